Source: an optimization exercise on an open RTL-to-GDS flow (aim: small area and a short achievable clock period). Production flows keep margins and buffers that such runs may drop. Only simulation tests tie the RTL to the original design; equivalence was not proved. The runs stand in the order in which they began. Some may have run side by side, so a run need not build on the results above it, and the first need not be the original design. The series may have gaps, and a smaller design here may also do less where the tests do not look. Power is estimated from default activity; no workload was simulated.

===== flow/config.mk =====
export PLATFORM = sky130hd
export DESIGN_NAME = singlecycle
export DESIGN_NICKNAME = singlecycle
export VERILOG_FILES = /design/flow/design.v
export SDC_FILE = /design/flow/constraint.sdc
export NUM_CORES = 4
export LEC_CHECK = 0
export CAP_MARGIN = 20
export CORE_MARGIN = 2
export CORE_UTILIZATION = 30
export PLACE_DENSITY = 0.5
export SETUP_SLACK_MARGIN = 1.0
export SLEW_MARGIN = 20

===== flow/run.sh =====
#!/bin/bash
# synth_recipe.tcl (not shown) runs the flow's synth.tcl, then flattens the netlist and writes it again
# the make line also repeats each setting of config.mk as NAME=value (left out here)
make -C /OpenROAD-flow-scripts/flow DESIGN_CONFIG=/design/flow/config.mk WORK_HOME=/design/flow/orfs CLKGATE_MAP_FILE= SYNTH_SCRIPT=/design/flow/synth_recipe.tcl finish

===== flow/design.v =====
module FF32(i_clk, i_rst, D, Q);
input i_clk, i_rst;
input logic [31:0] D;
output logic [31:0] Q;
always@(posedge i_clk) begin
	if (!i_rst)
		Q <= 32'b0;
	else 
		Q <= D;
end
endmodule
module FF1(i_clk, i_rst, D, Q);
input logic i_clk, i_rst;
input logic D;
output logic Q;
always@(posedge i_clk) begin
	if (i_rst)
		Q <= 32'b0;
	else 
		Q <= D;
end
endmodule: FF1
module ImmGen(inst_in, sel, imm_out);
input [31:0] inst_in;
input [2:0] sel;
output reg [31:0] imm_out;
parameter I = 3'd1;
parameter S = 3'd2;
parameter B = 3'd3;
parameter Jal = 3'd4;
parameter Jalr = 3'd5;
parameter U = 3'd6;
always @(inst_in or sel) begin
	case(sel)
		I: imm_out = {{20{inst_in[31]}},inst_in[31:20]};
		S: imm_out = {{20{inst_in[31]}},inst_in[31:25],inst_in[11:7]};
		B: imm_out = {{20{inst_in[31]}},inst_in[7],inst_in[30:25],inst_in[11:8],1'b0};
		Jal: imm_out = {{12{inst_in[31]}}, inst_in[19:12], inst_in[20], inst_in[30:21],1'b0};
		Jalr: imm_out = {{20{inst_in[31]}},inst_in[31:20]};
		U: imm_out = {inst_in[31:12], 12'b0};
		default: imm_out = 32'd0;
	endcase
end
endmodule  
module PC(i_clk, i_rst, pc_next, pc);
input logic i_clk, i_rst;
input logic [31:0] pc_next;
output logic [31:0] pc;
always @(posedge i_clk) begin
	if (!i_rst)
		pc <= 32'b0;
	else
		pc <= pc_next;
end
endmodule
module alu(i_operand_a,  i_operand_b, i_alu_op, o_alu_data);
input logic  [31:0] i_operand_a,  i_operand_b;
input logic [3:0] i_alu_op;
output logic [31:0] o_alu_data;
wire [31:0] a0, b0, a1, b1, a2, b2, a3, b3, a4, b4, a5, b5, a6, b6, a7, b7, a8, b8, a9, b9;
wire [31:0] o0, o1, o2, o3, o4 ,o5 ,o6 ,o7 ,o8 ,o9;
assign a0 = i_operand_a;
assign b0 = i_operand_b;
assign a1 = i_operand_a;
assign b1 = i_operand_b;
assign a2 = i_operand_a;
assign b2 = i_operand_b;
assign a3 = i_operand_a;
assign b3 = i_operand_b;
assign a4 = i_operand_a;
assign b4 = i_operand_b;
assign a5 = i_operand_a;
assign b5 = i_operand_b;
assign a6 = i_operand_a;
assign b6 = i_operand_b;
assign a7 = i_operand_a;
assign b7 = i_operand_b;
assign a8 = i_operand_a;
assign b8 = i_operand_b;
assign a9 = i_operand_a;
assign b9 = i_operand_b;
FA_32 FA_32(.x(a0),
		.y(b0),
		.out(o0),
		.z(0),
		.c());
FS FS(.x(a1),
		.y(b1),
		.out(o1),
		.s());
SLT SLT(.x(a2),
		  .y(b2),
		  .out(o2));
SLTU SLTU(.x(a3),
			 .y(b3),
			 .out(o3));
EXOR EXOR(.x(a4),
			 .y(b4),
			 .out(o4));
ORR ORR(.x(a5),
		  .y(b5),
		  .out(o5));
ANDD ANDD(.x(a6),
			 .y(b6),
			 .out(o6));
SLL SLL(.x(a7),
		  .y(b7),
		  .out(o7));
SRL SRL(.x(a8),
		  .y(b8),
		  .out(o8));
SRA SRA(.x(a9),
		  .y(b9),
		  .out(o9));
Muxx Mux(.a0(o0),
		  .a1(o1),
		  .a2(o2),
		  .a3(o3),
		  .a4(o4),
		  .a5(o5),
		  .a6(o6),
		  .a7(o7),
		  .a8(o8),
		  .a9(o9),
		  .sel(i_alu_op),
		  .out(o_alu_data)
		);
endmodule
module FA(x, y, z, out, c);
input   x, y;
input  z;
output  out;
output  c;
assign out = x^y^z;
assign c = x&y|y&z|x&z;
endmodule: FA  
module FA_32(x, y, z, out, c);
input [31:0] x, y;
input  z;
output  [31:0] out;
output  c;
wire c0, c1, c2, c3, c4, c5, c6, c7, c8, c9, c10, c11, c12, c13, c14, c15, c16, c17, c18, c19, c20, c21, c22, c23, c24, c25, c26, c27, c28, c29, c30, c31;
assign c = c31;
FA FA0(.x(x[0]),
		 .y(y[0]),
		 .z(z),
		 .c(c0),
		 .out(out[0]));	 
FA FA1(.x(x[1]),
		 .y(y[1]),
		 .z(c0),
		 .c(c1),
		 .out(out[1]));
FA FA2(.x(x[2]),
		 .y(y[2]),
		 .z(c1),
		 .c(c2),
		 .out(out[2]));
FA FA3(.x(x[3]),
		 .y(y[3]),
		 .z(c2),
		 .c(c3),
		 .out(out[3]));
FA FA4(.x(x[4]),
		 .y(y[4]),
		 .z(c3),
		 .c(c4),
		 .out(out[4]));
FA FA5(.x(x[5]),
		 .y(y[5]),
		 .z(c4),
		 .c(c5),
		 .out(out[5]));
FA FA6(.x(x[6]),
		 .y(y[6]),
		 .z(c5),
		 .c(c6),
		 .out(out[6]));
FA FA7(.x(x[7]),
		 .y(y[7]),
		 .z(c6),
		 .c(c7),
		 .out(out[7]));
FA FA8(.x(x[8]),
		 .y(y[8]),
		 .z(c7),
		 .c(c8),
		 .out(out[8]));
FA FA9(.x(x[9]),
		 .y(y[9]),
		 .z(c8),
		 .c(c9),
		 .out(out[9]));
FA FA10(.x(x[10]),
		 .y(y[10]),
		 .z(c9),
		 .c(c10),
		 .out(out[10]));
FA FA11(.x(x[11]),
		 .y(y[11]),
		 .z(c10),
		 .c(c11),
		 .out(out[11]));
FA FA12(.x(x[12]),
		 .y(y[12]),
		 .z(c11),
		 .c(c12),
		 .out(out[12]));
FA FA13(.x(x[13]),
		 .y(y[13]),
		 .z(c12),
		 .c(c13),
		 .out(out[13]));
FA FA14(.x(x[14]),
		 .y(y[14]),
		 .z(c13),
		 .c(c14),
		 .out(out[14]));
FA FA15(.x(x[15]),
		 .y(y[15]),
		 .z(c14),
		 .c(c15),
		 .out(out[15]));
FA FA16(.x(x[16]),
		 .y(y[16]),
		 .z(c15),
		 .c(c16),
		 .out(out[16]));
FA FA17(.x(x[17]),
		 .y(y[17]),
		 .z(c16),
		 .c(c17),
		 .out(out[17]));
FA FA18(.x(x[18]),
		 .y(y[18]),
		 .z(c17),
		 .c(c18),
		 .out(out[18]));
FA FA19(.x(x[19]),
		 .y(y[19]),
		 .z(c18),
		 .c(c19),
		 .out(out[19]));
FA FA20(.x(x[20]),
		 .y(y[20]),
		 .z(c19),
		 .c(c20),
		 .out(out[20]));
FA FA21(.x(x[21]),
		 .y(y[21]),
		 .z(c20),
		 .c(c21),
		 .out(out[21]));
FA FA22(.x(x[22]),
		 .y(y[22]),
		 .z(c21),
		 .c(c22),
		 .out(out[22]));
FA FA23(.x(x[23]),
		 .y(y[23]),
		 .z(c22),
		 .c(c23),
		 .out(out[23]));
FA FA24(.x(x[24]),
		 .y(y[24]),
		 .z(c23),
		 .c(c24),
		 .out(out[24]));
FA FA25(.x(x[25]),
		 .y(y[25]),
		 .z(c24),
		 .c(c25),
		 .out(out[25]));
FA FA26(.x(x[26]),
		 .y(y[26]),
		 .z(c25),
		 .c(c26),
		 .out(out[26]));
FA FA27(.x(x[27]),
		 .y(y[27]),
		 .z(c26),
		 .c(c27),
		 .out(out[27]));
FA FA28(.x(x[28]),
		 .y(y[28]),
		 .z(c27),
		 .c(c28),
		 .out(out[28]));
FA FA29(.x(x[29]),
		 .y(y[29]),
		 .z(c28),
		 .c(c29),
		 .out(out[29]));
FA FA30(.x(x[30]),
		 .y(y[30]),
		 .z(c29),
		 .c(c30),
		 .out(out[30]));
FA FA31(.x(x[31]),
		 .y(y[31]),
		 .z(c30),
		 .c(c31),
		 .out(out[31]));	 
endmodule: FA_32
module FS(x, y,s, out);
input  [31:0] x, y;
output  [31:0] out;
output s;
wire [31:0] ycom;
wire c;
assign ycom = ~y;
assign c = 1;
FA_32 FA1(.x(x),
			.y(ycom),
			.z(c),
			.out(out),
			.c(s));
endmodule: FS
module SLTU(x, y, out);
input [31:0] x, y;
output [31:0] out;
wire outtemp;
FS FS(.x(x),
		.y(y),
		.s(outtemp),
		.out());
assign out = {31'b0,~outtemp};
endmodule: SLTU
module SLT (x, y, out);
input logic [31:0] x, y;
output logic  [31:0] out;
wire t;
wire a_s;
wire b_s;
assign a_s = x[31];
assign b_s = y[31];
FS FS(.x(x), 
		.y(y),
		.s(t),
		.out());
always @(*) begin
	if (a_s && !b_s)
		out = 32'b1;
	else if (!a_s && b_s)
		out = 32'b0;
	else 
		out = {31'b0,~t};
end
endmodule: SLT
module EXOR(x, y, out);
input [31:0] x, y;
output [31:0] out;
assign out = x^y;
endmodule: EXOR
module ANDD(x, y, out);
input [31:0] x, y;
output [31:0] out;
assign out = x&y;
endmodule: ANDD
module ORR(x, y, out);
input [31:0] x, y;
output [31:0] out;
assign out = x|y;
endmodule: ORR
module SLL (x, y, out);
input [31:0] x, y;
output logic [31:0] out;
always @(*) begin
	case(y[4:0])
		32'd1: out = {x[30:0], 1'b0};
		32'd2: out = {x[29:0], 2'b0};
		32'd3: out = {x[28:0], 3'b0};
		32'd4: out = {x[27:0], 4'b0};
		32'd5: out = {x[26:0], 5'b0};
		32'd6: out = {x[25:0], 6'b0};
		32'd7: out = {x[24:0], 7'b0};
		32'd8: out = {x[23:0], 8'b0};
		32'd9: out = {x[22:0], 9'b0};
		32'd10: out = {x[21:0], 10'b0};
		32'd11: out = {x[20:0], 11'b0};
		32'd12: out = {x[19:0], 12'b0};
		32'd13: out = {x[18:0], 13'b0};
		32'd14: out = {x[17:0], 14'b0};
		32'd15: out = {x[16:0], 15'b0};
		32'd16: out = {x[15:0], 16'b0};
		32'd17: out = {x[14:0], 17'b0};
		32'd18: out = {x[13:0], 18'b0};
		32'd19: out = {x[12:0], 19'b0};
		32'd20: out = {x[11:0], 20'b0}; 
		32'd21: out = {x[10:0], 21'b0};
		32'd22: out = {x[9:0], 22'b0};
		32'd23: out = {x[8:0], 23'b0};
		32'd24: out = {x[7:0], 24'b0};
		32'd25: out = {x[6:0], 25'b0};
		32'd26: out = {x[5:0], 26'b0};
		32'd27: out = {x[4:0], 27'b0};
		32'd28: out = {x[3:0], 28'b0};
		32'd29: out = {x[2:0], 29'b0};
		32'd30: out = {x[1:0], 30'b0};
		32'd31: out = {x[0], 31'b0};
		default:  out = x;
	endcase
end
endmodule: SLL
module SRL (x, y, out);
input [31:0] x, y;
output logic [31:0] out;
always @(*) begin
	case(y[4:0])
		32'd1: out = {1'b0 ,x[31:1]};
		32'd2:out = {2'b0 ,x[31:2]};
		32'd3: out = {3'b0 ,x[31:3]};
		32'd4: out = {4'b0 ,x[31:4]};
		32'd5: out = {5'b0 ,x[31:5]};
		32'd6: out = {6'b0 ,x[31:6]};
		32'd7: out = {7'b0 ,x[31:7]};
		32'd8: out = {8'b0 ,x[31:8]};
		32'd9: out = {9'b0 ,x[31:9]};
		32'd10: out = {10'b0 ,x[31:10]};
		32'd11: out = {11'b0 ,x[31:11]};
		32'd12: out = {12'b0 ,x[31:12]};
		32'd13: out = {13'b0 ,x[31:13]};
		32'd14: out = {14'b0 ,x[31:14]};
		32'd15: out = {15'b0 ,x[31:15]};
		32'd16: out = {16'b0 ,x[31:16]};
		32'd17: out = {17'b0 ,x[31:17]};
		32'd18: out = {18'b0 ,x[31:18]};
		32'd19: out = {19'b0 ,x[31:19]};
		32'd20: out = {20'b0 ,x[31:20]};
		32'd21: out = {21'b0 ,x[31:21]};
		32'd22: out = {22'b0 ,x[31:22]};
		32'd23: out = {23'b0 ,x[31:23]};
		32'd24: out = {24'b0 ,x[31:24]};
		32'd25: out = {25'b0 ,x[31:25]};
		32'd26: out = {26'b0 ,x[31:26]};
		32'd27: out = {27'b0 ,x[31:27]};
		32'd28: out = {28'b0 ,x[31:28]};
		32'd29: out = {29'b0 ,x[31:29]};
		32'd30: out = {30'b0 ,x[31:30]};
		32'd31: out = {31'b0 ,x[31:31]};
		default:  out = x;
	endcase
end
endmodule: SRL
module SRA (x, y, out);
input [31:0] x, y;
output logic [31:0] out;
wire x_s = x[31];
always@(*)
begin
	if (x_s)
		begin
				case(y[4:0])
					32'd1: out = {1'd1 ,x[31:1]};
					32'd2: out = {2'd3 ,x[31:2]};
					32'd3: out = {3'd7 ,x[31:3]};
					32'd4: out = {4'd15 ,x[31:4]};
					32'd5: out = {5'd31 ,x[31:5]};
					32'd6: out = {6'd63 ,x[31:6]};
					32'd7: out = {7'd127 ,x[31:7]};
					32'd8: out = {8'd255 ,x[31:8]};
					32'd9: out = {9'd511 ,x[31:9]};
					32'd10: out = {10'd1023 ,x[31:10]};
					32'd11: out = {11'd2047 ,x[31:11]};
					32'd12: out = {12'd4095 ,x[31:12]};
					32'd13: out = {13'd8191 ,x[31:13]};
					32'd14: out = {14'd16383 ,x[31:14]};
					32'd15: out = {15'd32767 ,x[31:15]};
					32'd16: out = {16'd65535 ,x[31:16]};
					32'd17: out = {17'd131071 ,x[31:17]};
					32'd18: out = {18'd262143 ,x[31:18]};
					32'd19: out = {19'd524287 ,x[31:19]};
					32'd20: out = {20'd1048575 ,x[31:20]};
					32'd21: out = {21'd2097151 ,x[31:21]};
					32'd22: out = {22'd4194303 ,x[31:22]};
					32'd23: out = {23'd8388607 ,x[31:23]};
					32'd24: out = {24'd16777215 ,x[31:24]};
					32'd25: out = {25'd33554431 ,x[31:25]};
					32'd26: out = {26'd67108863 ,x[31:26]};
					32'd27: out = {27'd134217727 ,x[31:27]};
					32'd28: out = {28'd268435455 ,x[31:28]};
					32'd29: out = {29'd536870911 ,x[31:29]};
					32'd30: out = {30'd1073741823 ,x[31:30]};
					32'd31: out = {31'd2147483647 ,x[31:31]};
					default:  out = x;
				 endcase
			end
	else begin
				case(y[4:0])
					32'd1: out = {1'b0 ,x[31:1]};
					32'd2:out = {2'b0 ,x[31:2]};
					32'd3: out = {3'b0 ,x[31:3]};
					32'd4: out = {4'b0 ,x[31:4]};
					32'd5: out = {5'b0 ,x[31:5]};
					32'd6: out = {6'b0 ,x[31:6]};
					32'd7: out = {7'b0 ,x[31:7]};
					32'd8: out = {8'b0 ,x[31:8]};
					32'd9: out = {9'b0 ,x[31:9]};
					32'd10: out = {10'b0 ,x[31:10]};
					32'd11: out = {11'b0 ,x[31:11]};
					32'd12: out = {12'b0 ,x[31:12]};
					32'd13: out = {13'b0 ,x[31:13]};
					32'd14: out = {14'b0 ,x[31:14]};
					32'd15: out = {15'b0 ,x[31:15]};
					32'd16: out = {16'b0 ,x[31:16]};
					32'd17: out = {17'b0 ,x[31:17]};
					32'd18: out = {18'b0 ,x[31:18]};
					32'd19: out = {19'b0 ,x[31:19]};
					32'd20: out = {20'b0 ,x[31:20]};
					32'd21: out = {21'b0 ,x[31:21]};
					32'd22: out = {22'b0 ,x[31:22]};
					32'd23: out = {23'b0 ,x[31:23]};
					32'd24: out = {24'b0 ,x[31:24]};
					32'd25: out = {25'b0 ,x[31:25]};
					32'd26: out = {26'b0 ,x[31:26]};
					32'd27: out = {27'b0 ,x[31:27]};
					32'd28: out = {28'b0 ,x[31:28]};
					32'd29: out = {29'b0 ,x[31:29]};
					32'd30: out = {30'b0 ,x[31:30]};
					32'd31: out = {31'b0 ,x[31:31]};
				 default:  out = x;
				 endcase
			end
end
endmodule: SRA
module Muxx(a0, a1, a2, a3, a4, a5, a6, a7, a8, a9, sel, out);
input logic [31:0] a0, a1, a2, a3, a4, a5, a6, a7, a8, a9;
input logic [3:0] sel;
output logic [32:0] out;
always@(*) begin
	case (sel)
		4'd0: out = a0;
		4'd1: out = a1;
		4'd2: out = a2;
		4'd3: out = a3;
		4'd4: out = a4;
		4'd5: out = a5;
		4'd6: out = a6;
		4'd7: out = a7;
		4'd8: out = a8;
		4'd9: out = a9;
		default: out = 32'b0;
	endcase
end
endmodule: Muxx
module brc(i_rs1_data, i_rs2_data, i_br_un, o_br_less, o_br_equal);
input [31:0] i_rs1_data, i_rs2_data;
input i_br_un;
output reg o_br_less, o_br_equal;
wire [31:0] a0, a1, a2, b0, b1, b2;
wire o0, o1, o2;
assign a0 = i_rs1_data;
assign b0 = i_rs2_data;
assign a1 = i_rs1_data;
assign b1 = i_rs2_data;
assign a2 = i_rs1_data;
assign b2 = i_rs2_data;
SLT SLT(.x(a1),
		  .y(b1),
		  .out(o1));
SLTU SLTU(.x(a0),
			 .y(b0),
			 .out(o0));
zero zero(.x(a2),
			 .y(b2),
			 .out(o2));
always@(*) begin
	if (i_br_un) begin
		if (!o2) begin
			o_br_less = o0;
			o_br_equal = 0; end
		else begin
			o_br_equal = 1;
			o_br_less = 0; end
	end
	else begin
		if (!o2) begin
			o_br_less = o1;
			o_br_equal = 0; end
		else begin
			o_br_equal = 1;
			o_br_less = 0; end
	end
end
endmodule
module zero(x, y, out);
input [31:0] x, y;
output reg out;
wire [31:0] temp;
assign temp = x^y;
always@(*) begin
	if(!temp)
	 out = 1;
	else 
	 out = 0;
end
endmodule: zero
module control_unit(imm_sel, inst_in, pc_sel, rd_wren, inst_vld, br_un, br_less, br_equal, opa_sel, opb_sel, alu_op, mem_wren, wb_sel);
input [31:0] inst_in;
input br_less, br_equal;
output logic [2:0] imm_sel;
output logic pc_sel, rd_wren, br_un, opa_sel, opb_sel, inst_vld;
output logic mem_wren;  
output logic [1:0]  wb_sel;
output logic [3:0] alu_op;
logic [4:0] opcode;
logic [2:0] funct3;
logic [6:0] funct7;
assign opcode = inst_in[6:2];
assign funct3 = inst_in[14:12];
assign funct7 = inst_in[31:25];
assign imm_sel = (opcode == 5'b01100) ? 3'b000 : 												 
					  ((opcode == 5'b00000) | (opcode == 5'b00100)) ? 3'b001 :				 
					  (opcode == 5'b01000) ? 3'b010 : 												 
					  (opcode == 5'b11000) ? 3'b011 :												 
					  (opcode == 5'b11011) ? 3'b100 :												 
					  (opcode == 5'b11001) ? 3'b101 :												 
					  ((opcode == 5'b01101) | (opcode == 5'b00101)) ? 3'b110 : 3'b000;	 
assign pc_sel = ((((opcode == 5'b11000)&&((funct3 == 3'b000)|(funct3 == 3'b101)|(funct3 == 3'b111)))&&br_equal)|(((opcode == 5'b11000)&&((funct3 == 3'b001)|(funct3 == 3'b100)|(funct3 == 3'b110)))&&br_less)|(((opcode == 5'b11000)&&((funct3 == 3'b001)|(funct3 == 3'b101)|(funct3 == 3'b111)))&&(~br_equal)&&(~br_less))|
	(((opcode == 5'b11011))|(opcode == 5'b11001)))?1'b1:1'b0;
assign rd_wren = ((opcode == 5'b01100) | (opcode == 5'b00100) | (opcode == 5'b11011) | (opcode == 5'b11001)|(opcode == 5'b00000)|(opcode == 5'b01101)|(opcode == 5'b00101)) ? 1'b1 : 1'b0;
assign inst_vld = ((opcode == 5'b01100) | (opcode == 5'b00100) | (opcode == 5'b00000) | (opcode == 5'b01000) | (opcode == 5'b11000) | (opcode == 5'b11011) | (opcode == 5'b11001) | (opcode == 5'b01101) | (opcode == 5'b00101)) ? 1'b1 : 1'b0;
assign opa_sel = ((opcode == 5'b01100) | (opcode == 5'b00000) | (opcode == 5'b00100) | (opcode == 5'b11001)|(opcode == 5'b01000)) ? 1'b0 : 1'b1;
assign opb_sel = (opcode == 5'b01100) ? 1'b1 : 1'b0;
assign alu_op =  ((opcode == 5'b00000)|(opcode==5'b01000)|(opcode==5'b11000)|(opcode==5'b11011)|(opcode==5'b11001)|(opcode==5'b01101)|((opcode==5'b00100)&&(funct3==3'b000))|((opcode==5'b01100)&&(funct3==3'b000)&&(funct7 == 7'b0000000)))?4'b0000:  
					  ((opcode == 5'b01100) && (funct3 == 3'b000) && (funct7 == 7'b0100000)) ? 4'b0001 : 																																								   
					  (((opcode == 5'b01100) && (funct3 == 3'b010) && (funct7 == 7'b0000000)) | ((opcode == 5'b00100) && (funct3 == 3'b010))) ? 4'b0010 :																								   
					  (((opcode == 5'b01100) && (funct3 == 3'b011) && (funct7 == 7'b0000000)) | ((opcode == 5'b00100) && (funct3 == 3'b011))) ? 4'b0011 : 																								   
					  (((opcode == 5'b01100) && (funct3 == 3'b100) && (funct7 == 7'b0000000)) | ((opcode == 5'b00100) && (funct3 == 3'b100))) ? 4'b0100 :																								   
					  (((opcode == 5'b01100) && (funct3 == 3'b110) && (funct7 == 7'b0000000)) | ((opcode == 5'b00100) && (funct3 == 3'b110))) ? 4'b0101 :                           
					  (((opcode == 5'b01100) && (funct3 == 3'b111) && (funct7 == 7'b0000000)) | ((opcode == 5'b00100) && (funct3 == 3'b111))) ? 4'b0110 :                           
					  (((opcode == 5'b01100) && (funct3 == 3'b001))|((opcode == 5'b00100) && (funct3 == 3'b001))) ? 4'b0111 :                                                                                                      
					  (((opcode == 5'b01100) && (funct3 == 3'b101) && (funct7 == 7'b0100000))|((opcode == 5'b00100) && (funct3 == 3'b101) && (funct7 == 7'b0100000))) ? 4'b1001 :                                              
					  (((opcode == 5'b01100) && (funct3 == 3'b101))|((opcode == 5'b00100) && (funct3 == 3'b101))) ? 4'b1000 :                                                                                                      
					  ((((opcode == 5'b01100) && (funct3 == 3'b101) && (funct7 == 7'b0000000)))|(((opcode == 5'b00100) && (funct3 == 3'b101) && (funct7 == 7'b0000000)))) ? 4'b0111 : 4'b0000;                                                                 
assign mem_wren = ((opcode == 5'b01000)) ? 1'b1 : 1'b0;
assign wb_sel = ((opcode == 5'b00100) | (opcode == 5'b01100) | (opcode == 5'b01101) | (opcode == 5'b00101)) ? 2'b01 : 
					 ((opcode == 5'b11011) | (opcode == 5'b11001)) ? 2'b10 : 2'b00;
assign br_un = (((opcode == 5'b11000)&&((funct3 == 3'b110)|(funct3 == 3'b111)))|((opcode == 5'b00000)&&((funct3 == 3'b100)|(funct3 == 3'b101)))|((opcode == 5'b00100)&&(funct3 == 3'b011))|((opcode == 5'b01100)&&(funct3 == 3'b011)))?1'b1:1'b0;
endmodule
module mux2(x, y, sel, out);
input logic [31:0] x, y;
input logic sel;
output logic [31:0] out;
assign out = (sel) ? y : x;
endmodule 
module mux4(a, b, c, d, sel, y);
input logic [31:0] a, b, c, d;
input [1:0] sel;
output logic [31:0] y;
logic sel0, sel1;
assign sel0 = sel[0];
assign sel1 = sel[1];
assign y = sel1 ? (sel0 ? d : c) : (sel0 ? b : a);
endmodule
module regfile(i_clk, i_rst, i_rs1_addr, i_rs2_addr, o_rs1_data, o_rs2_data, i_rd_addr, i_rd_data, i_rd_wren);
input i_clk, i_rst;
input i_rd_wren;
input logic [4:0] i_rs1_addr, i_rs2_addr, i_rd_addr;
input logic [31:0] i_rd_data;
output logic [31:0] o_rs1_data, o_rs2_data;
reg [31:0] registers[31:0];
always @(posedge i_clk) begin
	if (!i_rst) begin
		for(int i = 0; i < 32; i++) begin
			registers[i] <= 32'b0;
		end
	end
	else begin
		if (i_rd_wren) begin
			registers[i_rd_addr] <= i_rd_data;
			registers[0] <= 32'b0;
		end
		else 
			registers[i_rd_addr] <= registers[i_rd_addr];
			registers[0] <= 32'b0;
	end
end
assign o_rs1_data = registers[i_rs1_addr];
assign o_rs2_data = registers[i_rs2_addr];
endmodule 
module singlecycle(i_clk, i_rst_n, o_pc, i_instr, o_dmem_addr, o_dmem_wdata, o_dmem_we, i_ld_data, o_pc_debug, o_insn_vld);
input logic i_clk, i_rst_n;
output logic [31:0] o_pc;
input logic [31:0] i_instr;
output logic [31:0] o_dmem_addr;
output logic [31:0] o_dmem_wdata;
output logic o_dmem_we;
input logic [31:0] i_ld_data;
output logic o_insn_vld;
output logic [31:0] o_pc_debug;
logic [31:0] pc_next, pc, instr, operand_a, operand_b, alu_data, rs2_data, ld_data, wb_data;
logic pc_sel;
logic rd_wren;
logic br_un;
logic insn_vld;
logic br_less;
logic br_equal;
logic opa_sel;
logic opb_sel;
logic [3:0] alu_op;
logic mem_wren;
logic [1:0] wb_sel;
logic [31:0] rs1_data;
logic [31:0] immgen;
logic [2:0] four;
logic [31:0] rd_data;
logic [2:0] imm_sel;
logic lui_zero;
logic [31:0] pc_or_zero;
assign four = 3'd4;
wire [31:0] pc_temp;
wire [31:0] pc_next_temp;
wire [31:0] pc_four;
assign pc_temp = pc;
assign pc_next_temp = pc_next;
control_unit controlunit(.pc_sel(pc_sel),
								 .rd_wren(rd_wren),
								 .inst_vld(o_insn_vld),
								 .imm_sel(imm_sel),
								 .br_un(br_un),
								 .br_less(br_less),
								 .br_equal(br_equal),
								 .opa_sel(opa_sel),
								 .opb_sel(opb_sel),
								 .alu_op(alu_op),
								 .mem_wren(mem_wren),
								 .wb_sel(wb_sel),
								 .inst_in(instr));
mux2 pcmux(.x(pc_four),
			  .y(alu_data),
			  .sel(pc_sel),
			  .out(pc_next));
PC PC(.i_clk(i_clk),
		.i_rst(i_rst_n),
		.pc_next(pc_next),
		.pc(pc));
assign pc_four = pc_temp + 'd4;
assign o_pc = pc;
assign instr = i_instr;
regfile regfile(.i_clk(i_clk),
					 .i_rst(i_rst_n),
					 .i_rs1_addr(instr[19:15]),
					 .i_rs2_addr(instr[24:20]),
					 .o_rs1_data(rs1_data),
					 .o_rs2_data(rs2_data),
					 .i_rd_addr(instr[11:7]),
					 .i_rd_data(wb_data),
					 .i_rd_wren(rd_wren));
ImmGen ImmGen(.inst_in(instr),
				  .sel(imm_sel),
				  .imm_out(immgen));
brc brc(.i_rs1_data(rs1_data),
		  .i_rs2_data(rs2_data),
		  .i_br_un(br_un),
		  .o_br_less(br_less),
		  .o_br_equal(br_equal));
assign lui_zero = (instr[6:2] == 5'b01101);
assign pc_or_zero = lui_zero ? 32'd0 : pc;
mux2 muxa(.x(rs1_data),
			 .y(pc_or_zero),
			 .sel(opa_sel),
			 .out(operand_a));
mux2 muxb(.x(immgen),
			 .y(rs2_data),
			 .sel(opb_sel),
			 .out(operand_b));
alu alu(.i_operand_a(operand_a),
		  .i_operand_b(operand_b),
		  .i_alu_op(alu_op),
		  .o_alu_data(alu_data));
assign o_dmem_addr = alu_data;
assign o_dmem_wdata = rs2_data;
assign o_dmem_we = mem_wren;
assign ld_data = i_ld_data;
mux4 muxwb(.a(ld_data),
			  .b(alu_data),
			  .c(pc_four),
			  .d(),
			  .sel(wb_sel),
			  .y(wb_data));
FF32 FFPC(.i_clk(i_clk),
			 .i_rst(i_rst_n),
			 .D(pc),
			 .Q(o_pc_debug));
endmodule

===== flow/constraint.sdc =====
create_clock -name core_clock -period 28.0 [get_ports {i_clk}]
set_input_delay 5.6000 -clock core_clock [delete_from_list [all_inputs] [get_ports {i_clk}]]
set_output_delay 5.6000 -clock core_clock [all_outputs]
set_load 0.01 [all_outputs]

==> impl_metrics.ini, run 1 <==
[worst_setup_path]
cp-startpoint = i_instr[15]
rrSetupSlack_ns = 11.66
cp-end-kind = primary output
slowest_delay_ns = 0.58
r2r_start = regfile.registers[17][0]$_SDFFCE_PN0P_
cp_max_fo = 7
critPathLaunchType = input port
cpMaxStageDelayCell = clkdlybuf4s50_1
critPathKind = in -> out
cpMostUsedCell = fa_2
arrival_ns = 21.22
required_ns = 22.40

[clock_tree]
clockBufferDepth = 3
hold_buffers = 0
cts_sinks = 1088
htree_levels = 4
clk_latency_ns = 0.86
cts-root-buf = clkbuf_16
cts_tree = done
cts_made_buffers = 134
cts.clk_slew.worst_paths_ns = 0.05

[yosys]
yosysWarnings = 47
avgSynthCellArea_um2 = 11.34
synth-seq-area-share_pct = 46.18
synth_cell_type_count = 115
synth_top_area_share_pct = 44.33
yosys-top-cells-area = edfxtp_1 (44%), mux4_2 (12%), mux2i_1 (6.0%)
synth.most_common_cell = nor2_1
syn_inst = 6119
synth_common_cells = nor2_1 (1,047), edfxtp_1 (1,024), mux2i_1 (418), mux4_2 (364), nand2_1 (306)
ys.flop_type = edfxtp_1
synth_seq_cells = 1088
syn-cell-area_mm2 = 0.06936
ys_async_sr_fraction_pct = 0
synth-edff-count = 1024
synth_largest_area_cell = edfxtp_1

[timing]
setup_ws_ns = 1.180
worst_slew_pin_slew_ns = 1.255
fin_skew_ns = 0.1045
fin_crit_ns = 26.82
post-route-period-util_pct = 95.78
hold_viol = 0
timing.fmax_mhz = 37.29
timing.hold.ws_ns = 0.6189
rsz0062_at_grt = true
slew_headroom_pct = 16.36
slew_violations = 0
setup_viol = 0

[power]
powerDensity_mw_per_mm2 = 56.83
clockPowerShare_pct = 37.6
leakage_nw = 28.96
power.total_mw = 4.582
switching_share_pct = 32.06
comb_power_share_pct = 21.7
p_int_mw = 3.113
power_switching_mw = 1.469
power_frac_seq_pct = 40.7
vdd_drop_max_mv = 0.05128

[routing]
dr.pass1.iters = 8
drtAntennaViolNets = 0
wl_met2_mm = 175.5
wire_per_inst_um = 41.47
wirelength_met1_mm = 140.2
highest_layer = met5
routed_wl_mm = 394.7
drcViolationCount = 0
routed_via_density = 6.433
num_vias = 61230
wl_met3_mm = 42.33
drt_iter0_drc = 8845

[placed_design]
place.gp.congestion = 1.044
port_buffers = 193
hpwlAfterDp_mm = 265.8
place_ws_ns = -0.6138

[die]
die_x_um = 484.8
start_util_pct = 30.17
ios = 196
die_h_um = 484.8
rows = 176
coreArea_mm2 = 0.2299
die_area_mm2 = 0.2351

[grt]
antenna_found_initial = 29
gr-total-overflow = 0
grt_pass1_wl_mm = 525.2
grt_pass1_vias = 59920
grt_max_degree = 68
track_usage_pct = 32.64

[flow_run]
maxCapViolations = 0

[min_path]
min_path_type = reg -> reg
worstHoldStart = PC.pc[10]$_SDFF_PN0_

[cells_and_area]
syn2layout_area_growth_pct = 16.23
finalNetCount = 6636
fillers = 22860
ff_latch_area_mm2 = 0.03203
layout-drive-gt1-share_pct = 20.69
multi_input_area_mm2 = 0.03426

[status]
status = no timing/DRC/antenna violations
==> path summary, 6_finish.rpt <==
kind	end	depth (start not counted)
worst max register to register	regfile.registers[20][0]$_SDFFCE_PN0P_	51
worst min register to register	FFPC.Q[10]$_SDFF_PN0_	1
worst min-delay path	FFPC.Q[10]$_SDFF_PN0_	1
worst max-delay path	o_dmem_addr[28]	42
==> metal layers <==
layer  vias up  global-route usage, %
li1      23940                      -
met1     31280                  38.36
met2      4612                  50.72
met3      1384                  8.895
met4        16                  25.08
met5         -                      0
==> kinds of logic after synthesis <==
family | share of synthesized area [%]
and+or+nand+nor | 13.59
other | 0.01083
muxes | 18.28
adders and majority gates | 4.080
xor gates and xnor gates | 0.3536
buffers and inverters | 5.718
DFF | 46.18
AOI/OAI and AO/OA | 11.79
==> placed cells by master (no fill, tap or decap), drive strengths merged, types with 86 or more instances in the layout <==
cell type	synthesis	final
nor2	1049	1049
edfxtp	1024	1024
buf	385	501
mux2i	422	422
mux4	364	364
nand2	307	307
nor3	289	289
o22ai	259	259
a22oi	230	230
clkdlybuf4s50	0	179
a21oi	178	178
clkbuf	236	177
nand3	138	138
ha	127	127
inv	119	125
o21ai	121	121
nand4	86	86
==> stage by stage <==
stage,utilization (%),std cells,setup TNS [ns],area (um2)
6_report,35.07,9518,0,80620
5_1_grt,35.05,9506,0,80590
4_1_cts,35.02,9501,0,80510
3_5_place_dp,33.15,9268,-2.417,76210
3_3_place_gp,33.14,9267,-2.515,76190
2_1_floorplan,-,6181,0,69660
==> cell type report <==
cell class,count,area share [%]
tap,3026,4.696
sequential,1088,39.73
inverter,128,0.5991
multi-input combinational,4344,42.50
clock inverter,57,0.7511
antenna,14,0.04345
clock buffer,176,4.459
timing repair buffer,685,7.224
==> worst max-delay path: cells and delay by family <==
kind | cells | cell delay, ns
AO/OA/AOI/OAI | 5 | 1.26
adder cells (fa/ha/maj) | 29 | 12.01
buffers and inverters | 5 | 1.14
multiplexers | 1 | 0.57
AND/OR/NAND/NOR | 2 | 0.59
==> registers in the layout, summed over array words and instances, names as in the netlist <==
signal and cells:
regfile.registers 1024, FFPC.Q 32, PC.pc 32
==> power by group through the flow <==
stage	clock network, mW	logic (mW)	registers (mW)
2_1_floorplan	0	0.489	1.89
3_3_place_gp	0	0.948	1.89
3_5_place_dp	0	0.949	1.90
4_1_cts	1.74	0.955	1.86
5_1_grt	1.80	1.01	1.87
6_report	1.72	0.993	1.86
==> timing repair <==
action,in CTS,in global routing
buffers inserted,0,1
pin swaps,8,5
resized for setup,39,14
setup endpoints to repair,8,4
==> run 2, diff against run 1 <==
==> flow/design.v (replaced) <==
module singlecycle(i_clk, i_rst_n, o_pc, i_instr, o_dmem_addr, o_dmem_wdata, o_dmem_we, i_ld_data, o_pc_debug, o_insn_vld);
input  logic        i_clk, i_rst_n;
output logic [31:0] o_pc;
input  logic [31:0] i_instr;
output logic [31:0] o_dmem_addr;
output logic [31:0] o_dmem_wdata;
output logic        o_dmem_we;
input  logic [31:0] i_ld_data;
output logic        o_insn_vld;
output logic [31:0] o_pc_debug;
wire [4:0] opc = i_instr[6:2];
wire [2:0] f3  = i_instr[14:12];
wire [4:0] rd_a  = i_instr[11:7];
wire [4:0] rs1_a = i_instr[19:15];
wire [4:0] rs2_a = i_instr[24:20];
wire is_op     = (opc == 5'b01100);
wire is_opimm  = (opc == 5'b00100);
wire is_load   = (opc == 5'b00000);
wire is_store  = (opc == 5'b01000);
wire is_branch = (opc == 5'b11000);
wire is_jal    = (opc == 5'b11011);
wire is_jalr   = (opc == 5'b11001);
wire is_lui    = (opc == 5'b01101);
wire is_auipc  = (opc == 5'b00101);
assign o_insn_vld = is_op | is_opimm | is_load | is_store | is_branch |
                    is_jal | is_jalr | is_lui | is_auipc;
assign o_dmem_we  = is_store;
wire rd_wren = is_op | is_opimm | is_load | is_jal | is_jalr | is_lui | is_auipc;
wire [31:0] imm_i = {{20{i_instr[31]}}, i_instr[31:20]};
wire [31:0] imm_s = {{20{i_instr[31]}}, i_instr[31:25], i_instr[11:7]};
wire [31:0] imm_b = {{20{i_instr[31]}}, i_instr[7], i_instr[30:25], i_instr[11:8], 1'b0};
wire [31:0] imm_j = {{12{i_instr[31]}}, i_instr[19:12], i_instr[20], i_instr[30:21], 1'b0};
wire [31:0] imm_u = {i_instr[31:12], 12'b0};
logic [31:0] pc, pc_dbg;
logic [31:0] rf [1:31];
logic [31:0] rs1, rs2;
always_comb begin
	rs1 = 32'b0;
	rs2 = 32'b0;
	for (int k = 1; k < 32; k++) begin
		rs1 = rs1 | (rf[k] & {32{rs1_a == k[4:0]}});
		rs2 = rs2 | (rf[k] & {32{rs2_a == k[4:0]}});
	end
end
wire [31:0] imm_ls  = (i_instr[5] & ~i_instr[6]) ? imm_s : imm_i;
wire [31:0] addr    = rs1 + imm_ls;
assign o_dmem_addr  = addr;
assign o_dmem_wdata = rs2;
wire        use_imm = ~i_instr[5];             
wire [31:0] opb     = use_imm ? imm_i : rs2;
wire        sub     = is_branch | (f3[2:1] == 2'b01) | (is_op & (f3 == 3'b000) & i_instr[30]);
wire [31:0] opbx    = opb ^ {32{sub}};
wire [32:0] sum     = {1'b0, rs1} + {1'b0, opbx} + {32'b0, sub};
wire        ltu     = ~sum[32];
wire        lt      = (rs1[31] ^ opb[31]) ? rs1[31] : sum[31];
wire [31:0] x_xor   = rs1 ^ opb;
wire        eq      = (x_xor == 32'b0);
wire [4:0]  shamt   = opb[4:0];
wire        left    = ~f3[2];
wire        fill    = f3[2] & i_instr[30] & rs1[31];
logic [31:0] sh_in, sh1, sh2, sh4, sh8, sh16, sh_out;
always_comb begin
	for (int k = 0; k < 32; k++) sh_in[k] = left ? rs1[31-k] : rs1[k];
	sh1  = shamt[0] ? {fill, sh_in[31:1]}       : sh_in;
	sh2  = shamt[1] ? {{2{fill}}, sh1[31:2]}    : sh1;
	sh4  = shamt[2] ? {{4{fill}}, sh2[31:4]}    : sh2;
	sh8  = shamt[3] ? {{8{fill}}, sh4[31:8]}    : sh4;
	sh16 = shamt[4] ? {{16{fill}}, sh8[31:16]}  : sh8;
	for (int k = 0; k < 32; k++) sh_out[k] = left ? sh16[31-k] : sh16[k];
end
logic [31:0] alu;
always_comb begin
	case (f3)
		3'b000: alu = sum[31:0];
		3'b001: alu = sh_out;
		3'b010: alu = {31'b0, lt};
		3'b011: alu = {31'b0, ltu};
		3'b100: alu = x_xor;
		3'b101: alu = sh_out;
		3'b110: alu = rs1 | opb;
		default: alu = rs1 & opb;
	endcase
end
wire [31:0] pc4    = pc + 32'd4;
wire [31:0] imm_t  = is_branch ? imm_b : is_jal ? imm_j : imm_u;
wire [31:0] pc_tgt = pc + imm_t;
wire        taken  = (f3[2] ? (f3[1] ? ltu : lt) : eq) ^ f3[0];
wire        jump   = is_jal | (is_branch & taken);
wire [31:0] pc_nxt = is_jalr ? addr : jump ? pc_tgt : pc4;
wire [31:0] wb = is_load  ? i_ld_data :
                 is_lui   ? imm_u :
                 is_auipc ? pc_tgt :
                 (is_jal | is_jalr) ? pc4 : alu;
wire [31:0] wd = wb & {32{i_rst_n}};
wire        we = rd_wren | ~i_rst_n;
always_ff @(posedge i_clk) begin
	for (int k = 1; k < 32; k++)
		if (we & (~i_rst_n | (rd_a == k[4:0])))
			rf[k] <= wd;
end
always_ff @(posedge i_clk) begin
	if (!i_rst_n) begin
		pc     <= 32'b0;
		pc_dbg <= 32'b0;
	end else begin
		pc     <= pc_nxt;
		pc_dbg <= pc;
	end
end
assign o_pc       = pc;
assign o_pc_debug = pc_dbg;
endmodule
==> impl_metrics.ini, run 2 <==
[yosys]
yosys-top-cells-area = edfxtp_1 (51%), a22oi_1 (7.4%), and3_1 (3.8%)
synth-seq-area-share_pct = 53.44
ys_async_sr_fraction_pct = 0
synth-simple-area-share_pct = 15.40
synth-adder-area-share_pct = 3.482
synth.most_common_cell = edfxtp_1
syn_inst = 5199
yosysWarnings = 2
synth_xor_area_share_pct = 2.019
synth_compound_area_share_pct = 19.54
ys.flop_type = edfxtp_1
avgSynthCellArea_um2 = 11.18
synth_cell_type_count = 101
syn-cell-area_mm2 = 0.05814
synth_largest_area_cell = edfxtp_1
synth_top_area_share_pct = 51.23
synth-edff-count = 992
synth_top_family_by_area = compound AO/OA/AOI/OAI gates
synth_seq_cells = 1056
synth_common_cells = edfxtp_1 (992), a22oi_1 (571), and3_1 (357), nand2_1 (354), nor2_1 (321)
synth_mux_area_share_pct = 2.501

[cells_and_area]
fillers = 18980
fin_cells = 8004
regMostFlops = rf
fin_util_pct = 35.40
most-common-layout-cells = edfxtp_1 (992), a22oi_1 (570), and3_1 (355), nand2_1 (353), nor2_1 (250)
final_common_cell = edfxtp_1
finalNetCount = 5576
largestRegisters = rf: 992 flops, pc: 32 flops, pc_dbg: 32 flops
syn2layout_area_growth_pct = 17.26
layout-drive-gt1-share_pct = 11.86
largest_reg_flops = 992

[worst_setup_path]
r2r_start = rf[31][0]$_DFFE_PP_
cp_max_fo = 30
required_ns = 22.40
reg2reg_to = pc[17]$_SDFF_PN0_
cpMostUsedCell = buf_4
path_cells = buf_2 > buf_4 > buf_4 > nand2b_1 > nor2_4 > buf_4 > a2111oi_0 > nand4_1 > or4_1 > ha_1 > a21boi_0 > o221ai_1 > a211o_1 > a31oi_1 > a41oi_1 > nand3_1 > o211ai_1 > o21ai_0 > o21a_1 > nor2_1 > xnor2_1 > clkdlybuf4s50_1
cpMaxStageDelayCell = or4_1
critPathKind = in -> out
critPathLaunchType = input port
rrSetupSlack_ns = 19.91
cp-end-kind = primary output
reg2reg_depth = 24
slowest_delay_ns = 0.90
arrival_ns = 13.86

[placed_design]
port_buffers = 193
dp.cells = 7759
hpwlAfterDp_mm = 205.5
place.gp.congestion = 0.9737

[timing]
hold_viol = 0
post-route-period-util_pct = 69.49
worst_slew_pin_slew_ns = 1.256
slew_violations = 0
rsz0062_at_grt = false
slew_headroom_pct = 15.61
timing.fmax_mhz = 51.40
setup_tns_ns = 0
fin_skew_ns = 0.06964
fin_crit_ns = 19.46
setup_viol = 0

[flow_run]
maxCapViolations = 0

[clock_tree]
cts.clk_slew.worst_paths_ns = 0.06
htree_levels = 3
postCtsSetupRepairBufs = 0
post_cts_resized = 0
hold_buffers = 0
cts_made_buffers = 115
clk_latency_ns = 0.80
cts-root-buf = clkbuf_16
cts_sinks = 1056
cts_tree = done
clockBufferDepth = 3

[grt]
busiest_layer = met2
grtUsageMet3_pct = 10.85
met1_usage_pct = 42.30
gr-total-overflow = 0
antenna_found_initial = 38
grt_use_met2_pct = 48.36
grt_pass1_vias = 51180
track_usage_pct = 33.35
grt_max_degree = 57
grt_pass1_wl_mm = 451.8

[routing]
drcViolationCount = 0
routed_wl_mm = 342.6
num_vias = 55340
drt_iter0_drc = 12190
drtAntennaViolNets = 0
routed_via_density = 6.914
wire_per_inst_um = 42.81
dr.pass1.iters = 9

[die]
start_util_pct = 30.19
rows = 161
die_area_mm2 = 0.1973
die_h_um = 444.2
die_x_um = 444.2
ios = 196
coreArea_mm2 = 0.1926

[min_path]
min_path_type = reg -> reg
holdPathEnd = pc_dbg[30]$_SDFF_PN0_
worstHoldStart = pc[30]$_SDFF_PN0_
min_path_cells = 1

[power]
leakage_nw = 25.32
vdd_drop_max_mv = 0.06467
powerDensity_mw_per_mm2 = 71.13

[status]
status = no timing/DRC/antenna violations
-- run 2: changes by cell type after synthesis, moves of 56 or more --
| cell | change |
|---|---|
| nor2_1 | -726 |
| mux2i_1 | -356 |
| a22oi_1 | +348 |
| mux4_2 | -338 |
| and3_1 | +336 |
| o22ai_1 | -240 |
| nor3_1 | -232 |
| buf_2 | -165 |
| a2111oi_0 | +81 |
| buf_4 | -80 |
| clkbuf_1 | +65 |
| a21o_1 | +64 |
| fa_1 | -59 |
| xor2_1 | +56 |
-- run 2: final cells by class --
cell class | instances | area, um2 | area share (%)
Timing Repair Buffer | 428 | 3641 | 5.340
Multi-Input combinational cell | 3644 | 25940 | 38.04
Clock buffer | 137 | 3034 | 4.450
Tap cell | 2526 | 3161 | 4.636
Clock inverter | 77 | 865.8 | 1.270
Inverter | 105 | 394.1 | 0.5781
Antenna cell | 31 | 77.57 | 0.1138
Sequential cell | 1056 | 31070 | 45.57
-- run 2: how the worst max path moves through the flow --
stage | slack [ns] | from | to | depth (start not counted)
finish | 8.54 | i_instr[15] | o_dmem_addr[30] | 22
global route | 8.46 | i_instr[15] | o_dmem_addr[30] | 22
CTS | 8.89 | i_instr[15] | o_dmem_addr[30] | 22
detailed placement | 8.91 | i_instr[15] | o_dmem_addr[30] | 22
global placement | 8.95 | i_instr[15] | o_dmem_addr[30] | 23
floorplan | 12.22 | i_instr[17] | o_dmem_addr[30] | 24
-- run 2: stage by stage --
step / area (um2) / setup slack, ns / total power, mW / hold slack, ns
global placement: 64180 / 8.947 / 3.211 / 0.5568
global route: 68150 / 8.458 / 4.942 / 0.5811
finish: 68180 / 8.544 / 4.850 / 0.5677
detailed placement: 64200 / 8.914 / 3.211 / 0.5567
CTS: 68100 / 8.891 / 4.789 / 0.5687
floorplan: 58140 / 12.22 / 2.603 / 0.4970
-- run 2: cell families after synthesis --
kind of cell    Yosys count
compound gates         1543
mux                     110
xor+xnor                134
fa+ha+maj               160
buf+inv                 499
flops                  1056
simple gates           1697
-- run 2: worst max-delay path, delay by kind of cell --
kind,cells,cell delay [ns]
buf+inv,5,2.20
simple gates,6,2.16
xor+xnor,1,0.40
fa+ha+maj,1,0.50
compound gates,9,2.92
-- run 2: report_power, final --
part | switching, mW | leakage, nW | internal, mW
Clock | 0.694 | 1.89 | 0.913
Sequential | 0.0871 | 10.2 | 1.93
Combinational | 0.867 | 13.2 | 0.361
-- run 2: per-layer routing --
| metal | wire length [um] | up-vias |
|---|---|---|
| li1 | - | 21080 |
| met1 | 122700 | 27240 |
| met2 | 141700 | 5583 |
| met3 | 50450 | 1426 |
| met4 | 27720 | 18 |
| met5 | 122 | - |
==> run 3, diff against run 2 <==
--- a/flow/design.v
+++ b/flow/design.v
@@ -1,3 +1,17 @@
+module aoi222(input logic a1, input logic a2, input logic b1, input logic b2,
+              input logic c1, input logic c2, output logic y);
+assign y = ~((a1 & a2) | (b1 & b2) | (c1 & c2));
+endmodule
+module rd_bit(input logic [31:1] d, input logic [31:1] s, output logic y);
+logic [10:0] n;
+genvar g;
+generate for (g = 0; g < 10; g++) begin : g_t
+	aoi222 u (.a1(d[3*g+1]), .a2(s[3*g+1]), .b1(d[3*g+2]), .b2(s[3*g+2]),
+	          .c1(d[3*g+3]), .c2(s[3*g+3]), .y(n[g]));
+end endgenerate
+assign n[10] = ~(d[31] & s[31]);
+assign y = ~&n;
+endmodule
 module singlecycle(i_clk, i_rst_n, o_pc, i_instr, o_dmem_addr, o_dmem_wdata, o_dmem_we, i_ld_data, o_pc_debug, o_insn_vld);
 input  logic        i_clk, i_rst_n;
 output logic [31:0] o_pc;
@@ -33,18 +47,31 @@
 wire [31:0] imm_u = {i_instr[31:12], 12'b0};
 logic [31:0] pc, pc_dbg;
 logic [31:0] rf [1:31];
+logic [31:1] s1, s2;
+always_comb
+	for (int k = 1; k < 32; k++) begin
+		s1[k] = (rs1_a == k[4:0]);
+		s2[k] = (rs2_a == k[4:0]);
+	end
 logic [31:0] rs1, rs2;
-always_comb begin
-	rs1 = 32'b0;
-	rs2 = 32'b0;
-	for (int k = 1; k < 32; k++) begin
-		rs1 = rs1 | (rf[k] & {32{rs1_a == k[4:0]}});
-		rs2 = rs2 | (rf[k] & {32{rs2_a == k[4:0]}});
+genvar b;
+generate for (b = 0; b < 32; b++) begin : g_rd
+	logic [31:1] col;
+	for (genvar k = 1; k < 32; k++) begin : g_col
+		assign col[k] = rf[k][b];
 	end
-end
-wire [31:0] imm_ls  = (i_instr[5] & ~i_instr[6]) ? imm_s : imm_i;
-wire [31:0] addr    = rs1 + imm_ls;
-assign o_dmem_addr  = addr;
+	rd_bit u1 (.d(col), .s(s1), .y(rs1[b]));
+	rd_bit u2 (.d(col), .s(s2), .y(rs2[b]));
+end endgenerate
+wire        pcrel   = is_branch | is_jal | is_auipc;
+wire        use_rs1 = ~pcrel & ~is_lui;
+wire [31:0] base    = (pc & {32{pcrel}}) | (rs1 & {32{use_rs1}});
+wire [31:0] imm_x   = is_branch ? imm_b :
+                      is_jal    ? imm_j :
+                      (is_lui | is_auipc) ? imm_u :
+                      is_store  ? imm_s : imm_i;
+wire [31:0] tgt     = base + imm_x;
+assign o_dmem_addr  = tgt;
 assign o_dmem_wdata = rs2;
 wire        use_imm = ~i_instr[5];             
 wire [31:0] opb     = use_imm ? imm_i : rs2;
@@ -81,15 +108,12 @@
 		default: alu = rs1 & opb;
 	endcase
 end
-wire [31:0] pc4    = pc + 32'd4;
-wire [31:0] imm_t  = is_branch ? imm_b : is_jal ? imm_j : imm_u;
-wire [31:0] pc_tgt = pc + imm_t;
+wire [31:0] pc4    = {pc[31:2] + 30'd1, pc[1:0]};
 wire        taken  = (f3[2] ? (f3[1] ? ltu : lt) : eq) ^ f3[0];
-wire        jump   = is_jal | (is_branch & taken);
-wire [31:0] pc_nxt = is_jalr ? addr : jump ? pc_tgt : pc4;
-wire [31:0] wb = is_load  ? i_ld_data :
-                 is_lui   ? imm_u :
-                 is_auipc ? pc_tgt :
+wire        jump   = is_jal | is_jalr | (is_branch & taken);
+wire [31:0] pc_nxt = jump ? tgt : pc4;
+wire [31:0] wb = is_load ? i_ld_data :
+                 (is_lui | is_auipc) ? tgt :
                  (is_jal | is_jalr) ? pc4 : alu;
 wire [31:0] wd = wb & {32{i_rst_n}};
 wire        we = rd_wren | ~i_rst_n;
--- a/flow/config.mk
+++ b/flow/config.mk
@@ -11,3 +11,5 @@
 export PLACE_DENSITY = 0.5
 export SETUP_SLACK_MARGIN = 1.0
 export SLEW_MARGIN = 20
+export SYNTH_HIERARCHICAL = 1
+export SYNTH_MINIMUM_KEEP_SIZE = 0
==> impl_metrics.ini, run 3 <==
[die]
start_util_pct = 30.10
die_x_um = 418.2
rows = 152
die_area_mm2 = 0.1749
coreArea_mm2 = 0.1710
ios = 196
die_h_um = 418.2

[yosys]
synth.most_common_cell = edfxtp_1
syn_inst = 3839
synth-edff-count = 992
syn-cell-area_mm2 = 0.05146
synth_common_cells = edfxtp_1 (992), a222oi_1 (642), nand2_1 (246), nor2_1 (205), a21oi_1 (203)
synth-seq-area-share_pct = 60.38
ys_async_sr_fraction_pct = 0
synth_cell_type_count = 85
ys.flop_type = edfxtp_1
synth_largest_area_cell = edfxtp_1
yosys-top-cells-area = edfxtp_1 (58%), a222oi_1 (12%), ha_1 (3.1%)
synth_top_area_share_pct = 57.89
avgSynthCellArea_um2 = 13.40
synth_seq_cells = 1056
yosysWarnings = 8

[routing]
routed_wl_mm = 243.3
wire_per_inst_um = 37.34
dr.pass1.iters = 15
drt_iter0_drc = 8370
routed_via_density = 6.651
drtAntennaViolNets = 0
drcViolationCount = 0
num_vias = 43340

[worst_setup_path]
critPathLaunchType = input port
arrival_ns = 13.39
required_ns = 22.40
cp-end-kind = primary output
critPathKind = in -> out
cp_max_fo = 32

[cells_and_area]
syn2layout_area_growth_pct = 19.43
largest_reg_flops = 992
layout-drive-gt1-share_pct = 12.68
fin_cells = 6517
final_common_cell = edfxtp_1
most-common-layout-cells = edfxtp_1 (992), a222oi_1 (642), nand2_1 (246), clkdlybuf4s50_1 (188), buf_4 (180)
regMostFlops = rf
largestRegisters = rf: 992 flops, pc: 32 flops, pc_dbg: 32 flops
fillers = 16510
finalNetCount = 4380

[grt]
grt_pass1_vias = 41250
track_usage_pct = 26.78
busiest_layer = met2
grt_pass1_wl_mm = 331.0
gr-total-overflow = 0
grt_use_met2_pct = 40.98
met1_usage_pct = 34.80
grt_max_degree = 65
grtUsageMet3_pct = 7.157
antenna_found_initial = 13

[min_path]
min_path_type = reg -> reg

[timing]
fin_crit_ns = 18.99
setup_viol = 0
setup_tns_ns = 0
rsz0062_at_grt = false
slew_headroom_pct = 14.12
slew_violations = 0
post-route-period-util_pct = 67.81
timing.fmax_mhz = 52.67
fin_skew_ns = 0.09302
worst_slew_pin_slew_ns = 1.276
hold_viol = 0

[clock_tree]
hold_buffers = 0
post_cts_resized = 0
clockBufferDepth = 3
cts_sinks = 1056
htree_levels = 3
cts-root-buf = clkbuf_16
clk_latency_ns = 0.76
postCtsSetupRepairBufs = 0
cts_tree = done
cts.clk_slew.worst_paths_ns = 0.06
cts_made_buffers = 107

[placed_design]
hpwlAfterDp_mm = 153.6
dp.cells = 6308
port_buffers = 193
place.gp.congestion = 0.9932

[power]
p_int_mw = 3.201
clockPowerShare_pct = 30.0
powerDensity_mw_per_mm2 = 78.88
leakage_nw = 21.15
power_frac_seq_pct = 42.8
vdd_drop_max_mv = 0.05403
power_switching_mw = 1.647
comb_power_share_pct = 27.2
switching_share_pct = 33.97

[status]
status = no timing/DRC/antenna violations

[flow_run]
maxCapViolations = 0
run 3: cells by family after synthesis:
kind of cell	share of synthesized area, %
flops	60.38
compound gates	21.69
buf+inv	1.717
xor+xnor	2.008
fa+ha+maj	3.190
mux	2.650
simple gates	8.362
run 3: final timing paths:
| path | end | from | depth (start not counted) | slack (ns) |
|---|---|---|---|---|
| max reg2reg | pc[10]$_SDFF_PN0_ | rf[1][0]$_DFFE_PP_ | 18 | 20.28 |
| min | pc_dbg[20]$_SDFF_PN0_ | pc[20]$_SDFF_PN0_ | 2 | 0.54 |
| min reg2reg | pc_dbg[20]$_SDFF_PN0_ | pc[20]$_SDFF_PN0_ | 2 | 0.54 |
| max | o_dmem_addr[29] | i_instr[17] | 18 | 9.01 |
run 3: routing by layer:
metal,part of all wire [%],up-vias,wire length (um)
met5,0.023,-,56
met4,5.9,6,14360
met3,12,608,29910
met1,38,21970,92320
li1,-,17670,-
met2,44,3092,106700
run 3: cell type report:
class | instances | area, um2 | share of cell area (%)
Clock inverter | 69 | 706.9 | 1.150
Timing Repair Buffer | 372 | 3253 | 5.293
Tap cell | 2233 | 2794 | 4.546
Clock buffer | 130 | 2785 | 4.532
Multi-Input combinational cell | 2560 | 20490 | 33.35
Antenna cell | 10 | 25.02 | 0.04072
Sequential cell | 1056 | 31070 | 50.56
Inverter | 87 | 326.6 | 0.5314
run 3: critical path, stage by stage:
cell             delay (ns)
clkdlybuf4s50_1        0.63
inv_1                  0.26
nand2_1                0.54
nor2_4                 0.07
buf_4                  0.31
a222oi_1               0.55
nand4_1                0.54
a2111o_1               0.80
a22o_1                 0.33
ha_1                   0.34
o21ai_0                0.25
nor4_1                 0.10
a211oi_1               0.51
o21ai_0                0.45
o221ai_1               0.53
a31oi_1                0.25
xor2_1                 0.60
clkdlybuf4s50_1        0.70
run 3: through the flow:
step | hold slack (ns) | util (%) | cell area (um2) | worst slack (ns) | total power [mW]
after floorplan | 0.5227 | - | 51460 | 11.66 | 2.745
after global placement | 0.5316 | 33.88 | 57930 | 9.246 | 3.375
after detailed placement | 0.5252 | 33.89 | 57940 | 9.284 | 3.386
after CTS | 0.5399 | 35.93 | 61430 | 9.278 | 4.823
after global routing | 0.5618 | 35.93 | 61430 | 8.859 | 4.995
final | 0.5386 | 35.94 | 61460 | 9.014 | 4.847
run 3: per-module statistics from Yosys, one instance, submodules excluded:
module / cells / times used
rd_bit: 4 / 64
singlecycle: 2943 / 1
aoi222: 1 / 640
run 3: power by group through the flow:
stage	sequential, mW	combinational (mW)	clock, mW
5_1_grt	2.10	1.37	1.53
3_3_place_gp	2.10	1.28	0
4_1_cts	2.07	1.29	1.47
6_report	2.08	1.32	1.45
2_1_floorplan	2.09	0.657	0
3_5_place_dp	2.10	1.28	0
==> run 4, diff against run 3 <==
==> flow/flow/run.sh (new file) <==
#!/bin/bash
set -euo pipefail
MARGIN=$(cat flow/margin.txt)
bash standard.sh SETUP_SLACK_MARGIN=$MARGIN finish > flow_make.log 2>&1
==> flow/flow/margin.txt (new file) <==
13
==> flow/standard.sh (new file) <==
#!/bin/bash
# synth_recipe.tcl (not shown) runs the flow's synth.tcl, then flattens the netlist and writes it again
# the make line also repeats each setting of config.mk as NAME=value (left out here)
make -C /OpenROAD-flow-scripts/flow DESIGN_CONFIG=/design/flow/config.mk WORK_HOME=/design/flow/orfs CLKGATE_MAP_FILE= SYNTH_SCRIPT=/design/flow/synth_recipe.tcl "${@:-finish}"
--- a/flow/config.mk
+++ b/flow/config.mk
@@ -9,7 +9,6 @@
 export CORE_MARGIN = 2
 export CORE_UTILIZATION = 30
 export PLACE_DENSITY = 0.5
-export SETUP_SLACK_MARGIN = 1.0
 export SLEW_MARGIN = 20
 export SYNTH_HIERARCHICAL = 1
 export SYNTH_MINIMUM_KEEP_SIZE = 0
removed: flow/run.sh
==> impl_metrics.ini, run 4 <==
[placed_design]
place.gp.congestion = 0.9609
dp.cells = 6311
hpwlAfterDp_mm = 154.7
place_ws_ns = 9.315
port_buffers = 193

[routing]
drtAntennaViolNets = 0
routed_via_density = 6.648
dr.pass1.iters = 13
routed_wl_mm = 250.2
wire_per_inst_um = 37.48
drt_iter0_drc = 8975
num_vias = 44380
drcViolationCount = 0

[worst_setup_path]
required_ns = 22.40
cp_max_fo = 7
critPathKind = in -> out
reg2reg_depth = 17
cp-startpoint = i_instr[15]
r2r_start = rf[16][0]$_DFFE_PP_
arrival_ns = 10.63
critPathLaunchType = input port
rrSetupSlack_ns = 20.08
reg2reg_to = pc[8]$_SDFF_PN0_
cpMaxStageDelayCell = or4_1
cp-end-kind = primary output
crit_buf_inv = 10
cp_top_family = compound AO/OA/AOI/OAI gates
slowest_delay_ns = 0.51

[cells_and_area]
final_common_cell = edfxtp_1
finalNetCount = 4535
regMostFlops = rf
syn2layout_area_growth_pct = 24.81
largestRegisters = rf: 992 flops, pc: 32 flops, pc_dbg: 32 flops
most-common-layout-cells = edfxtp_1 (992), a222oi_1 (642), buf_4 (278), nand2_1 (238), a21oi_1 (159)
fin_cells = 6675
layout-drive-gt1-share_pct = 19.52
largest_reg_flops = 992

[clock_tree]
hold_buffers = 0
clockBufferDepth = 3
cts-root-buf = clkbuf_16
cts.clk_slew.worst_paths_ns = 0.08
cts_made_buffers = 108
clk_latency_ns = 0.78
htree_levels = 3
cts_tree = done
cts_sinks = 1056

[die]
ios = 196
die_x_um = 418.2
die_h_um = 418.2
rows = 152
start_util_pct = 30.10
die_area_mm2 = 0.1749
coreArea_mm2 = 0.1710

[yosys]
synth-edff-count = 992
synth_cell_type_count = 85
yosysWarnings = 8
synth_common_cells = edfxtp_1 (992), a222oi_1 (642), nand2_1 (246), nor2_1 (205), a21oi_1 (203)
syn_inst = 3839
synth-seq-area-share_pct = 60.38
ys_async_sr_fraction_pct = 0
yosys-top-cells-area = edfxtp_1 (58%), a222oi_1 (12%), ha_1 (3.1%)
syn-cell-area_mm2 = 0.05146
ys.flop_type = edfxtp_1
avgSynthCellArea_um2 = 13.40
synth_largest_area_cell = edfxtp_1
synth_top_area_share_pct = 57.89
synth_seq_cells = 1056
synth.most_common_cell = edfxtp_1

[power]
vdd_drop_max_mv = 0.05206
power.total_mw = 5.009
powerDensity_mw_per_mm2 = 78.00
leakage_nw = 22.45

[grt]
grt_pass1_wl_mm = 336.2
grt_max_degree = 53
track_usage_pct = 27.29
antenna_found_initial = 15
gr-total-overflow = 0
grt_pass1_vias = 41900

[min_path]
min_path_type = reg -> reg
worstHoldStart = pc[23]$_SDFF_PN0_
min_path_cells = 1
holdPathEnd = pc_dbg[23]$_SDFF_PN0_

[timing]
setup_tns_ns = 0
setup_viol = 0
fin_crit_ns = 16.23
timing.hold.ws_ns = 0.5356
setup_ws_ns = 11.77
timing.fmax_mhz = 61.61
hold_viol = 0
worst_slew_pin_slew_ns = 1.073
slew_headroom_pct = 28.19
rsz0062_at_grt = true
post-route-period-util_pct = 57.97
slew_violations = 0
fin_skew_ns = 0.08301

[flow_run]
maxCapViolations = 0

[status]
status = no timing/DRC/antenna violations
-- run 4: cell count changes in the layout (fill, tap and decap cells not counted), moves of 17 or more --
cell / before / now
buf_12: 0 / 23
buf_4: 180 / 278
buf_6: 0 / 36
clkdlybuf4s50_1: 188 / 147
xnor2_1: 87 / 64
xnor2_2: 0 / 17
-- run 4: per-layer routing --
layer / part of all wire [%] / global-route usage (%) / up-vias
met5: 0.020 / 0 / -
met4: 5.2 / 12.43 / 8
met3: 12 / 6.526 / 566
met2: 44 / 41.66 / 3219
met1: 39 / 36.61 / 22600
li1: - / - / 17990
-- run 4: cell type report --
class	count	area [um2]
well taps	2233	2794
repair buffers	526	4976
clock inverters	75	754.5
multi-input cells	2560	21480
fillers	16400	106800
diodes	11	27.53
clock buffers	127	2774
inverters	87	345.3
flip-flops and latches	1056	31070
-- run 4: worst max path at each step --
stage	end	slack, ns	depth (start not counted)
floorplan	o_dmem_addr[31]	13.00	18
global placement	o_dmem_addr[30]	9.28	21
detailed placement	o_dmem_addr[30]	9.32	21
CTS	o_dmem_addr[30]	11.81	21
global route	o_dmem_addr[30]	11.66	22
finish	o_dmem_addr[31]	11.77	25
-- run 4: repair_timing --
action	in CTS	in global routing
endpoints found under the setup margin	64	32
endpoints found under the hold margin	0	0
setup buffers	86	54
cloned	5	6
pin swaps	88	78
gates resized for setup	343	71
-- run 4: power by group --
part | leakage [nW] | switching, mW | internal [mW]
logic | 10.5 | 0.940 | 0.529
registers | 10.2 | 0.111 | 1.96
clock network | 1.71 | 0.659 | 0.806
total | 22.4 | 1.71 | 3.30
-- run 4: Yosys stat by module (local to each module, per instance) --
module / cell area (um2) / times used / flops+latches
singlecycle: 43290 / 1 / 1056
rd_bit: 27.53 / 64 / 0
aoi222: 10.01 / 640 / 0
-- run 4: through the flow --
stage               utilization, %  cell area [um2]
global route                 37.55            64200
detailed placement           33.97            58080
global placement             33.97            58080
CTS                          37.09            63410
finish                       37.56            64220
floorplan                        -            51760
-- run 4: kinds of logic after synthesis --
family	synth area share, %
xor gates and xnor gates	2.008
buffers and inverters	1.717
muxes	2.650
DFF	60.38
and+or+nand+nor	8.362
adders and majority gates	3.190
AOI/OAI and AO/OA	21.69
==> run 5, diff against run 4 <==
--- a/flow/design.v
+++ b/flow/design.v
@@ -1,16 +1,86 @@
-module aoi222(input logic a1, input logic a2, input logic b1, input logic b2,
-              input logic c1, input logic c2, output logic y);
+module add32_ks(input logic [31:0] a, input logic [31:0] b, output logic [31:0] s);
+logic [31:0] gg [0:5];
+logic [31:0] tt [0:5];
+logic [31:0] p;
+genvar l, i;
+generate
+	for (i = 0; i < 32; i++) begin : g_l0
+		g_nand2 u_g (.a(a[i]), .b(b[i]), .y(gg[0][i]));
+		g_nor2  u_t (.a(a[i]), .b(b[i]), .y(tt[0][i]));
+		g_xor2  u_p (.a(a[i]), .b(b[i]), .y(p[i]));
+	end
+	for (l = 1; l <= 5; l++) begin : g_lv
+		localparam int D = 1 << (l - 1);
+		for (i = 0; i < 32; i++) begin : g_b
+			if (i < D) begin : g_pass
+				g_inv u_g (.a(gg[l-1][i]), .y(gg[l][i]));
+				assign tt[l][i] = 1'b0;
+			end else if (l % 2 == 1) begin : g_odd
+				g_oai21 u_g (.a(gg[l-1][i]), .b(tt[l-1][i]), .c(gg[l-1][i-D]), .y(gg[l][i]));
+				if (i >= 2 * D) begin : g_t
+					g_nor2 u_t (.a(tt[l-1][i]), .b(tt[l-1][i-D]), .y(tt[l][i]));
+				end else begin : g_nt
+					assign tt[l][i] = 1'b0;
+				end
+			end else begin : g_even
+				g_aoi21 u_g (.a(gg[l-1][i]), .b(tt[l-1][i]), .c(gg[l-1][i-D]), .y(gg[l][i]));
+				if (i >= 2 * D) begin : g_t
+					g_nand2 u_t (.a(tt[l-1][i]), .b(tt[l-1][i-D]), .y(tt[l][i]));
+				end else begin : g_nt
+					assign tt[l][i] = 1'b0;
+				end
+			end
+		end
+	end
+	assign s[0] = p[0];
+	for (i = 1; i < 32; i++) begin : g_s
+		g_xor2 u_s (.a(p[i]), .b(gg[5][i-1]), .y(s[i]));
+	end
+endgenerate
+endmodule
+module g_inv  (input logic a, output logic y); assign y = ~a; endmodule
+module g_nand2(input logic a, input logic b, output logic y); assign y = ~(a & b); endmodule
+module g_nor2 (input logic a, input logic b, output logic y); assign y = ~(a | b); endmodule
+module g_xor2 (input logic a, input logic b, output logic y); assign y = a ^ b; endmodule
+module g_xnor2(input logic a, input logic b, output logic y); assign y = ~(a ^ b); endmodule
+module g_nand3(input logic a, input logic b, input logic c, output logic y); assign y = ~(a & b & c); endmodule
+module g_nand4(input logic a, input logic b, input logic c, input logic d, output logic y); assign y = ~(a & b & c & d); endmodule
+module g_nor3 (input logic a, input logic b, input logic c, output logic y); assign y = ~(a | b | c); endmodule
+module g_or3  (input logic a, input logic b, input logic c, output logic y); assign y = a | b | c; endmodule
+module g_aoi21(input logic a, input logic b, input logic c, output logic y); assign y = ~(a | (b & c)); endmodule
+module g_oai21(input logic a, input logic b, input logic c, output logic y); assign y = ~(a & (b | c)); endmodule
+module g_aoi222(input logic a1, input logic a2, input logic b1, input logic b2,
+                input logic c1, input logic c2, output logic y);
 assign y = ~((a1 & a2) | (b1 & b2) | (c1 & c2));
 endmodule
 module rd_bit(input logic [31:1] d, input logic [31:1] s, output logic y);
 logic [10:0] n;
+logic [2:0]  h;
 genvar g;
 generate for (g = 0; g < 10; g++) begin : g_t
-	aoi222 u (.a1(d[3*g+1]), .a2(s[3*g+1]), .b1(d[3*g+2]), .b2(s[3*g+2]),
-	          .c1(d[3*g+3]), .c2(s[3*g+3]), .y(n[g]));
+	g_aoi222 u (.a1(d[3*g+1]), .a2(s[3*g+1]), .b1(d[3*g+2]), .b2(s[3*g+2]),
+	            .c1(d[3*g+3]), .c2(s[3*g+3]), .y(n[g]));
 end endgenerate
-assign n[10] = ~(d[31] & s[31]);
-assign y = ~&n;
+g_nand2 u_n10 (.a(d[31]), .b(s[31]), .y(n[10]));
+g_nand4 u_h0 (.a(n[0]), .b(n[1]), .c(n[2]), .d(n[3]), .y(h[0]));
+g_nand4 u_h1 (.a(n[4]), .b(n[5]), .c(n[6]), .d(n[7]), .y(h[1]));
+g_nand3 u_h2 (.a(n[8]), .b(n[9]), .c(n[10]), .y(h[2]));
+g_or3   u_y  (.a(h[0]), .b(h[1]), .c(h[2]), .y(y));
+endmodule
+module rd_bit2(input logic [31:1] d, input logic [31:1] s, output logic y, output logic ya_n);
+logic [10:0] n;
+logic [2:0]  h;
+genvar g;
+generate for (g = 0; g < 10; g++) begin : g_t
+	g_aoi222 u (.a1(d[3*g+1]), .a2(s[3*g+1]), .b1(d[3*g+2]), .b2(s[3*g+2]),
+	            .c1(d[3*g+3]), .c2(s[3*g+3]), .y(n[g]));
+end endgenerate
+g_nand2 u_n10 (.a(d[31]), .b(s[31]), .y(n[10]));
+g_nand4 u_h0 (.a(n[0]), .b(n[1]), .c(n[2]), .d(n[3]), .y(h[0]));
+g_nand4 u_h1 (.a(n[4]), .b(n[5]), .c(n[6]), .d(n[7]), .y(h[1]));
+g_nand3 u_h2 (.a(n[8]), .b(n[9]), .c(n[10]), .y(h[2]));
+g_or3   u_y  (.a(h[0]), .b(h[1]), .c(h[2]), .y(y));
+g_nor3  u_ya (.a(h[0]), .b(h[1]), .c(h[2]), .y(ya_n));
 endmodule
 module singlecycle(i_clk, i_rst_n, o_pc, i_instr, o_dmem_addr, o_dmem_wdata, o_dmem_we, i_ld_data, o_pc_debug, o_insn_vld);
 input  logic        i_clk, i_rst_n;
@@ -53,39 +123,42 @@
 		s1[k] = (rs1_a == k[4:0]);
 		s2[k] = (rs2_a == k[4:0]);
 	end
-logic [31:0] rs1, rs2;
+logic [31:0] rs1, rs2, rs1a_n;
 genvar b;
 generate for (b = 0; b < 32; b++) begin : g_rd
 	logic [31:1] col;
 	for (genvar k = 1; k < 32; k++) begin : g_col
 		assign col[k] = rf[k][b];
 	end
-	rd_bit u1 (.d(col), .s(s1), .y(rs1[b]));
+	rd_bit2 u1 (.d(col), .s(s1), .y(rs1[b]), .ya_n(rs1a_n[b]));
 	rd_bit u2 (.d(col), .s(s2), .y(rs2[b]));
 end endgenerate
 wire        pcrel   = is_branch | is_jal | is_auipc;
 wire        use_rs1 = ~pcrel & ~is_lui;
-wire [31:0] base    = (pc & {32{pcrel}}) | (rs1 & {32{use_rs1}});
+wire [31:0] base    = (pc & {32{pcrel}}) | (~rs1a_n & {32{use_rs1}});
 wire [31:0] imm_x   = is_branch ? imm_b :
                       is_jal    ? imm_j :
                       (is_lui | is_auipc) ? imm_u :
                       is_store  ? imm_s : imm_i;
-wire [31:0] tgt     = base + imm_x;
+wire [31:0] tgt;
+add32_ks u_tgt (.a(base), .b(imm_x), .s(tgt));
 assign o_dmem_addr  = tgt;
 assign o_dmem_wdata = rs2;
 wire        use_imm = ~i_instr[5];             
 wire [31:0] opb     = use_imm ? imm_i : rs2;
 wire        sub     = is_branch | (f3[2:1] == 2'b01) | (is_op & (f3 == 3'b000) & i_instr[30]);
 wire [31:0] opbx    = opb ^ {32{sub}};
-wire [32:0] sum     = {1'b0, rs1} + {1'b0, opbx} + {32'b0, sub};
+wire [33:0] sumc    = {1'b0, rs1, 1'b1} + {1'b0, opbx, sub};
+wire [32:0] sum     = sumc[33:1];
 wire        ltu     = ~sum[32];
 wire        lt      = (rs1[31] ^ opb[31]) ? rs1[31] : sum[31];
-wire [31:0] x_xor   = rs1 ^ opb;
-wire        eq      = (x_xor == 32'b0);
+wire [31:0] t_x     = rs1 ^ opb;
+wire [31:0] t_a     = rs1 & opb;
+wire        eq      = (t_x == 32'b0);
 wire [4:0]  shamt   = opb[4:0];
 wire        left    = ~f3[2];
 wire        fill    = f3[2] & i_instr[30] & rs1[31];
-logic [31:0] sh_in, sh1, sh2, sh4, sh8, sh16, sh_out;
+logic [31:0] sh_in, sh1, sh2, sh4, sh8, sh16, sh_rev;
 always_comb begin
 	for (int k = 0; k < 32; k++) sh_in[k] = left ? rs1[31-k] : rs1[k];
 	sh1  = shamt[0] ? {fill, sh_in[31:1]}       : sh_in;
@@ -93,21 +166,18 @@
 	sh4  = shamt[2] ? {{4{fill}}, sh2[31:4]}    : sh2;
 	sh8  = shamt[3] ? {{8{fill}}, sh4[31:8]}    : sh4;
 	sh16 = shamt[4] ? {{16{fill}}, sh8[31:16]}  : sh8;
-	for (int k = 0; k < 32; k++) sh_out[k] = left ? sh16[31-k] : sh16[k];
+	for (int k = 0; k < 32; k++) sh_rev[k] = sh16[31-k];
 end
-logic [31:0] alu;
-always_comb begin
-	case (f3)
-		3'b000: alu = sum[31:0];
-		3'b001: alu = sh_out;
-		3'b010: alu = {31'b0, lt};
-		3'b011: alu = {31'b0, ltu};
-		3'b100: alu = x_xor;
-		3'b101: alu = sh_out;
-		3'b110: alu = rs1 | opb;
-		default: alu = rs1 & opb;
-	endcase
-end
+wire s_add = (f3 == 3'b000);
+wire s_sl  = (f3 == 3'b001);
+wire s_sr  = (f3 == 3'b101);
+wire s_x   = (f3 == 3'b100) | (f3 == 3'b110);
+wire s_a   = (f3[2:1] == 2'b11);
+wire s_lt  = (f3 == 3'b010);
+wire s_ltu = (f3 == 3'b011);
+wire [31:0] alu = ({32{s_add}} & sum[31:0]) | ({32{s_sr}} & sh16) | ({32{s_sl}} & sh_rev) |
+                  ({32{s_x}} & t_x) | ({32{s_a}} & t_a) |
+                  {31'b0, (s_lt & lt) | (s_ltu & ltu)};
 wire [31:0] pc4    = {pc[31:2] + 30'd1, pc[1:0]};
 wire        taken  = (f3[2] ? (f3[1] ? ltu : lt) : eq) ^ f3[0];
 wire        jump   = is_jal | is_jalr | (is_branch & taken);
==> flow/flow/run.sh (replaced) <==
#!/bin/bash
# Own flow: the standard ORFS layout (standard synthesis unchanged) with
#  - small port buffers (buf_2) instead of the default delay-cell buffers;
#  - a clock tree of clkbuf_16 over larger sink clusters, no dummy loads.
# The make output goes to flow_make.log; ORFS keeps each step's log in orfs/logs.
set -euo pipefail
MARGIN=$(cat flow/margin.txt)
export BUFFER_PORTS_ARGS="-buffer_cell sky130_fd_sc_hd__buf_2"
export CTS_ARGS="-sink_clustering_enable -repair_clock_nets -dont_use_dummy_load -buf_list sky130_fd_sc_hd__clkbuf_16 -root_buf sky130_fd_sc_hd__clkbuf_16 -sink_clustering_size 24 -sink_clustering_max_diameter 80"
bash standard.sh SETUP_SLACK_MARGIN=$MARGIN "BUFFER_PORTS_ARGS=$BUFFER_PORTS_ARGS" "CTS_ARGS=$CTS_ARGS" finish > flow_make.log 2>&1
==> flow/flow/margin.txt (replaced) <==
14
--- a/flow/config.mk
+++ b/flow/config.mk
@@ -7,8 +7,8 @@
 export LEC_CHECK = 0
 export CAP_MARGIN = 20
 export CORE_MARGIN = 2
-export CORE_UTILIZATION = 30
-export PLACE_DENSITY = 0.5
+export CORE_UTILIZATION = 55
+export PLACE_DENSITY = 0.68
 export SLEW_MARGIN = 20
 export SYNTH_HIERARCHICAL = 1
 export SYNTH_MINIMUM_KEEP_SIZE = 0
==> impl_metrics.ini, run 5 <==
[die]
start_util_pct = 55.34
die_area_mm2 = 0.09608
ios = 196
die_h_um = 310.0
rows = 112
coreArea_mm2 = 0.09305
die_x_um = 310.0

[timing]
setup_ws_ns = 13.17
setup_tns_ns = 0
rsz0062_at_grt = true
setup_viol = 0
hold_viol = 0
slew_violations = 0
fin_skew_ns = 0.1510
timing.fmax_mhz = 67.42
worst_slew_pin_slew_ns = 1.232
slew_headroom_pct = 17.86
post-route-period-util_pct = 52.97
fin_crit_ns = 14.83

[placed_design]
hpwlAfterDp_mm = 144.9
port_buffers = 193
place.gp.congestion = 1.058
place_ws_ns = 11.37

[worst_setup_path]
crit_buf_inv = 7
cp_max_fo = 32
rrSetupSlack_ns = 21.31
required_ns = 22.40
cpMaxStageDelayCell = a222oi_1
critPathKind = in -> out
cp_top_family = compound AO/OA/AOI/OAI gates
arrival_ns = 9.23
critPathLaunchType = input port
path_cells = buf_12 > clkinvlp_4 > buf_12 > nand3_4 > nor2_4 > buf_12 > a222oi_1 > nand4_1 > buf_4 > nor3_4 > o21ai_2 > nor2_4 > o21ai_1 > a21oi_2 > o21ai_2 > a21oi_2 > o21ai_2 > xor2_1 > buf_4 > buf_6
cp-end-kind = primary output
slowest_delay_ns = 0.47

[yosys]
synth_common_cells = edfxtp_1 (992), a222oi_1 (648), nand2_1 (367), nor2_1 (195), nand4_1 (154)
synth-seq-area-share_pct = 60.34
synth-edff-count = 992
syn_inst = 3903
yosysWarnings = 12
ys.flop_type = edfxtp_1
synth.most_common_cell = edfxtp_1
synth_largest_area_cell = edfxtp_1
avgSynthCellArea_um2 = 13.19
synth_top_area_share_pct = 57.85
syn-cell-area_mm2 = 0.05149
synth_seq_cells = 1056
yosys-top-cells-area = edfxtp_1 (58%), a222oi_1 (13%), nand2_1 (2.7%)
ys_async_sr_fraction_pct = 0
synth_cell_type_count = 79

[flow_run]
maxCapViolations = 0

[cells_and_area]
largest_reg_flops = 992
multi_input_area_mm2 = 0.02263
largestRegisters = rf: 992 flops, pc: 32 flops, pc_dbg: 32 flops
ff_latch_area_mm2 = 0.03107
layout-drive-gt1-share_pct = 26.28
finalNetCount = 4572
final_common_cell = edfxtp_1
syn2layout_area_growth_pct = 20.37
most-common-layout-cells = edfxtp_1 (992), a222oi_1 (648), nand2_1 (347), buf_4 (298), buf_2 (165)
regMostFlops = rf
fillers = 6856

[routing]
routed_via_density = 8.015
wire_per_inst_um = 41.35
drcViolationCount = 0
dr.pass1.iters = 13
drt_iter0_drc = 11210
routed_wl_mm = 235.4
drtAntennaViolNets = 0
num_vias = 45640

[min_path]
min_path_type = reg -> reg

[grt]
gr-total-overflow = 0
grt_use_met2_pct = 68.64
antenna_found_initial = 17
grtUsageMet3_pct = 17.11
met1_usage_pct = 58.20
grt_pass1_wl_mm = 318.6
busiest_layer = met2
track_usage_pct = 47.73
grt_max_degree = 99
grt_pass1_vias = 41960

[clock_tree]
cts_made_buffers = 52
htree_levels = 2
cts_sinks = 1056
clockBufferDepth = 3
hold_buffers = 0
cts.clk_slew.worst_paths_ns = 0.09
cts_tree = done
clk_latency_ns = 0.74
cts-root-buf = clkbuf_16

[power]
vdd_drop_max_mv = 0.05290
switching_share_pct = 36.90
power_switching_mw = 1.652
leakage_nw = 21.73
comb_power_share_pct = 34.9
power_frac_seq_pct = 47.0
power.total_mw = 4.475
clockPowerShare_pct = 18.1
powerDensity_mw_per_mm2 = 72.21
p_int_mw = 2.824

[status]
status = no timing/DRC/antenna violations
==> run 5: cell count changes after synthesis, moves of 21 or more <==
cell | before | now
o21ai_1 | 7 | 74
xor2_1 | 31 | 119
a21oi_1 | 203 | 124
a221oi_1 | 17 | 38
xnor2_1 | 87 | 25
a22o_1 | 31 | 6
inv_1 | 80 | 54
ha_1 | 128 | 74
nor3_1 | 69 | 34
nand3_1 | 56 | 99
or3_1 | 6 | 75
a21oi_2 | 0 | 53
nand2_1 | 246 | 367
a2111o_1 | 64 | 0
==> run 5: repair_timing <==
item / CTS / global route
pin swaps: 217 / 121
endpoints found under the setup margin: 64 / 61
resized for setup: 326 / 169
cloned: 18 / 4
buffers inserted: 176 / 55
hold endpoints to repair: 0 / 0
==> run 5: area by class of cell <==
class | count | area share [%]
well taps | 1254 | 2.531
repair buffers | 589 | 8.252
clock buffers | 52 | 2.099
flip-flops and latches | 1056 | 50.13
multi-input cells | 2676 | 36.51
inverters | 57 | 0.4360
diodes | 10 | 0.04037
==> run 5: Yosys stat by module (local to each module, per instance), excerpt <==
| module | flops+latches | cells |
|---|---|---|
| g_aoi222 | 0 | 1 |
| g_oai21 | 0 | 1 |
| singlecycle | 1056 | 2537 |
| add32_ks | 0 | 1 |
| g_nor3 | 0 | 1 |
| g_or3 | 0 | 1 |
| g_inv | 0 | 1 |
| g_nor2 | 0 | 1 |
| g_aoi21 | 0 | 1 |
| g_nand2 | 0 | 1 |
| g_nand4 | 0 | 1 |
==> run 5: logic make-up (layout without fill, tap and decap cells) <==
family	Yosys count	in the layout	share of synthesized area (%)
and+or+nand+nor	1077	1089	10.34
muxes	115	115	3.110
DFF	1056	1056	60.34
AOI/OAI and AO/OA	1254	1254	20.53
adders and majority gates	74	74	1.798
xor gates and xnor gates	144	144	2.449
buffers and inverters	183	698	1.434
other	0	10	0
==> run 5: path summary, 6_finish.rpt <==
check / from / endpoint / depth (start not counted)
max: i_instr[16] / o_dmem_addr[31] / 20
min: pc[5]$_SDFF_PN0_ / pc_dbg[5]$_SDFF_PN0_ / 1
max reg2reg: rf[10][3]$_DFFE_PP_ / pc[3]$_SDFF_PN0_ / 18
min reg2reg: pc[5]$_SDFF_PN0_ / pc_dbg[5]$_SDFF_PN0_ / 1
==> run 5: routing by layer <==
metal | vias to the layer above | wire length (um)
met4 | 12 | 24440
met5 | - | 77
met2 | 4565 | 97940
li1 | 18140 | -
met3 | 956 | 38870
met1 | 21970 | 74100
==> run 5: worst register-to-register path: cells and delay by family, from the launching register on <==
family	cells	cell delay, ns
AND/OR/NAND/NOR	4	2.11
AO/OA/AOI/OAI	7	1.97
buffers and inverters	3	1.04
multiplexers	2	0.44
flip-flops	1	0.43
adder cells (fa/ha/maj)	1	0.36
XOR/XNOR	1	0.15
==> run 5: power by group through the flow <==
stage	combinational [mW]	clock, mW	sequential, mW
2_1_floorplan	0.678	0	2.11
3_3_place_gp	1.26	0	2.12
3_5_place_dp	1.27	0	2.13
4_1_cts	1.42	0.802	2.10
5_1_grt	1.59	0.856	2.12
6_report	1.56	0.809	2.10
==> run 5: metrics by stage <==
step,hold WS [ns],std cells,instance area (um2),utilization (%)
floorplan,0.5372,3903,51940,-
global placement,0.5312,5377,55960,60.14
detailed placement,0.5389,5377,55960,60.14
CTS,0.5409,5623,60530,65.05
global route,0.5632,5689,61970,66.60
finish,0.5512,5694,61980,66.61
==> run 6, diff against run 5 <==
==> flow/flow/margin.txt (replaced) <==
13
==> impl_metrics.ini, run 6 <==
[status]
status = no timing/DRC/antenna violations

[clock_tree]
htree_levels = 2
cts_tree = done
clk_latency_ns = 0.72
clockBufferDepth = 3
cts.clk_slew.worst_paths_ns = 0.09
cts-root-buf = clkbuf_16
cts_made_buffers = 52
cts_sinks = 1056

[min_path]
holdPathEnd = pc_dbg[0]$_SDFF_PN0_
min_path_cells = 1
worstHoldStart = pc[0]$_SDFFE_PN0P_
min_path_type = reg -> reg

[yosys]
syn_inst = 3903
synth_cell_type_count = 79
synth_common_cells = edfxtp_1 (992), a222oi_1 (648), nand2_1 (367), nor2_1 (195), nand4_1 (154)
ys_async_sr_fraction_pct = 0
syn-cell-area_mm2 = 0.05149
synth_top_area_share_pct = 57.85
synth-seq-area-share_pct = 60.34
synth-edff-count = 992
ys.flop_type = edfxtp_1
avgSynthCellArea_um2 = 13.19
synth_largest_area_cell = edfxtp_1
yosys-top-cells-area = edfxtp_1 (58%), a222oi_1 (13%), nand2_1 (2.7%)
yosysWarnings = 12
synth.most_common_cell = edfxtp_1
synth_seq_cells = 1056

[grt]
grt_max_degree = 102
track_usage_pct = 45.59
antenna_found_initial = 17
grt_pass1_vias = 40310
grt_pass1_wl_mm = 305.8
gr-total-overflow = 0

[die]
coreArea_mm2 = 0.09305
die_area_mm2 = 0.09608
rows = 112
start_util_pct = 55.34
die_x_um = 310.0
ios = 196
die_h_um = 310.0

[worst_setup_path]
reg2reg_to = rf[25][23]$_DFFE_PP_
cp-end-kind = primary output
arrival_ns = 9.50
r2r_start = rf[7][2]$_DFFE_PP_
required_ns = 22.40
path_cells = buf_6 > clkinvlp_4 > nand2_8 > nor2_2 > buf_6 > a222oi_1 > nand4_1 > nor3_2 > o21ai_0 > xor2_1 > xor2_2 > buf_2
critPathLaunchType = input port
cp_max_fo = 32
reg2reg_depth = 18
critPathKind = in -> out
slowest_delay_ns = 0.87
cpMaxStageDelayCell = nor3_2
cp_top_family = simple AND/OR/NAND/NOR gates
cpMostUsedCell = buf_6
rrSetupSlack_ns = 21.52
crit_buf_inv = 4

[placed_design]
port_buffers = 193
place.gp.congestion = 1.063
hpwlAfterDp_mm = 145.0
place_ws_ns = 11.13

[cells_and_area]
largestRegisters = rf: 992 flops, pc: 32 flops, pc_dbg: 32 flops
final_common_cell = edfxtp_1
ff_latch_area_mm2 = 0.03107
largest_reg_flops = 992
fillers = 7297
syn2layout_area_growth_pct = 14.32
most-common-layout-cells = edfxtp_1 (992), a222oi_1 (648), nand2_1 (359), buf_4 (204), buf_2 (189)
layout-drive-gt1-share_pct = 20.11
multi_input_area_mm2 = 0.02151
finalNetCount = 4409
regMostFlops = rf

[routing]
routed_wl_mm = 224.9
num_vias = 43970
wire_per_inst_um = 40.68
drcViolationCount = 0
drt_iter0_drc = 10890
drtAntennaViolNets = 0
routed_via_density = 7.955
dr.pass1.iters = 17

[timing]
fin_crit_ns = 15.10
worst_slew_pin_slew_ns = 1.267
timing.fmax_mhz = 66.23
hold_viol = 0
rsz0062_at_grt = true
fin_skew_ns = 0.1415
slew_violations = 0
setup_viol = 0
slew_headroom_pct = 15.31
post-route-period-util_pct = 53.93
setup_tns_ns = 0
setup_ws_ns = 12.90

[power]
powerDensity_mw_per_mm2 = 73.04
vdd_drop_max_mv = 0.05975
leakage_nw = 20.51

[flow_run]
maxCapViolations = 0
[run 6: cell counts after synthesis]
Identical to the previous run, type by type.
[run 6: cells by family after synthesis]
family / count (synthesis) / share of synthesized area [%]
compound gates: 1254 / 20.53
simple gates: 1077 / 10.34
flops: 1056 / 60.34
buf+inv: 183 / 1.434
xor+xnor: 144 / 2.449
mux: 115 / 3.110
fa+ha+maj: 74 / 1.798
[run 6: cell type report]
cell class	instances	share of cell area [%]
Tap cell	1254	2.665
Multi-Input combinational cell	2666	36.54
Inverter	57	0.4038
Clock buffer	52	2.210
Sequential cell	1056	52.78
Timing Repair Buffer	436	5.377
Antenna cell	6	0.02551
[run 6: timing repair]
action                     4_1_cts  5_1_grt
pin swaps                       89       76
setup endpoints to repair       32       31
gates resized for setup        131      101
cloned                           0        3
buffers inserted                67       21
hold buffers                     0        0
[run 6: stage by stage]
step	total power, mW	cell area, um2	utilization [%]	instances	hold slack [ns]
2_1_floorplan	2.781	51570	-	3903	0.5372
3_3_place_gp	3.367	55690	59.85	5368	0.5496
3_5_place_dp	3.383	55820	59.99	5374	0.5537
4_1_cts	4.196	58210	62.56	5493	0.5592
5_1_grt	4.405	58860	63.26	5524	0.5652
6_report	4.300	58870	63.27	5527	0.5547
[run 6: worst max-delay path by stage]
stage | slack [ns] | end | depth (start not counted) | from
after floorplan | 13.05 | o_dmem_addr[31] | 14 | i_instr[19]
after global placement | 11.19 | o_dmem_addr[25] | 15 | i_instr[5]
after detailed placement | 11.13 | o_dmem_addr[21] | 17 | i_instr[19]
after CTS | 13.00 | o_dmem_addr[26] | 18 | i_instr[18]
after global routing | 12.91 | o_dmem_addr[18] | 17 | i_instr[18]
final | 12.90 | o_dmem_addr[31] | 12 | i_instr[18]
[run 6: per-module statistics from Yosys (local to each module, per instance), a selection]
module	cells inside	area [um2]
add32_ks	1	7.507
g_or3	1	6.256
g_aoi21	1	8.758
g_nand2	1	3.754
g_oai21	1	5.005
g_xor2	1	8.758
singlecycle	2537	40930
g_nand3	1	5.005
g_inv	1	3.754
g_nand4	1	6.256
[run 6: power by group]
part | internal (mW) | leakage, nW | switching [mW]
clock | 0.330 | 0.641 | 0.475
combinational | 0.416 | 9.59 | 0.974
sequential | 1.98 | 10.3 | 0.122
[run 6: metal layers]
layer,GRT usage (%),vias to the layer above,part of all wire [%]
met4,33.04,18,9.3
met2,66.23,4088,42
li1,-,17770,-
met1,57.60,21360,33
met3,14.68,738,16
met5,0,-,0.046
==> run 7, diff against run 6 <==
--- a/flow/design.v
+++ b/flow/design.v
@@ -53,6 +53,7 @@
                 input logic c1, input logic c2, output logic y);
 assign y = ~((a1 & a2) | (b1 & b2) | (c1 & c2));
 endmodule
+module g_ha  (input logic a, input logic b, output logic s, output logic c); assign s = a ^ b; assign c = a & b; endmodule
 module rd_bit(input logic [31:1] d, input logic [31:1] s, output logic y);
 logic [10:0] n;
 logic [2:0]  h;
@@ -81,6 +82,26 @@
 g_nand3 u_h2 (.a(n[8]), .b(n[9]), .c(n[10]), .y(h[2]));
 g_or3   u_y  (.a(h[0]), .b(h[1]), .c(h[2]), .y(y));
 g_nor3  u_ya (.a(h[0]), .b(h[1]), .c(h[2]), .y(ya_n));
+endmodule
+module dec5(input logic [4:0] a, output logic [31:1] s);
+logic [4:0] an;
+logic [3:0] p_n;
+logic [7:0] q_n;
+genvar i, j;
+generate
+	for (i = 0; i < 5; i++) begin : g_inv
+		g_inv u (.a(a[i]), .y(an[i]));
+	end
+	for (j = 0; j < 4; j++) begin : g_p
+		g_nand2 u (.a(j[1] ? a[4] : an[4]), .b(j[0] ? a[3] : an[3]), .y(p_n[j]));
+	end
+	for (j = 0; j < 8; j++) begin : g_q
+		g_nand3 u (.a(j[2] ? a[2] : an[2]), .b(j[1] ? a[1] : an[1]), .c(j[0] ? a[0] : an[0]), .y(q_n[j]));
+	end
+	for (i = 1; i < 32; i++) begin : g_s
+		g_nor2 u (.a(p_n[i >> 3]), .b(q_n[i & 7]), .y(s[i]));
+	end
+endgenerate
 endmodule
 module singlecycle(i_clk, i_rst_n, o_pc, i_instr, o_dmem_addr, o_dmem_wdata, o_dmem_we, i_ld_data, o_pc_debug, o_insn_vld);
 input  logic        i_clk, i_rst_n;
@@ -118,11 +139,8 @@
 logic [31:0] pc, pc_dbg;
 logic [31:0] rf [1:31];
 logic [31:1] s1, s2;
-always_comb
-	for (int k = 1; k < 32; k++) begin
-		s1[k] = (rs1_a == k[4:0]);
-		s2[k] = (rs2_a == k[4:0]);
-	end
+dec5 u_dec1 (.a(rs1_a), .s(s1));
+dec5 u_dec2 (.a(rs2_a), .s(s2));
 logic [31:0] rs1, rs2, rs1a_n;
 genvar b;
 generate for (b = 0; b < 32; b++) begin : g_rd
@@ -178,7 +196,15 @@
 wire [31:0] alu = ({32{s_add}} & sum[31:0]) | ({32{s_sr}} & sh16) | ({32{s_sl}} & sh_rev) |
                   ({32{s_x}} & t_x) | ({32{s_a}} & t_a) |
                   {31'b0, (s_lt & lt) | (s_ltu & ltu)};
-wire [31:0] pc4    = {pc[31:2] + 30'd1, pc[1:0]};
+logic [31:0] pc4;
+logic [31:2] pc4_c;
+assign pc4[1:0]  = pc[1:0];
+assign pc4[2]    = ~pc[2];
+assign pc4_c[2]  = pc[2];
+genvar gi;
+generate for (gi = 3; gi < 32; gi++) begin : g_inc
+	g_ha u (.a(pc[gi]), .b(pc4_c[gi-1]), .s(pc4[gi]), .c(pc4_c[gi]));
+end endgenerate
 wire        taken  = (f3[2] ? (f3[1] ? ltu : lt) : eq) ^ f3[0];
 wire        jump   = is_jal | is_jalr | (is_branch & taken);
 wire [31:0] pc_nxt = jump ? tgt : pc4;
==> impl_metrics.ini, run 7 <==
[yosys]
syn_inst = 3922
synth-edff-count = 992
syn-cell-area_mm2 = 0.05129
synth-seq-area-share_pct = 60.57
synth_cell_type_count = 69
synth_seq_cells = 1056
synth.most_common_cell = edfxtp_1
yosysWarnings = 12
ys_async_sr_fraction_pct = 0
synth_top_area_share_pct = 58.07
synth_common_cells = edfxtp_1 (992), a222oi_1 (643), nand2_1 (413), nor2_1 (194), nand4_1 (139)
synth_largest_area_cell = edfxtp_1
ys.flop_type = edfxtp_1
yosys-top-cells-area = edfxtp_1 (58%), a222oi_1 (13%), nand2_1 (3.0%)
avgSynthCellArea_um2 = 13.08

[worst_setup_path]
reg2reg_depth = 33
crit_buf_inv = 6
path_depth = 19
cpMaxStageDelayCell = a222oi_1
path_cells = clkbuf_4 > clkinvlp_4 > nand3_4 > nor2_4 > buf_4 > buf_4 > a222oi_1 > nand4_1 > buf_4 > nor3_4 > o21ai_1 > nand2_1 > o21ai_1 > a21oi_2 > o21ai_1 > a21oi_2 > o21ai_2 > xor2_2 > buf_2
cp-end-kind = primary output
cp_max_fo = 7
critPathKind = in -> out
cp_top_family = compound AO/OA/AOI/OAI gates
required_ns = 22.40
slowest_delay_ns = 0.43
critPathLaunchType = input port
arrival_ns = 9.47

[timing]
setup_tns_ns = 0
fin_crit_ns = 15.07
setup_viol = 0
timing.hold.ws_ns = 0.5023
worst_slew_pin_slew_ns = 1.222
rsz0062_at_grt = true
timing.fmax_mhz = 66.35
slew_headroom_pct = 18.37
setup_ws_ns = 12.93
hold_viol = 0
slew_violations = 0
fin_skew_ns = 0.1503
post-route-period-util_pct = 53.83

[placed_design]
place.gp.congestion = 1.073
hpwlAfterDp_mm = 142.6
place_area_mm2 = 0.05524
dp.cells = 5377
port_buffers = 193
place_ws_ns = 11.43

[power]
vdd_drop_max_mv = 0.06009
power_frac_seq_pct = 50.0
p_int_mw = 2.645
powerDensity_mw_per_mm2 = 69.37
comb_power_share_pct = 30.0
power.total_mw = 4.079
clockPowerShare_pct = 20.0
switching_share_pct = 35.15
power_switching_mw = 1.434
leakage_nw = 20.75

[cells_and_area]
fin_cells = 5584
final_common_cell = edfxtp_1
largest_reg_flops = 992
layout-drive-gt1-share_pct = 20.29
syn2layout_area_growth_pct = 14.63
fillers = 7114
fin_util_pct = 63.29
finalNetCount = 4487
ff_latch_area_mm2 = 0.03107
final_area_mm2 = 0.05880
largestRegisters = rf: 992 flops, pc: 32 flops, pc_dbg: 32 flops
multi_input_area_mm2 = 0.02121
most-common-layout-cells = edfxtp_1 (992), a222oi_1 (643), nand2_1 (408), buf_4 (214), buf_2 (188)
regMostFlops = rf

[grt]
grt_pass1_wl_mm = 298.8
grt_pass1_vias = 39400
gr-total-overflow = 0
grt_max_degree = 73
antenna_found_initial = 29
track_usage_pct = 44.62

[routing]
drtAntennaViolNets = 0
wire_per_inst_um = 39.32
dr.pass1.iters = 12
routed_wl_mm = 219.6
routed_via_density = 7.890
drcViolationCount = 0
num_vias = 44060
drt_iter0_drc = 11390

[min_path]
min_path_cells = 1
min_path_type = reg -> reg

[clock_tree]
cts_tree = done
cts_made_buffers = 53
cts_sinks = 1056
hold_buffers = 0
cts.clk_slew.worst_paths_ns = 0.10
clk_latency_ns = 0.76
clockBufferDepth = 3
htree_levels = 2
cts-root-buf = clkbuf_16

[die]
rows = 112
die_area_mm2 = 0.09572
coreArea_mm2 = 0.09291
start_util_pct = 55.21
die_x_um = 309.4
ios = 196
die_h_um = 309.4

[status]
status = no timing/DRC/antenna violations

[flow_run]
maxCapViolations = 0
[run 7: changes by cell type in the layout (fill, tap and decap cells not counted), moves of 15 or more]
cell      delta
nor2_4      +28
nand4_1     -15
nor3_4      -19
mux2i_1     +34
o21ai_0     +25
o211ai_1    -19
ha_1        +28
xor2_1      -49
nand3_1     +21
o211a_1     -25
xnor2_1     +29
nor2_1      -31
nand2_1     +49
[run 7: power groups by stage]
stage	clock network, mW	registers, mW	logic [mW]
6_report	0.814	2.04	1.23
5_1_grt	0.864	2.06	1.25
4_1_cts	0.811	2.04	1.13
3_5_place_dp	0	2.07	1.09
3_3_place_gp	0	2.06	1.08
2_1_floorplan	0	2.06	0.600
[run 7: logic make-up after synthesis]
logic type | share of synthesized area, %
xor gates and xnor gates | 2.168
muxes | 3.376
and+or+nand+nor | 10.22
adders and majority gates | 2.488
buffers and inverters | 1.466
AOI/OAI and AO/OA | 19.71
DFF | 60.57
[run 7: final cells by class]
cell class | instances | share of cell area, %
Antenna cell | 13 | 0.05533
Multi-Input combinational cell | 2690 | 36.08
Tap cell | 1254 | 2.668
Sequential cell | 1056 | 52.84
Clock buffer | 53 | 2.256
Timing Repair Buffer | 453 | 5.656
Inverter | 65 | 0.4447
[run 7: final timing paths]
path / start / to / slack [ns]
hold reg to reg: pc[3]$_SDFF_PN0_ / pc_dbg[3]$_SDFF_PN0_ / 0.50
hold / removal: pc[3]$_SDFF_PN0_ / pc_dbg[3]$_SDFF_PN0_ / 0.50
setup / recovery: i_instr[17] / o_dmem_addr[30] / 12.93
setup reg to reg: pc[2]$_SDFF_PN0_ / rf[7][30]$_DFFE_PP_ / 20.69
[run 7: modules after synthesis (local to each module, per instance), a selection]
module,flops+latches,cells inside,times used
g_nand2,0,1,145
g_xor2,0,1,63
g_aoi222,0,1,640
g_inv,0,1,41
g_or3,0,1,64
g_nand3,0,1,80
g_ha,0,1,29
g_nand4,0,1,128
[run 7: worst register-to-register path, delay by kind of cell, from the launching register on]
| kind | cells | cell delay (ns) |
|---|---|---|
| buf+inv | 1 | 0.42 |
| fa+ha+maj | 28 | 5.68 |
| simple gates | 1 | 0.08 |
| compound gates | 3 | 0.45 |
| flops | 1 | 0.41 |
[run 7: routing by layer]
metal  vias to the layer above  routed length, um  track usage, %
met5                         -                 89               0
met4                        12              17310           25.77
met3                       744              37470           13.55
met2                      4228              90410           64.20
met1                     21360              74280           60.16
li1                      17710                  -               -
[run 7: repair_timing]
action | in CTS | in global routing
setup endpoints to repair | 31 | 31
resized for setup | 120 | 107
setup buffers | 79 | 51
gates cloned | 8 | 0
pin swaps | 75 | 73
==> run 8, diff against run 7 <==
==> flow/flow/run.sh (replaced) <==
#!/bin/bash
# Own flow: the standard ORFS layout (standard synthesis unchanged) with
#  - small port buffers (buf_1) instead of the default delay-cell buffers;
#  - a clock tree of clkbuf_16 over larger sink clusters, no dummy loads.
# The make output goes to flow_make.log; ORFS keeps each step's log in orfs/logs.
set -euo pipefail
MARGIN=$(cat flow/margin.txt)
export BUFFER_PORTS_ARGS="-buffer_cell sky130_fd_sc_hd__buf_1"
export CTS_ARGS="-sink_clustering_enable -repair_clock_nets -dont_use_dummy_load -buf_list sky130_fd_sc_hd__clkbuf_16 -root_buf sky130_fd_sc_hd__clkbuf_16 -sink_clustering_size 24 -sink_clustering_max_diameter 80"
bash standard.sh SETUP_SLACK_MARGIN=$MARGIN "BUFFER_PORTS_ARGS=$BUFFER_PORTS_ARGS" "CTS_ARGS=$CTS_ARGS" finish > flow_make.log 2>&1
==> impl_metrics.ini, run 8 <==
[min_path]
min_path_type = reg -> reg

[routing]
highest_layer = met5
drcViolationCount = 0
dr.pass1.iters = 13
drt_iter0_drc = 10510
routed_via_density = 7.870
routed_wl_mm = 217.3
wirelength_met1_mm = 75.08
num_vias = 43560
wl_met2_mm = 90.88
drtAntennaViolNets = 0
wire_per_inst_um = 39.26
wl_met3_mm = 34.73

[worst_setup_path]
required_ns = 22.40
rrSetupSlack_ns = 20.82
critPathLaunchType = input port
cp_max_fo = 14
path_cells = clkbuf_4 > inv_2 > nand2_4 > buf_12 > nor2_4 > buf_4 > a222oi_1 > nand4_1 > buf_4 > nor3_4 > o21ai_1 > nand2_1 > o21ai_1 > inv_1 > o21ai_1 > inv_1 > o21ai_1 > xor2_2 > buf_1
slowest_delay_ns = 0.33
cp-end-kind = primary output
cpMostUsedCell = o21ai_1
critPathKind = in -> out
arrival_ns = 9.47
cp_top_family = buffers and inverters
cpMaxStageDelayCell = xor2_2
crit_buf_inv = 8

[yosys]
avgSynthCellArea_um2 = 13.08
yosysWarnings = 12
synth.most_common_cell = edfxtp_1
synth-edff-count = 992
yosys-top-cells-area = edfxtp_1 (58%), a222oi_1 (13%), nand2_1 (3.0%)
synth_cell_type_count = 69
synth-seq-area-share_pct = 60.57
synth_largest_area_cell = edfxtp_1
syn-cell-area_mm2 = 0.05129
synth_common_cells = edfxtp_1 (992), a222oi_1 (643), nand2_1 (413), nor2_1 (194), nand4_1 (139)
synth_top_area_share_pct = 58.07
syn_inst = 3922
ys.flop_type = edfxtp_1
synth_seq_cells = 1056
ys_async_sr_fraction_pct = 0

[timing]
slew_headroom_pct = 17.35
slew_violations = 0
worst_slew_pin_slew_ns = 1.237
timing.fmax_mhz = 66.36
fin_skew_ns = 0.1456
rsz0062_at_grt = true
hold_viol = 0
post-route-period-util_pct = 53.82
fin_crit_ns = 15.07
setup_viol = 0
setup_tns_ns = 0

[die]
start_util_pct = 55.21
rows = 112
die_x_um = 309.4
die_area_mm2 = 0.09572
ios = 196
coreArea_mm2 = 0.09291
die_h_um = 309.4

[clock_tree]
clockBufferDepth = 3
clk_latency_ns = 0.73
cts_sinks = 1056
htree_levels = 2
cts_made_buffers = 53
cts.clk_slew.worst_paths_ns = 0.06
cts_tree = done
cts-root-buf = clkbuf_16

[placed_design]
place.gp.congestion = 1.068
hpwlAfterDp_mm = 145.0
port_buffers = 193

[power]
vdd_drop_max_mv = 0.05109
power.total_mw = 4.056
powerDensity_mw_per_mm2 = 70.14
leakage_nw = 19.86

[cells_and_area]
layout-drive-gt1-share_pct = 14.61
regMostFlops = rf
most-common-layout-cells = edfxtp_1 (992), a222oi_1 (643), nand2_1 (406), buf_4 (180), buf_1 (178)
largestRegisters = rf: 992 flops, pc: 32 flops, pc_dbg: 32 flops
syn2layout_area_growth_pct = 12.75
final_common_cell = edfxtp_1
largest_reg_flops = 992
finalNetCount = 4434

[grt]
track_usage_pct = 44.13
grt_pass1_vias = 38960
gr-total-overflow = 0
antenna_found_initial = 27
grt_pass1_wl_mm = 295.3
grt_max_degree = 86

[flow_run]
maxCapViolations = 0

[status]
status = no timing/DRC/antenna violations
==> run 8: kinds of logic after synthesis <==
kind of cell    after synthesis  share of synthesized area (%)
mux                         140                          3.376
simple gates               1088                          10.22
xor+xnor                    127                          2.168
buf+inv                     184                          1.466
flops                      1056                          60.57
compound gates             1225                          19.71
fa+ha+maj                   102                          2.488
==> run 8: timing repair <==
item / CTS / global route
buffers inserted: 51 / 20
hold buffers: 0 / 0
pin swaps: 58 / 29
resized for setup: 134 / 62
endpoints found under the setup margin: 33 / 34
==> run 8: modules after synthesis, one instance, submodules excluded, a selection <==
module | area, um2 | flip-flops and latches | times used
g_aoi21 | 8.758 | 0 | 52
add32_ks | 7.507 | 0 | 1
singlecycle | 39990 | 1056 | 1
g_nand4 | 6.256 | 0 | 128
g_nor3 | 10.01 | 0 | 32
g_nand3 | 5.005 | 0 | 80
g_aoi222 | 10.01 | 0 | 640
g_nor2 | 3.754 | 0 | 144
g_or3 | 6.256 | 0 | 64
g_inv | 3.754 | 0 | 41
g_xor2 | 8.758 | 0 | 63
g_nand2 | 3.754 | 0 | 145
g_oai21 | 5.005 | 0 | 72
==> run 8: routing by layer <==
metal	vias up	GRT usage, %
li1	17600	-
met1	21080	59.70
met2	4179	63.85
met3	683	11.81
met4	18	26.79
met5	-	0
==> run 8: final timing paths <==
check,from,to,cells after the start
worst max-delay path,i_instr[18],o_dmem_addr[22],19
worst min-delay path,pc[0]$_SDFFE_PN0P_,pc_dbg[0]$_SDFF_PN0_,2
worst min register to register,pc[0]$_SDFFE_PN0P_,pc_dbg[0]$_SDFF_PN0_,2
worst max register to register,pc[2]$_SDFF_PN0_,rf[6][30]$_DFFE_PP_,33
==> run 8: where the power goes <==
part,internal [mW],total (mW),switching [mW]
Combinational,0.333,1.21,0.874
Sequential,1.96,2.04,0.0809
Clock,0.336,0.810,0.474
Total,2.63,4.06,1.43
==> run 8: through the flow <==
step / worst slack [ns] / area (um2) / utilization (%) / cells / hold slack (ns)
floorplan: 13.66 / 51290 / - / 3922 / 0.4560
global placement: 11.35 / 55040 / 59.24 / 5388 / 0.4819
detailed placement: 11.40 / 55070 / 59.27 / 5389 / 0.4832
CTS: 13.00 / 57340 / 61.72 / 5493 / 0.4908
global route: 12.96 / 57800 / 62.21 / 5521 / 0.5288
finish: 12.93 / 57830 / 62.25 / 5535 / 0.4923
==> run 8: worst min-delay path, delay by kind of cell (launching register included) <==
kind                   cells  cell delay (ns)
DFF                        1             0.33
and+or+nand+nor            1             0.08
buffers and inverters      1             0.04
==> run 8: area by class of cell <==
type,count,area (um2)
fill,7201,35080
sequential,1056,31070
multi-input combinational,2682,20940
timing repair buffer,408,2639
tap,1254,1569
clock buffer,53,1326
inverter,65,246.5
antenna,17,42.54

==> port drivers added, routing unchanged <==
How much do the figures lean on ideal ports? The routed layouts below were timed once more, with nothing changed but the port constraints.
Step 1 assumes that a clkbuf_16 drives the clock port and a buf_2 every other input.
Step 2 times the ports against the registers' clock, not the clock port: input delays grow and output delays shrink by t, the midpoint of the rising clock arrivals with the driver on.
Slacks: ideal / step 1 / step 2; pairs: ideal / step 1.
| run | t (ns) | setup slack, ns | worst setup path after step 2 | latest minus earliest clock arrival (ns) | worst data-port slew with drivers (ns) |
|---|---|---|---|---|---|
| run 1 | 0.905 | 1.180 / 1.130 / 1.130 | input to output | 0.105 / 0.104 | 0.20 |
| run 2 | 0.856 | 8.544 / 8.524 / 8.524 | input to output | 0.070 / 0.070 | 0.39 |
| run 3 | 0.801 | 9.014 / 8.993 / 8.993 | input to output | 0.094 / 0.094 | 0.12 |
| run 4 | 0.809 | 11.768 / 11.681 / 11.681 | input to output | 0.083 / 0.083 | 0.13 |
| run 5 | 0.735 | 13.169 / 13.026 / 13.026 | input to output | 0.150 / 0.151 | 0.16 |
| run 6 | 0.728 | 12.900 / 12.804 / 12.804 | input to output | 0.141 / 0.142 | 0.13 |
| run 7 | 0.767 | 12.928 / 12.793 / 12.793 | input to output | 0.150 / 0.151 | 0.13 |
| run 8 | 0.732 | 12.931 / 12.868 / 12.868 | input to output | 0.146 / 0.146 | 0.13 |
After both steps setup and hold are still met in every run listed. For run 5, which loses most, drivers alone change the setup slack by -0.143 ns; drivers and shift together by -0.143 ns.
